Background: an optimization exercise with open tools, aiming at small area. Do not read the settings as production practice. The RTL was checked by simulation tests, not by an equivalence proof against the original design. The runs stand in the order in which they began. Some may have run side by side, so a run need not build on the results above it, and the first need not be the original design. Not every run is shown, and edits may drop behaviour that the tests do not exercise. Power figures rest on the tool's default switching activity, not on a simulated workload.

File: design.v
`timescale 1ns / 1ps
module CPU(
    input clk,
    input rst_n,
    input [7:0] op,
    input [7:0] Data,
    input prog_done,
    output reg [7:0] pos,
    output reg [6:0] seg1,
    output reg [6:0] seg2 
);
    wire rst;
    assign rst = ~rst_n;
    wire clk_bps;
    reg [7:0] R [3:0];
    reg [15:0] dict[31:0];
    wire set;
    reg [3:0] PC;
    reg [3:0] num;
    keyfilter Setfilter(clk, rst, prog_done, set);
    clkDiv ClkDiv(clk, rst, clk_bps);
    segMsg segMsg(clk,num, pos, seg1, seg2);
    always @ (posedge rst or posedge clk) begin
        if(rst) begin
            PC <= 0;
            num <= 0;
            pos <= 8'b00000001;
            {R[0], R[1], R[2], R[3]} <= 0;
            {dict[ 0], dict[ 1], dict[ 2], dict[ 3], dict[ 4], 
             dict[ 5], dict[ 6], dict[ 7], dict[ 8], dict[ 9],
             dict[10], dict[11], dict[12], dict[13], dict[14],
             dict[15], dict[16], dict[17], dict[18], dict[19],
             dict[20], dict[21], dict[22], dict[23], dict[24],
             dict[25], dict[26], dict[27], dict[28], dict[29], dict[30], dict[31]} <= 0;
        end
        else begin
            if(set) begin
                case(op[7:4])
                    4'b0000: begin  
                        R[op[3:2]] <= Data;
                        dict[PC+1] <= Data;
                        PC <= PC + 1;
                    end
                    4'b0001: begin   
                        R[op[3:2]] <= R[op[1:0]];
                        dict[PC+1] <= R[op[1:0]];
                        PC <= PC + 1;
                    end 
                    4'b0010: begin   
                        R[op[3:2]] <= R[op[3:2]] + R[op[1:0]];
                        dict[PC+1] <= R[op[3:2]] + R[op[1:0]];
                        PC <= PC + 1;;
                    end 
                    4'b0011: begin  
                        R[op[3:2]] <= R[op[3:2]] - R[op[1:0]];
                        dict[PC+1] <= R[op[3:2]] - R[op[1:0]];
                        PC <= PC + 1;
                    end
                    4'b0100: begin  
                        dict[PC+1] <= (R[op[1:0]][0] ? R[op[3:2]]<<0 : 0) + 
                                      (R[op[1:0]][1] ? R[op[3:2]]<<1 : 0) +
                                      (R[op[1:0]][2] ? R[op[3:2]]<<2 : 0) +
                                      (R[op[1:0]][3] ? R[op[3:2]]<<3 : 0) +
                                      (R[op[1:0]][4] ? R[op[3:2]]<<4 : 0) +
                                      (R[op[1:0]][5] ? R[op[3:2]]<<5 : 0) +
                                      (R[op[1:0]][6] ? R[op[3:2]]<<6 : 0) +
                                      (R[op[1:0]][7] ? R[op[3:2]]<<7 : 0) ;
                        PC <= PC + 1;
                    end
                    default: ;
                endcase
            end
            if(clk_bps) begin
                pos <= (pos << 1) | (pos >> 7);
            end
            if(op[7:4] == 4'b1111) begin
                case(pos)
                    8'b00000001: num <= dict[op[3:0]]%10;
                    8'b00000010: num <= dict[op[3:0]]/10%10;
                    8'b00000100: num <= dict[op[3:0]]/100%10;
                    8'b00001000: num <= dict[op[3:0]]/1000%10;
                    8'b00010000: num <= dict[op[3:0]]/10000;
                    8'b00100000: num <= op[3:0]%10;
                    8'b01000000: num <= op[3:0]/10%10;
                    8'b10000000: num <= op[3:0]/100;
                    default: num <= 0;
                endcase
            end   
            else begin
                num <= 0;
            end       
        end
    end
endmodule
`timescale 1ns / 1ps
module keyfilter(
    input   wire  clk,
    input   wire  rst,
    input   wire  key_in,
    output  reg   key_flag            
);  
    reg [2:0] cnt_10ms;
    parameter CNT_10MS_MAX=3'd4;
    always @ (posedge clk or posedge rst) begin
        if(rst)
            cnt_10ms<=3'd0;
        else if(!key_in)
            cnt_10ms<=3'd0;
        else if(cnt_10ms==CNT_10MS_MAX && key_in==1)
            cnt_10ms<=CNT_10MS_MAX;
        else
            cnt_10ms<=cnt_10ms+1'b1;
    end
    always @ (posedge clk or posedge rst) begin
        if(rst)
            key_flag<=1'b0;
        else if(cnt_10ms==CNT_10MS_MAX-1'b1)
            key_flag<=1'b1;
        else
            key_flag<=1'b0;
    end
endmodule
`timescale 1ns / 1ps
module clkDiv (
    input  wire clk,
    input  wire rst,
    output wire clk_bps
);
    reg [2:0] cnt_first;
    reg [1:0] cnt_second;
    always @(posedge clk)
        if(rst)
            cnt_first <= 3'd0;
        else if(cnt_first == (3'd4))
            cnt_first <= 3'd0;
        else 
            cnt_first <= cnt_first + 1'b1;
    always @(posedge clk)
        if(rst)
            cnt_second <= 2'd0;
        else if(cnt_second == 2'd2)
            cnt_second <= 2'd0;
        else if(cnt_first == 3'd4)
            cnt_second <= cnt_second + 1'b1;
    assign clk_bps = cnt_second == 2'd2 ? 1'b1 : 1'b0;
endmodule
module segMsg(
    input clk,
    input [3:0] show,
    input [7:0] pos,
    output reg [6:0] seg1,
    output reg [6:0] seg2
);
    always @ (posedge clk) begin 
        if(pos <= 8'b0000_1000) begin
            case (show)
                4'd0: seg1 = 7'b0111111; 
                4'd1: seg1 = 7'b0000110; 
                4'd2: seg1 = 7'b1011011; 
                4'd3: seg1 = 7'b1001111; 
                4'd4: seg1 = 7'b1100110; 
                4'd5: seg1 = 7'b1101101; 
                4'd6: seg1 = 7'b1111101; 
                4'd7: seg1 = 7'b0000111; 
                4'd8: seg1 = 7'b1111111; 
                4'd9: seg1 = 7'b1101111; 
                default: seg1 = 7'b0111111; 
            endcase    
        end  
        else begin
            case (show)
                4'd0: seg2 = 7'b0111111; 
                4'd1: seg2 = 7'b0000110; 
                4'd2: seg2 = 7'b1011011; 
                4'd3: seg2 = 7'b1001111; 
                4'd4: seg2 = 7'b1100110; 
                4'd5: seg2 = 7'b1101101; 
                4'd6: seg2 = 7'b1111101; 
                4'd7: seg2 = 7'b0000111; 
                4'd8: seg2 = 7'b1111111; 
                4'd9: seg2 = 7'b1101111; 
                default: seg2 = 7'b0111111; 
            endcase            
        end  
    end
endmodule
File: run.sh
#!/bin/bash
# synth_recipe.tcl (not shown) runs the flow's synth.tcl, then flattens the netlist and writes it again
# the make line also repeats each setting of config.mk as NAME=value (left out here)
make -C /OpenROAD-flow-scripts/flow DESIGN_CONFIG=/design/flow/config.mk WORK_HOME=/design/flow/orfs CLKGATE_MAP_FILE= SYNTH_SCRIPT=/design/flow/synth_recipe.tcl finish
File: config.mk
export PLATFORM = sky130hd
export DESIGN_NAME = CPU
export DESIGN_NICKNAME = CPU
export VERILOG_FILES = /design/flow/design.v
export SDC_FILE = /design/flow/constraint.sdc
export NUM_CORES = 4
export LEC_CHECK = 0
export CAP_MARGIN = 20
export CORE_MARGIN = 2
export CORE_UTILIZATION = 40
export SLEW_MARGIN = 20
File: constraint.sdc
create_clock -name core_clock -period 150.0 [get_ports {clk}]
set_input_delay 30.0000 -clock core_clock [delete_from_list [all_inputs] [get_ports {clk}]]
set_output_delay 30.0000 -clock core_clock [all_outputs]
set_load 0.01 [all_outputs]
==> results_dict.tcl, run 1 <==
set metrics [dict create \
    drtPass1Iterations 6 \
    grt_max_degree 139 \
    crit_path_end "num[3]" \
    hold_violations 0 \
    hold_buffers 0 \
    r2r_start "pos[4]" \
    cts_setup_buffers 0 \
    num_vias 27710 \
    routed_wl_um 96290 \
    relSlewSlack 0.2997 \
    rsz0062_at_grt "no" \
    grt_antenna_before_repair 0 \
    worst_slack_ns 91.21 \
    cts_sinks 327 \
    yosysSeqAreaShare 0.2819 \
    die_w_um 274.1 \
    viasPerCell 6.085 \
    ys_async_sr_fraction 0.9419 \
    nets 3747 \
    ys_ff_latch 327 \
    status "timing/DRC/antenna clean" \
    synth-compound-area-share 0.2648 \
    synthMuxAreaShare 0.06121 \
    netlist_area_sq_um 29190 \
    path_clk_slew_ns 0.06 \
    drc 0 \
    total_power_uw 491.3 \
    synth-edff-count 14 \
    synth-xor-area-share 0.04342 \
    grt_pass1_vias 26490 \
    cp_slowest_stage_delay_ns 0.66 \
    fin_crit_sh 0.3919 \
    timing.setup.tns_ns 0 \
    syn_inst 3608 \
    leakage_nw 13.35 \
    netlist.area_leader.share 0.2632 \
    setup_viol 0 \
    reg2reg_depth 114 \
    yosys_warnings 6 \
    maxCapViolCount 0 \
    ios 41 \
    pre_cts_slack_ns 91.26 \
    hpwl_um 69910 \
    post-route-cell-area_sq_um 31880 \
    crit_fanout 45 \
    cp_data_required_time_ns 150.45 \
    cts_buffers 38 \
    antenna_cells 0 \
    min_path_type "reg -> reg" \
    synth.distinct_cells 134 \
    crit_path_end_kind "flop" \
    ys_top_cells_by_area "dfrtp_1 26%, nand2_1 6.8%, o21ai_0 6.6%" \
    synth-adder-area-share 0.08371 \
    cp-startpoint "op[2]" \
    grt_pass1_wl_um 152200 \
    synth_top_family_by_area "compound AO/OA/AOI/OAI gates" \
    synthFlopType "dfrtp_1" \
    rows 99 \
    cpMostUsedCell "ha_1" \
    p_per_area_nw_per_um2 15.41 \
    drt_iter0_markers 2468 \
    io_buffers 40 \
    grt_usage 0.2542 \
    synthSimpleGateAreaFrac 0.2231 \
    cts_root_buf "clkbuf_16" \
    synth.largest_area_cell "dfrtp_1" \
    holdWs_ns 0.4754 \
    clock_skew_ns 0.03898 \
    r2r-end "num[3]" \
    chipHeight_um 274.1 \
    max_freq_ghz 0.01701 \
    fin_util 0.4392 \
    cts_resized 0 \
    grt_overflow 0 \
    routabilityCongestion 0.9338 \
    h-tree-depth 2 \
    synth_commonest_cells "532 x nand2_1, 385 x o21ai_0, 307 x dfrtp_1" \
    die_area_sq_um 75150 \
    regArea_sq_um 8229 \
    irDropWorstVdd_uv 14.52 \
    multi_input_area_sq_um 19830 \
    crit_arrival_ns 59.23 \
    num-fill-cells 7334 \
    slew_viol_final 0 \
    drive_gt1_frac 0.09485 \
    avgSynthCellArea_sq_um 8.090 \
    coreArea_sq_um 72590 \
    placed_area_sq_um 30540 \
    clkLatencyLatePin_ns 0.59 \
    initial_core_util 0.4021 \
    synthToLayoutAreaGrowth_pct 9.203 \
    place_inst 4485 \
    cts_max_path_buffers 3 \
    final_antenna_net_count 0 \
    fin_crit_ns 58.79 \
    stdcell_count 4554 \
    cp_slowest_cell "o32ai_2" \
    start_kind "primary input" \
    crit_type "in -> reg" \
    tritoncts "yes" \
    yosys.cell_count.top_type "nand2_1" \
    worst_pin_slew_ns 1.041 \
    reg2reg_slack_ns 121.18 \
    wire_per_inst_um 21.14 \
]
==> layout make-up <==
class	count	area share
flip-flops and latches	327	0.2582
multi-input cells	2981	0.6222
repair buffers	106	0.02818
well taps	959	0.03764
clock buffers	51	0.03325
inverters	113	0.01331
clock inverters	17	0.007301
==> routing by layer <==
| layer | share of wire | track usage | wire (um) |
|---|---|---|---|
| met1 | 0.45 | 0.3482 | 43180 |
| met2 | 0.46 | 0.4140 | 44250 |
| met3 | 0.060 | 0.03398 | 5776 |
| met4 | 0.032 | 0.08252 | 3084 |
| met5 | 0 | 0 | 0 |
==> cell families (layout without fill, tap and decap cells) <==
kind of cell | after synthesis | count (layout)
simple gates | 1347 | 1347
other cells | 1 | 1
buf+inv | 300 | 287
flops | 327 | 327
fa+ha+maj | 173 | 173
compound gates | 1172 | 1172
xor+xnor | 143 | 143
mux | 145 | 145
==> critical path: cells and delay by family <==
family / cells / cell delay, ns
buffers and inverters: 6 / 1.67
XOR/XNOR: 7 / 1.27
multiplexers: 6 / 1.79
AND/OR/NAND/NOR: 46 / 10.40
adder cells (fa/ha/maj): 11 / 3.48
AO/OA/AOI/OAI: 41 / 10.55
==> worst min path at each step <==
stage,startpoint,end,slack [ns],cells past startpoint
3_5_place_dp,dict[6][11],dict[6][11],0.46,2
5_1_grt,dict[0][6],dict[0][6],0.49,2
4_1_cts,dict[6][11],dict[6][11],0.48,2
6_report,dict[11][6],dict[11][6],0.48,2
3_3_place_gp,dict[6][11],dict[6][11],0.46,2
2_1_floorplan,dict[1][14],dict[1][14],0.44,2
==> layout by cell type (no fill, tap or decap), types with 42 or more instances in the layout <==
cell type	instances
nand2_1	531
o21ai_0	384
dfrtp_1	307
nor2_1	278
a21oi_1	189
ha_1	120
inv_1	105
xnor2_1	99
nor3_1	87
nand3_1	84
buf_4	67
mux2_2	66
and2_1	58
mux2i_1	52
a21o_1	47
xor2_1	42
==> state kept, by name, indices dropped and copies added (netlist names) <==
register / count
PC: 4
pos: 8
num: 4
ClkDiv.cnt_second: 2
Setfilter.cnt_10ms: 3
segMsg.seg1: 7
segMsg.seg2: 7
R: 32
dict: 256
Setfilter.key_flag: 1
ClkDiv.cnt_first: 3
==> report_power, final <==
group          leakage, nW  internal (mW)  switching [mW]
registers             4.46         0.0939         0.00355
logic                 8.26          0.115           0.183
clock network        0.630         0.0557          0.0404
total                 13.3          0.264           0.227
==> inputs of run 2 (changes only) <==
==> design.v (replaced) <==
`timescale 1ns / 1ps
module CPU(
    input clk,
    input rst_n,
    input [7:0] op,
    input [7:0] Data,
    input prog_done,
    output [7:0] pos,
    output [6:0] seg1,
    output [6:0] seg2
);
    wire rst = ~rst_n;
    wire set;
    wire clk_bps;
    keyfilter Setfilter(clk, rst, prog_done, set);
    clkDiv ClkDiv(clk, rst, clk_bps);
    reg [2:0] p;
    always @(posedge clk or posedge rst)
        if (rst) p <= 3'd0;
        else if (clk_bps) p <= p + 3'd1;
    assign pos = 8'b1 << p;
    reg [7:0] R0, R1, R2, R3;
    reg [3:0] PC;
    reg full;                        
    wire [3:0] opc = op[7:4];
    wire exec = set & ~opc[3] & (~opc[2] | (opc[1:0] == 2'b00));
    reg [7:0] rx, ry;
    always @* begin
        case (op[3:2]) 2'd0: rx = R0; 2'd1: rx = R1; 2'd2: rx = R2; default: rx = R3; endcase
        case (op[1:0]) 2'd0: ry = R0; 2'd1: ry = R1; 2'd2: ry = R2; default: ry = R3; endcase
    end
    wire sub = opc[0];
    wire [8:0] s = {1'b0, rx} + {sub, ry ^ {8{sub}}} + {8'd0, sub};
    wire [15:0] prod = rx * ry;
    reg [15:0] wdata;
    always @* begin
        case (opc[2:0])
            3'd0: wdata = {8'd0, Data};
            3'd1: wdata = {8'd0, ry};
            3'd2: wdata = {7'd0, s};
            3'd3: wdata = {{7{s[8]}}, s};
            default: wdata = prod;
        endcase
    end
    wire wr_reg = exec & ~opc[2];
    always @(posedge clk or posedge rst)
        if (rst) begin
            R0 <= 8'd0; R1 <= 8'd0; R2 <= 8'd0; R3 <= 8'd0;
            PC <= 4'd0;
            full <= 1'b0;
        end else if (exec) begin
            PC <= PC + 4'd1;
            if (PC == 4'd15) full <= 1'b1;
            if (wr_reg) begin
                case (op[3:2])
                    2'd0: R0 <= wdata[7:0];
                    2'd1: R1 <= wdata[7:0];
                    2'd2: R2 <= wdata[7:0];
                    default: R3 <= wdata[7:0];
                endcase
            end
        end
    reg [15:0] dict [1:15];
    genvar k;
    generate
        for (k = 1; k < 16; k = k + 1) begin : g_dict
            always @(posedge clk)
                if (exec && PC == k - 1)
                    dict[k] <= wdata;
        end
    endgenerate
    wire [3:0] a = op[3:0];
    wire valid = (a != 4'd0) & (full | (a <= PC));
    reg [15:0] v;
    integer i;
    always @* begin
        v = 16'd0;
        for (i = 1; i < 16; i = i + 1)
            if (a == i) v = dict[i];
        if (!valid) v = 16'd0;
    end
    function [19:0] bin2bcd(input [15:0] b);
        integer x, y;
        reg [35:0] t;
        begin
            t = {20'd0, b};
            for (x = 0; x < 16; x = x + 1) begin
                for (y = 0; y < 5; y = y + 1)
                    if (t[16 + 4*y +: 4] >= 4'd5) t[16 + 4*y +: 4] = t[16 + 4*y +: 4] + 4'd3;
                t = t << 1;
            end
            bin2bcd = t[35:16];
        end
    endfunction
    wire [19:0] bcd = bin2bcd(v);
    reg [3:0] dig;
    always @* begin
        case (p)
            3'd0: dig = bcd[3:0];
            3'd1: dig = bcd[7:4];
            3'd2: dig = bcd[11:8];
            3'd3: dig = bcd[15:12];
            3'd4: dig = bcd[19:16];
            3'd5: dig = (a >= 4'd10) ? a - 4'd10 : a;
            3'd6: dig = {3'd0, a >= 4'd10};
            default: dig = 4'd0;
        endcase
    end
    reg [3:0] num;
    always @(posedge clk or posedge rst)
        if (rst) num <= 4'd0;
        else num <= (opc == 4'b1111) ? dig : 4'd0;
    segMsg segMsg(clk, num, p[2], seg1, seg2);
endmodule
`timescale 1ns / 1ps
module keyfilter(
    input   wire  clk,
    input   wire  rst,
    input   wire  key_in,
    output  reg   key_flag
);
    reg [2:0] cnt_10ms;
    always @ (posedge clk or posedge rst) begin
        if(rst)
            cnt_10ms <= 3'd0;
        else if(!key_in)
            cnt_10ms <= 3'd0;
        else if(cnt_10ms != 3'd4)
            cnt_10ms <= cnt_10ms + 1'b1;
    end
    always @ (posedge clk or posedge rst) begin
        if(rst)
            key_flag <= 1'b0;
        else
            key_flag <= cnt_10ms == 3'd3;
    end
endmodule
`timescale 1ns / 1ps
module clkDiv (
    input  wire clk,
    input  wire rst,
    output wire clk_bps
);
    reg [3:0] cnt;
    always @(posedge clk)
        if (rst)
            cnt <= 4'd0;
        else if (cnt == 4'd10)
            cnt <= 4'd1;
        else
            cnt <= cnt + 4'd1;
    assign clk_bps = cnt == 4'd10;
endmodule
module segMsg(
    input clk,
    input [3:0] show,
    input hi,                
    output reg [6:0] seg1,
    output reg [6:0] seg2
);
    reg [6:0] pat;
    always @* begin
        case (show)
            4'd1: pat = 7'b0000110;
            4'd2: pat = 7'b1011011;
            4'd3: pat = 7'b1001111;
            4'd4: pat = 7'b1100110;
            4'd5: pat = 7'b1101101;
            4'd6: pat = 7'b1111101;
            4'd7: pat = 7'b0000111;
            4'd8: pat = 7'b1111111;
            4'd9: pat = 7'b1101111;
            default: pat = 7'b0111111;
        endcase
    end
    always @(posedge clk) begin
        if (!hi) seg1 <= pat;
        else     seg2 <= pat;
    end
endmodule
--- a/config.mk
+++ b/config.mk
@@ -7,2 +7,3 @@
 export LEC_CHECK = 0
+export ABC_AREA = 1
 export CAP_MARGIN = 20
==> results_dict.tcl, run 2 <==
set metrics [dict create \
    cp_slowest_cell "clkdlybuf4s50_1" \
    fin_util 0.4528 \
    hold_buffers 0 \
    viasPerCell 5.150 \
    grt_pass1_wl_um 72320 \
    hold_path.startpoint "full" \
    rsz0062_at_grt "no" \
    max_freq_ghz 0.02413 \
    synth_commonest_cells "453 x nand2_1, 257 x inv_1, 254 x edfxtp_1" \
    yosys_warnings 5 \
    io_buffers 40 \
    ys_top_cells_by_area "edfxtp_1 40%, nand2_1 8.9%, ha_1 7.1%" \
    initial_core_util 0.4065 \
    ios 41 \
    coreArea_sq_um 46750 \
    synth.largest_area_cell "edfxtp_1" \
    crit_type "in -> reg" \
    cp_slowest_stage_delay_ns 1.00 \
    use_met3 0.01550 \
    tritoncts "yes" \
    worst_pin_slew_ns 1.048 \
    antenna_cells 0 \
    grt_overflow 0 \
    clkLatencyLatePin_ns 0.57 \
    cts_max_path_buffers 3 \
    final_common_cell "nand2_1" \
    grt_pass1_vias 14030 \
    grt_max_degree 52 \
    yosysSeqAreaShare 0.4687 \
    cts_sinks 306 \
    hold_depth 2 \
    netlist.area_leader.share 0.4013 \
    h-tree-depth 1 \
    cts_setup_buffers 0 \
    status "timing/DRC/antenna clean" \
    top_usage_layer "met2" \
    grt_antenna_before_repair 1 \
    timing.setup.tns_ns 0 \
    crit_path_end_kind "flop" \
    final_cell_mix "453 x nand2_1, 257 x inv_1, 254 x edfxtp_1" \
    cpMostUsedCell "nand2_1" \
    drtPass1Iterations 7 \
    synthToLayoutAreaGrowth_pct 11.40 \
    syn_inst 2051 \
    regMostFlops "dict" \
    min_path_type "reg -> reg" \
    routabilityCongestion 0.8742 \
    path_clk_slew_ns 0.06 \
    chipHeight_um 222.0 \
    netlist_area_sq_um 19010 \
    drt_iter0_markers 994 \
    yosys.cell_count.top_type "nand2_1" \
    grt_use_met2 0.3220 \
    drc 0 \
    relSlewSlack 0.3003 \
    fin_crit_sh 0.2763 \
    cts_root_buf "clkbuf_16" \
    drive_gt1_frac 0.1458 \
    hpwl_um 31880 \
    fin_crit_ns 41.44 \
    r2r-end "num[2]" \
    crit_arrival_ns 41.94 \
    die_w_um 222.0 \
    place_inst 2687 \
    cp_data_required_time_ns 150.50 \
    largest_reg_flops 240 \
    synth.distinct_cells 68 \
    rows 79 \
    maxCapViolCount 0 \
    use_met1 0.2382 \
    start_kind "primary input" \
    ys_async_sr_fraction 0.1569 \
    crit_fanout 18 \
    reg2reg_slack_ns 138.94 \
    wire_per_inst_um 16.15 \
    reg2reg_depth 90 \
    hold_violations 0 \
    holdWs_ns 0.4694 \
    hold_end "full" \
    stdcell_count 2740 \
    r2r_start "PC[1]" \
    slew_viol_final 0 \
    num-fill-cells 4395 \
    final_antenna_net_count 0 \
    ys_ff_latch 306 \
    setup_viol 0 \
    cts_buffers 29 \
    synth-edff-count 254 \
    routed_wl_um 44250 \
    nets 2275 \
    cts_resized 0 \
    avgSynthCellArea_sq_um 9.267 \
    synthFlopType "edfxtp_1" \
    num_vias 14110 \
    clock_skew_ns 0.009994 \
    die_area_sq_um 49270 \
    grt_usage 0.1807 \
]
-- run 2: worst max path at each step --
stage          start      to  depth (start not counted)
2_1_floorplan  op[0]  num[2]                         90
3_3_place_gp   op[0]  num[2]                         89
3_5_place_dp   op[0]  num[2]                         91
4_1_cts        op[0]  num[2]                         91
5_1_grt        op[0]  num[2]                         93
6_report       op[0]  num[2]                         89
-- run 2: per-stage QoR --
stage,setup WS [ns],cell area [sq um]
3_3_place_gp,108.61,20210
4_1_cts,108.62,21170
5_1_grt,107.34,21170
6_report,108.56,21170
3_5_place_dp,108.09,20220
2_1_floorplan,110.85,19010
-- run 2: metal layers --
| layer | vias up | share of wire |
|---|---|---|
| li1 | 7051 | - |
| met3 | 35 | 0.042 |
| met5 | - | 0 |
| met2 | 284 | 0.49 |
| met4 | 0 | 0.017 |
| met1 | 6742 | 0.46 |
-- run 2: cell type report --
cell class	instances	area [sq um]	area share
Clock buffer	36	752.0	0.03552
Multi-Input combinational cell	1410	8840	0.4175
Sequential cell	306	8909	0.4208
Clock inverter	17	198.9	0.009397
Tap cell	607	759.5	0.03587
Inverter	300	1137	0.05372
Timing Repair Buffer	64	575.6	0.02719
-- run 2: logic make-up (layout without fill, tap and decap cells) --
group,after synthesis,count (layout),synth area share
AOI/OAI and AO/OA,252,252,0.08071
xor gates and xnor gates,26,26,0.01396
adders and majority gates,145,145,0.1101
buffers and inverters,335,417,0.06919
DFF,306,306,0.4687
muxes,15,15,0.008887
and+or+nand+nor,972,972,0.2485
-- run 2: critical path, delay by kind of cell --
family	cells	cell delay (ns)
compound gates	1	0.33
fa+ha+maj	14	2.64
buf+inv	18	2.19
simple gates	56	6.79
Power of run 2 is left out: the tool's default activity adds up to more than one toggle a clock period on the data nets, which glitch-free logic cannot reach.
==> inputs of run 3 (changes only) <==
--- a/design.v
+++ b/design.v
@@ -33,3 +33,30 @@
     wire [8:0] s = {1'b0, rx} + {sub, ry ^ {8{sub}}} + {8'd0, sub};
-    wire [15:0] prod = rx * ry;
+    wire [15:0] prod;
+    wire [7:0] ms [0:7];
+    wire [7:0] mc [0:7];
+    assign ms[0] = rx & {8{ry[0]}};
+    assign mc[0] = 8'd0;
+    assign prod[0] = ms[0][0];
+    genvar mi, mj;
+    generate
+        for (mi = 1; mi < 8; mi = mi + 1) begin : g_mrow
+            for (mj = 0; mj < 8; mj = mj + 1) begin : g_mcol
+                wire a_in = (mj == 7) ? 1'b0 : ms[mi-1][mj+1];
+                wire b_in = rx[mj] & ry[mi];
+                wire c_in = mc[mi-1][mj];
+                assign ms[mi][mj] = a_in ^ b_in ^ c_in;
+                assign mc[mi][mj] = (a_in & b_in) | (a_in & c_in) | (b_in & c_in);
+            end
+            assign prod[mi] = ms[mi][0];
+        end
+    endgenerate
+    wire [7:0] mcc;
+    wire [7:0] mss = {1'b0, ms[7][7:1]};
+    generate
+        for (mj = 0; mj < 8; mj = mj + 1) begin : g_mfin
+            wire ci = (mj == 0) ? 1'b0 : mcc[mj-1];
+            assign prod[8+mj] = mss[mj] ^ mc[7][mj] ^ ci;
+            assign mcc[mj] = (mss[mj] & mc[7][mj]) | (mss[mj] & ci) | (mc[7][mj] & ci);
+        end
+    endgenerate
     reg [15:0] wdata;
@@ -81,2 +108,13 @@
     end
+    function [3:0] add3(input [3:0] i);
+        case (i)
+            4'd5: add3 = 4'd8;
+            4'd6: add3 = 4'd9;
+            4'd7: add3 = 4'd10;
+            4'd8: add3 = 4'd11;
+            4'd9: add3 = 4'd12;
+            4'd10, 4'd11, 4'd12, 4'd13, 4'd14, 4'd15: add3 = 4'bxxxx;
+            default: add3 = i;
+        endcase
+    endfunction
     function [19:0] bin2bcd(input [15:0] b);
@@ -87,4 +125,5 @@
             for (x = 0; x < 16; x = x + 1) begin
-                for (y = 0; y < 5; y = y + 1)
-                    if (t[16 + 4*y +: 4] >= 4'd5) t[16 + 4*y +: 4] = t[16 + 4*y +: 4] + 4'd3;
+                for (y = 0; y < 4; y = y + 1)
+                    if (x >= 3 + 3*y + (y == 3))
+                        t[16 + 4*y +: 4] = add3(t[16 + 4*y +: 4]);
                 t = t << 1;
@@ -157,8 +196,12 @@
     input hi,                
-    output reg [6:0] seg1,
-    output reg [6:0] seg2
-);
-    reg [6:0] pat;
-    always @* begin
-        case (show)
+    output [6:0] seg1,
+    output [6:0] seg2
+);
+    reg [3:0] d1, d2;
+    always @(posedge clk) begin
+        if (!hi) d1 <= show;
+        else     d2 <= show;
+    end
+    function [6:0] pat(input [3:0] d);
+        case (d)
             4'd1: pat = 7'b0000110;
@@ -172,9 +215,8 @@
             4'd9: pat = 7'b1101111;
-            default: pat = 7'b0111111;
-        endcase
-    end
-    always @(posedge clk) begin
-        if (!hi) seg1 <= pat;
-        else     seg2 <= pat;
-    end
-endmodule
+            4'd0: pat = 7'b0111111;
+            default: pat = 7'bxxxxxxx;
+        endcase
+    endfunction
+    assign seg1 = pat(d1);
+    assign seg2 = pat(d2);
+endmodule
==> results_dict.tcl, run 3 <==
set metrics [dict create \
    tritoncts "yes" \
    ys_async_sr_fraction 0.1529 \
    drtPass1Iterations 5 \
    viasPerCell 5.080 \
    timing.setup.tns_ns 0 \
    relSlewSlack 0.2851 \
    final_common_cell "nand2_1" \
    wire_per_inst_um 17.34 \
    synth-edff-count 248 \
    synth_commonest_cells "486 x nand2_1, 248 x edfxtp_1, 237 x inv_1" \
    clock_skew_ns 0.02610 \
    fin_crit_ns 38.57 \
    final_antenna_net_count 0 \
    avgSynthCellArea_sq_um 9.084 \
    setup_viol 0 \
    slew_viol_final 0 \
    cp_slowest_stage_delay_ns 0.96 \
    min_path_type "reg -> reg" \
    h-tree-depth 2 \
    cts_buffers 34 \
    io_buffers 40 \
    rows 76 \
    netlist_area_sq_um 17600 \
    hold_violations 0 \
    clkLatencyLatePin_ns 0.54 \
    cts_setup_buffers 0 \
    grt_antenna_before_repair 0 \
    synth.distinct_cells 54 \
    largest_reg_flops 240 \
    cp_data_required_time_ns 150.16 \
    yosys.cell_count.top_type "nand2_1" \
    ys_top_cells_by_area "edfxtp_1 42%, nand2_1 10%, dfrtp_1 6.8%" \
    syn_inst 1937 \
    ys_ff_latch 314 \
    reg2reg_slack_ns 141.82 \
    grt_pass1_vias 13120 \
    coreArea_sq_um 43270 \
    grt_overflow 0 \
    worst_pin_slew_ns 1.065 \
    path_clk_slew_ns 0.06 \
    drt_iter0_markers 945 \
    grt_max_degree 52 \
    antenna_cells 0 \
    cts_sinks 314 \
    synthToLayoutAreaGrowth_pct 13.14 \
    maxCapViolCount 0 \
    die_w_um 213.7 \
    cts_root_buf "clkbuf_16" \
    crit_type "in -> reg" \
    cts_resized 0 \
    cp_slowest_cell "o21ai_1" \
    grt_pass1_wl_um 72290 \
    initial_core_util 0.4067 \
    hpwl_um 31950 \
    ios 41 \
    fin_crit_sh 0.2571 \
    cpMostUsedCell "fa_1" \
    synth.largest_area_cell "edfxtp_1" \
    crit_fanout 16 \
    yosysSeqAreaShare 0.5120 \
    rsz0062_at_grt "no" \
    start_kind "primary input" \
    chipHeight_um 213.7 \
    max_freq_ghz 0.02593 \
    netlist.area_leader.share 0.4232 \
    crit_family "adder cells" \
    drc 0 \
    status "timing/DRC/antenna clean" \
    crit_path_end_kind "flop" \
    cts_max_path_buffers 3 \
    grt_usage 0.2062 \
    synthFlopType "edfxtp_1" \
    routabilityCongestion 0.8880 \
    routed_wl_um 45410 \
    num_vias 13300 \
    regMostFlops "dict" \
    crit_arrival_ns 38.73 \
    die_area_sq_um 45680 \
    nets 2120 \
    hold_buffers 0 \
    yosys_warnings 5 \
    cp_num_buf_inv 7 \
    drive_gt1_frac 0.1087 \
    final_cell_mix "486 x nand2_1, 248 x edfxtp_1, 237 x inv_1" \
]
-- run 3: cell types whose count changed after synthesis, moves of 33 or more --
cell     change
ha_1        -63
nand2_1     +33
nand2_2     -40
nand3_1     -46
nor2_1      +79
-- run 3: cell families (layout without fill, tap and decap cells) --
logic type      Yosys count  in the layout  synth area share
flops                   314            314            0.5120
compound gates          258            258           0.08974
buf+inv                 309            405           0.06819
mux                       2              2          0.001138
fa+ha+maj                94             94           0.08775
xor+xnor                 12             12          0.005973
simple gates            948            948            0.2352
-- run 3: final cells by class --
class	instances	area [sq um]
multi-input combinational	1314	7412
fill	4091	23360
sequential	314	9009
clock buffer	41	919.6
timing repair buffer	71	628.1
clock inverter	21	186.4
tap	585	732.0
inverter	272	1021
-- run 3: per-layer routing --
metal / vias to the layer above / part of all wire / global-route usage
met2: 324 / 0.45 / 0.3346
li1: 6595 / - / -
met5: - / 0 / 0
met3: 79 / 0.059 / 0.03940
met1: 6302 / 0.45 / 0.2772
met4: 0 / 0.033 / 0.07256
-- run 3: tightest hold or removal path: stages (launching register included) --
cell,delay (ns)
dfrtp_1,0.32
inv_1,0.06
o21ai_0,0.06
-- run 3: final timing paths --
path | from | endpoint | depth (start not counted)
worst min-delay path | full | full | 2
worst min register to register | full | full | 2
worst max register to register | R2[1] | dict[13][14] | 26
worst max-delay path | op[0] | dict[13][14] | 26
max in group asynchronous | rst_n | R1[4] | 2
min in group asynchronous | rst_n | num[2] | 2
-- run 3: metrics by stage --
| step | instances | hold WS [ns] | utilization | area, sq um | setup WS [ns] |
|---|---|---|---|---|---|
| final | 2618 | 0.4757 | 0.4601 | 19910 | 111.43 |
| after global placement | 2556 | 0.4645 | 0.4346 | 18800 | 111.02 |
| after CTS | 2618 | 0.4825 | 0.4601 | 19910 | 111.43 |
| after global routing | 2618 | 0.5042 | 0.4601 | 19910 | 110.89 |
| after detailed placement | 2556 | 0.4677 | 0.4346 | 18800 | 110.88 |
| after floorplan | 1937 | 0.4279 | - | 17600 | 112.77 |
Power of run 3 is not shown: the default activity estimate is doubtful for this run.
==> inputs of run 4 (changes only) <==
--- a/config.mk
+++ b/config.mk
@@ -11,2 +11,3 @@
 export CORE_UTILIZATION = 40
+export CTS_BUF_LIST = sky130_fd_sc_hd__clkbuf_4
 export SLEW_MARGIN = 20
==> results_dict.tcl, run 4 <==
set metrics [dict create \
    ys_async_sr_fraction 0.1529 \
    setup_viol 0 \
    reg2reg_depth 26 \
    hold_buffers 0 \
    start_kind "primary input" \
    num_vias 13670 \
    hold_violations 0 \
    num-fill-cells 4151 \
    synth_commonest_cells "486 x nand2_1, 248 x edfxtp_1, 237 x inv_1" \
    drt_iter0_markers 900 \
    crit_type "in -> reg" \
    crit_path_end_kind "flop" \
    cp_slowest_cell "o21ai_1" \
    final_common_cell "nand2_1" \
    wire_per_inst_um 16.93 \
    rows 76 \
    cp_num_buf_inv 7 \
    cp_slowest_stage_delay_ns 0.96 \
    netlist_area_sq_um 17600 \
    yosys.cell_count.top_type "nand2_1" \
    reg2reg_slack_ns 141.79 \
    status "timing/DRC/antenna clean" \
    drtPass1Iterations 6 \
    rsz0062_at_grt "no" \
    cts_root_buf "clkbuf_4" \
    ys_ff_latch 314 \
    fin_crit_sh 0.2563 \
    cts_resized 0 \
    nets 2167 \
    cp_data_required_time_ns 150.33 \
    maxCapViolCount 0 \
    r2r-end "dict[11][14]" \
    cts_setup_buffers 0 \
    min_path_type "reg -> reg" \
    slew_viol_final 0 \
    r2r_start "R2[1]" \
    hpwl_um 31950 \
    placed_area_sq_um 18800 \
    crit_fanout 16 \
    regMostFlops "dict" \
    grt_max_degree 52 \
    ys_top_cells_by_area "edfxtp_1 42%, nand2_1 10%, dfrtp_1 6.8%" \
    h-tree-depth 3 \
    ios 41 \
    die_w_um 213.7 \
    relSlewSlack 0.2878 \
    synth-edff-count 248 \
    path_clk_slew_ns 0.07 \
    initial_core_util 0.4067 \
    routed_wl_um 45720 \
    yosys_warnings 5 \
    post-route-cell-area_sq_um 19800 \
    timing.setup.tns_ns 0 \
    hold_path.startpoint "full" \
    grt_pass1_wl_um 72980 \
    cts_buffers 81 \
    final_cell_mix "486 x nand2_1, 248 x edfxtp_1, 237 x inv_1" \
    hold_end "full" \
    die_area_sq_um 45680 \
    clock_skew_ns 0.05743 \
    pre_cts_slack_ns 110.88 \
    cts_max_path_buffers 3 \
    max_freq_ghz 0.02602 \
    netlist.area_leader.share 0.4232 \
    cpMostUsedCell "fa_1" \
    route.met3.wl_um 2946 \
    worst_pin_slew_ns 1.061 \
    routabilityCongestion 0.8880 \
    top_layer "met4" \
    synth.distinct_cells 54 \
    synthFlopType "edfxtp_1" \
    tritoncts "yes" \
    drive_gt1_frac 0.1410 \
    avgSynthCellArea_sq_um 9.084 \
    grt_overflow 0 \
    largest_reg_flops 240 \
    coreArea_sq_um 43270 \
    yosysSeqAreaShare 0.5120 \
    synthToLayoutAreaGrowth_pct 12.52 \
    grt_antenna_before_repair 1 \
    viasPerCell 5.061 \
    clkLatencyLatePin_ns 0.74 \
    crit_arrival_ns 38.77 \
    grt_usage 0.2082 \
    grt_pass1_vias 13580 \
    drc 0 \
    met2_length_um 21100 \
    synth.largest_area_cell "edfxtp_1" \
    syn_inst 1937 \
    worst_slack_ns 111.56 \
    hold_depth 2 \
    wl_met1_um 20520 \
    fin_crit_ns 38.44 \
    cts_sinks 314 \
    chipHeight_um 213.7 \
    crit_family "adder cells" \
    final_antenna_net_count 0 \
    io_buffers 40 \
]
[run 4: routing by layer]
metal  up-vias  GRT usage
li1       6747          -
met4         0    0.07160
met5         -          0
met3        78    0.04584
met1      6445     0.2746
met2       396     0.3405
[run 4: logic make-up (layout without fill, tap and decap cells)]
group | Yosys count | in the layout | synth area share
adders and majority gates | 94 | 94 | 0.08775
and+or+nand+nor | 948 | 948 | 0.2352
AOI/OAI and AO/OA | 258 | 258 | 0.08974
xor gates and xnor gates | 12 | 12 | 0.005973
DFF | 314 | 314 | 0.5120
other | 0 | 1 | 0
buffers and inverters | 309 | 486 | 0.06819
muxes | 2 | 2 | 0.001138
[run 4: stage by stage]
step                      hold WS (ns)  std cells  utilization
final                           0.4731       2700       0.4576
after global routing            0.4996       2700       0.4576
after CTS                       0.4847       2699       0.4575
after detailed placement        0.4677       2556       0.4346
after global placement          0.4645       2556       0.4346
after floorplan                 0.4279       1937            -
[run 4: worst min-delay path, cell delays in order, from the launching register on]
cell	delay, ns
dfrtp_1	0.33
inv_1	0.05
o21ai_0	0.06
[run 4: worst max-delay path by stage]
stage	from	slack [ns]	cells after the start	end
floorplan	op[2]	112.77	27	dict[10][13]
global placement	op[0]	111.02	26	dict[13][14]
detailed placement	op[0]	110.88	26	dict[13][14]
CTS	op[0]	111.64	26	dict[10][14]
global route	op[0]	111.11	26	dict[10][14]
finish	op[0]	111.56	26	dict[11][14]
[run 4: cell type report]
| type | instances | area, sq um | share of cell area |
|---|---|---|---|
| Antenna cell | 1 | 2.502 | 0.0001264 |
| Clock buffer | 114 | 855.8 | 0.04323 |
| Clock inverter | 29 | 138.9 | 0.007015 |
| Inverter | 272 | 1021 | 0.05157 |
| Multi-Input combinational cell | 1314 | 7412 | 0.3744 |
| Sequential cell | 314 | 9009 | 0.4550 |
| Tap cell | 585 | 732.0 | 0.03697 |
| Timing Repair Buffer | 71 | 628.1 | 0.03172 |
Power of run 4 is not shown: the default activity estimate is doubtful for this run.
==> inputs of run 5 (changes only) <==
--- a/design.v
+++ b/design.v
@@ -32,20 +32,44 @@
     wire sub = opc[0];
-    wire [8:0] s = {1'b0, rx} + {sub, ry ^ {8{sub}}} + {8'd0, sub};
-    wire [15:0] prod;
-    wire [7:0] ms [0:7];
-    wire [7:0] mc [0:7];
-    assign ms[0] = rx & {8{ry[0]}};
-    assign mc[0] = 8'd0;
-    assign prod[0] = ms[0][0];
+    wire [8:0] s;
+    wire [8:0] ac;
+    assign ac[0] = sub;
+    genvar aj;
+    generate
+        for (aj = 0; aj < 8; aj = aj + 1) begin : g_add
+            fa u_fa(.a(rx[aj]), .b(ry[aj] ^ sub), .c(ac[aj]), .s(s[aj]), .co(ac[aj+1]));
+        end
+    endgenerate
+    assign s[8] = ac[8] ^ sub;
+    wire [15:0] prod_n;
+    wire [7:0] ms [0:7];             
+    wire [7:0] mc [0:7];             
+    wire [7:0] pp_n [0:7];
     genvar mi, mj;
     generate
-        for (mi = 1; mi < 8; mi = mi + 1) begin : g_mrow
+        for (mi = 0; mi < 8; mi = mi + 1) begin : g_pp
+            assign pp_n[mi] = ~(rx & {8{ry[mi]}});
+        end
+    endgenerate
+    assign ms[0] = pp_n[0];
+    assign prod_n[0] = ms[0][0];
+    generate
+        for (mj = 0; mj < 8; mj = mj + 1) begin : g_mrow1
+            if (mj == 7) begin : g_top
+                assign ms[1][7] = pp_n[1][7];
+                assign mc[1][7] = 1'b1;
+            end else begin : g_ha
+                han u_ha(.a(ms[0][mj+1]), .b(pp_n[1][mj]), .s(ms[1][mj]), .co(mc[1][mj]));
+            end
+        end
+        assign prod_n[1] = ms[1][0];
+        for (mi = 2; mi < 8; mi = mi + 1) begin : g_mrow
             for (mj = 0; mj < 8; mj = mj + 1) begin : g_mcol
-                wire a_in = (mj == 7) ? 1'b0 : ms[mi-1][mj+1];
-                wire b_in = rx[mj] & ry[mi];
-                wire c_in = mc[mi-1][mj];
-                assign ms[mi][mj] = a_in ^ b_in ^ c_in;
-                assign mc[mi][mj] = (a_in & b_in) | (a_in & c_in) | (b_in & c_in);
-            end
-            assign prod[mi] = ms[mi][0];
+                if (mj == 7) begin : g_top
+                    han u_ha(.a(pp_n[mi][7]), .b(mc[mi-1][7]), .s(ms[mi][7]), .co(mc[mi][7]));
+                end else begin : g_fa
+                    fa u_fa(.a(ms[mi-1][mj+1]), .b(pp_n[mi][mj]), .c(mc[mi-1][mj]),
+                            .s(ms[mi][mj]), .co(mc[mi][mj]));
+                end
+            end
+            assign prod_n[mi] = ms[mi][0];
         end
@@ -53,10 +77,14 @@
     wire [7:0] mcc;
-    wire [7:0] mss = {1'b0, ms[7][7:1]};
     generate
         for (mj = 0; mj < 8; mj = mj + 1) begin : g_mfin
-            wire ci = (mj == 0) ? 1'b0 : mcc[mj-1];
-            assign prod[8+mj] = mss[mj] ^ mc[7][mj] ^ ci;
-            assign mcc[mj] = (mss[mj] & mc[7][mj]) | (mss[mj] & ci) | (mc[7][mj] & ci);
-        end
-    endgenerate
+            if (mj == 0) begin : g_ha
+                han u_ha(.a(ms[7][1]), .b(mc[7][0]), .s(prod_n[8]), .co(mcc[0]));
+            end else if (mj == 7) begin : g_top
+                han u_ha(.a(mc[7][7]), .b(mcc[6]), .s(prod_n[15]), .co(mcc[7]));
+            end else begin : g_fa
+                fa u_fa(.a(ms[7][mj+1]), .b(mc[7][mj]), .c(mcc[mj-1]), .s(prod_n[8+mj]), .co(mcc[mj]));
+            end
+        end
+    endgenerate
+    wire [15:0] prod = ~prod_n;
     reg [15:0] wdata;
@@ -99,11 +127,22 @@
     wire [3:0] a = op[3:0];
-    wire valid = (a != 4'd0) & (full | (a <= PC));
-    reg [15:0] v;
-    integer i;
-    always @* begin
-        v = 16'd0;
-        for (i = 1; i < 16; i = i + 1)
-            if (a == i) v = dict[i];
-        if (!valid) v = 16'd0;
-    end
+    wire [15:1] sel;
+    generate
+        for (k = 1; k < 16; k = k + 1) begin : g_sel
+            assign sel[k] = (a == k) & (full | (PC >= k));
+        end
+    endgenerate
+    wire [15:0] v;
+    genvar b;
+    generate
+        for (b = 0; b < 16; b = b + 1) begin : g_rd
+            wire [4:0] y;
+            for (k = 0; k < 5; k = k + 1) begin : g_grp
+                rdsel3 u_sel(
+                    .d({dict[3*k+3][b], dict[3*k+2][b], dict[3*k+1][b]}),
+                    .s(sel[3*k+3:3*k+1]),
+                    .y(y[k]));
+            end
+            rdnand5 u_or(.y(y), .v(v[b]));
+        end
+    endgenerate
     function [3:0] add3(input [3:0] i);
@@ -153,2 +192,48 @@
 endmodule
+module rdsel3(
+    input [2:0] d,
+    input [2:0] s,
+    output y
+);
+    assign y = ~((d[0] & s[0]) | (d[1] & s[1]) | (d[2] & s[2]));
+endmodule
+module rdnand5(
+    input [4:0] y,
+    output v
+);
+    assign v = ~&y;
+endmodule
+module fa(
+    input a,
+    input b,
+    input c,
+    output s,
+    output co
+);
+    assign s = a ^ b ^ c;
+    assign co = (a & b) | (a & c) | (b & c);
+endmodule
+module han(
+    input a,
+    input b,
+    output s,
+    output co
+);
+    xnor2m u_s(.a(a), .b(b), .y(s));
+    or2m u_c(.a(a), .b(b), .y(co));
+endmodule
+module xnor2m(
+    input a,
+    input b,
+    output y
+);
+    assign y = ~(a ^ b);
+endmodule
+module or2m(
+    input a,
+    input b,
+    output y
+);
+    assign y = a | b;
+endmodule
 `timescale 1ns / 1ps
@@ -204,19 +289,24 @@
     end
-    function [6:0] pat(input [3:0] d);
+    segdec u_dec1(.d(d1), .seg(seg1));
+    segdec u_dec2(.d(d2), .seg(seg2));
+endmodule
+module segdec(
+    input [3:0] d,
+    output reg [6:0] seg
+);
+    always @* begin
         case (d)
-            4'd1: pat = 7'b0000110;
-            4'd2: pat = 7'b1011011;
-            4'd3: pat = 7'b1001111;
-            4'd4: pat = 7'b1100110;
-            4'd5: pat = 7'b1101101;
-            4'd6: pat = 7'b1111101;
-            4'd7: pat = 7'b0000111;
-            4'd8: pat = 7'b1111111;
-            4'd9: pat = 7'b1101111;
-            4'd0: pat = 7'b0111111;
-            default: pat = 7'bxxxxxxx;
+            4'd0: seg = 7'b0111111;
+            4'd1: seg = 7'b0000110;
+            4'd2: seg = 7'b1011011;
+            4'd3: seg = 7'b1001111;
+            4'd4: seg = 7'b1100110;
+            4'd5: seg = 7'b1101101;
+            4'd6: seg = 7'b1111101;
+            4'd7: seg = 7'b0000111;
+            4'd8: seg = 7'b1111111;
+            4'd9: seg = 7'b1101111;
+            default: seg = 7'bxxxxxxx;
         endcase
-    endfunction
-    assign seg1 = pat(d1);
-    assign seg2 = pat(d2);
-endmodule
+    end
+endmodule
==> flow/run.sh (new file) <==
#!/bin/bash
# Own layout flow: the standard flow (standard.sh) with these changes:
#  - synthesis maps the logic with an area-oriented ABC script (flow/area.abc);
#    synth_recipe.tcl is otherwise unchanged, and registers are mapped before abc,
#    so they are the standard synthesis's registers;
#  - ports are buffered with the smallest buffer;
#  - clock tree: small clock buffers, larger sink clusters, no dummy loads.
# make's output goes to flow_make.log here; each tool's full log is under orfs/logs.
set -euo pipefail
W=$(pwd)
TARGET=${OWN_FLOW_TARGET:-finish}
{
  head -n 1 synth_recipe.tcl
  cat <<EOT
proc abc {args} {
  set i [lsearch -exact \$args -script]
  if { \$i >= 0 } { lset args [expr {\$i + 1}] $W/flow/area.abc }
  yosys abc {*}\$args
}
EOT
  tail -n +2 synth_recipe.tcl
} > own_synth.tcl
source flow/knobs.sh
bash standard.sh SYNTH_SCRIPT=$W/own_synth.tcl "${KNOBS[@]}" $TARGET > flow_make.log 2>&1
==> flow/area.abc (new file) <==
strash
dch
amap
strash
dch
amap
topo
stime -c
==> flow/knobs.sh (new file) <==
KNOBS=(
  "BUFFER_PORTS_ARGS=-buffer_cell sky130_fd_sc_hd__buf_1"
  "CTS_ARGS=-sink_clustering_enable -repair_clock_nets -dont_use_dummy_load -buf_list {sky130_fd_sc_hd__clkbuf_8} -sink_clustering_size 16 -sink_clustering_max_diameter 50"
)
==> standard.sh (new file) <==
#!/bin/bash
# synth_recipe.tcl (not shown) runs the flow's synth.tcl, then flattens the netlist and writes it again
# the make line also repeats each setting of config.mk as NAME=value (left out here)
make -C /OpenROAD-flow-scripts/flow DESIGN_CONFIG=/design/flow/config.mk WORK_HOME=/design/flow/orfs CLKGATE_MAP_FILE= SYNTH_SCRIPT=/design/flow/synth_recipe.tcl "${@:-finish}"
--- a/config.mk
+++ b/config.mk
@@ -11,3 +11,3 @@
 export CORE_UTILIZATION = 40
-export CTS_BUF_LIST = sky130_fd_sc_hd__clkbuf_4
 export SLEW_MARGIN = 20
+export SYNTH_HIERARCHICAL = 1
removed: run.sh
==> results_dict.tcl, run 5 <==
set metrics [dict create \
    cp_slowest_stage_delay_ns 0.60 \
    initial_core_util 0.4044 \
    die_area_sq_um 39470 \
    reg2reg_depth 63 \
    final_antenna_net_count 0 \
    grt_pass1_wl_um 59260 \
    cp-startpoint "op[1]" \
    hpwl_um 26700 \
    placed_area_sq_um 16390 \
    cts_max_path_buffers 3 \
    setup_viol 0 \
    crit_path_end_kind "flop" \
    cts_sinks 300 \
    stdcell_count 1941 \
    ios 41 \
    cts_buffers 26 \
    fin_crit_ns 43.03 \
    tritoncts "yes" \
    fin_crit_sh 0.2869 \
    crit_path_end "num[1]" \
    io_buffers 40 \
    max_freq_ghz 0.02324 \
    syn_inst 1316 \
    cpMostUsedCell "nor2_1" \
    slew_viol_final 0 \
    drt_iter0_markers 1232 \
    cp_slowest_cell "o21ai_0" \
    wire_per_inst_um 19.66 \
    post-route-cell-area_sq_um 16760 \
    synthToLayoutAreaGrowth_pct 10.56 \
    hold_violations 0 \
    rsz0062_at_grt "no" \
    num-fill-cells 3520 \
    regMostFlops "dict" \
    drtPass1Iterations 12 \
    grt_pass1_vias 10630 \
    num_vias 11000 \
    hold_buffers 0 \
    clkLatencyLatePin_ns 0.57 \
    cts_root_buf "clkbuf_8" \
    netlist_area_sq_um 15160 \
    rows 71 \
    clock_skew_ns 0.05765 \
    grt_overflow 0 \
    die_w_um 198.7 \
    status "timing/DRC/antenna clean" \
    grt_antenna_before_repair 1 \
    place_inst 1914 \
    chipHeight_um 198.7 \
    drive_gt1_frac 0.06438 \
    reg2reg_slack_ns 135.97 \
    crit_arrival_ns 43.46 \
    path_clk_slew_ns 0.07 \
    largest_reg_flops 240 \
    grt_max_degree 46 \
    r2r_start "PC[1]" \
    h-tree-depth 1 \
    cts_setup_buffers 0 \
    viasPerCell 5.666 \
    relSlewSlack 0.2354 \
    routed_wl_um 38160 \
    maxCapViolCount 0 \
    grt_usage 0.1943 \
    crit_type "in -> reg" \
    yosys_warnings 13 \
    cts_resized 0 \
    worst_pin_slew_ns 1.147 \
    drc 0 \
    nets 1534 \
    cp_data_required_time_ns 150.43 \
    coreArea_sq_um 37490 \
    r2r-end "num[1]" \
    routabilityCongestion 0.8679 \
    min_path_type "reg -> reg" \
    final_cell_mix "248 x edfxtp_1, 182 x nor2_1, 159 x clkinv_1" \
    crit_fanout 16 \
    avgSynthCellArea_sq_um 11.52 \
    start_kind "primary input" \
    final_common_cell "edfxtp_1" \
    timing.setup.tns_ns 0 \
]
[run 5: cell types whose count changed in the layout (fill, tap and decap cells not counted), moves of 83 or more]
cell      before  now
clkinv_1      20  159
nand2_1      486  115
a222oi_1       0   83
clkbuf_4     114    0
nand3_1      122   22
inv_1        237    0
[run 5: worst min path at each step]
stage	to	slack (ns)	cells after the start	start
finish	segMsg.d2[0]	0.43	0	num[0]
global route	segMsg.d2[0]	0.45	0	num[0]
CTS	segMsg.d2[0]	0.43	0	num[0]
detailed placement	segMsg.d2[0]	0.44	0	num[0]
global placement	segMsg.d2[0]	0.45	0	num[0]
floorplan	segMsg.d1[0]	0.42	0	num[0]
[run 5: metrics by stage]
stage / hold WS, ns / setup WS (ns) / util
floorplan: 0.4204 / 108.59 / -
global route: 0.4469 / 105.09 / 0.4470
detailed placement: 0.4407 / 106.65 / 0.4373
CTS: 0.4306 / 107.16 / 0.4469
finish: 0.4293 / 106.97 / 0.4471
global placement: 0.4548 / 107.35 / 0.4373
[run 5: worst max-delay path: cells and delay by family]
| family | cells | cell delay (ns) |
|---|---|---|
| compound gates | 26 | 8.45 |
| buf+inv | 15 | 2.44 |
| simple gates | 21 | 2.54 |
[run 5: metal layers]
metal,global-route usage,wire length [um],vias to the layer above
met5,0,0,-
met4,0.04533,658,0
met3,0.02425,2409,46
met2,0.3193,17840,318
met1,0.2759,17260,5434
li1,-,-,5199
[run 5: layout make-up]
cell class              count  area, sq um  share of cell area
flip-flops and latches    300         8728              0.5208
multi-input cells         859         5947              0.3548
well taps                 511        639.4             0.03815
inverters                 159        596.8             0.03561
repair buffers             85        489.2             0.02919
clock buffers              26        357.8             0.02135
diodes                      1        2.502           0.0001493
Power of run 5 is left out: the tool's default activity adds up to more than one toggle a clock period on the data nets, which glitch-free logic cannot reach.
==> inputs of run 6 (changes only) <==
--- a/design.v
+++ b/design.v
@@ -31,13 +31,8 @@
     end
-    wire sub = opc[0];
-    wire [8:0] s;
-    wire [8:0] ac;
-    assign ac[0] = sub;
-    genvar aj;
-    generate
-        for (aj = 0; aj < 8; aj = aj + 1) begin : g_add
-            fa u_fa(.a(rx[aj]), .b(ry[aj] ^ sub), .c(ac[aj]), .s(s[aj]), .co(ac[aj+1]));
-        end
-    endgenerate
-    assign s[8] = ac[8] ^ sub;
+    wire is_mul = opc[2];
+    wire is_sub = ~opc[2] & opc[1] & opc[0];
+    wire [7:0] my = {ry[7:1] & {7{is_mul}}, is_mul ? ry[0] : opc[1]};
+    wire [7:0] mz = is_mul ? 8'd0 :
+                    opc[1] ? (ry ^ {8{opc[0]}}) :
+                    opc[0] ? ry : Data;
     wire [15:0] prod_n;
@@ -49,7 +44,12 @@
         for (mi = 0; mi < 8; mi = mi + 1) begin : g_pp
-            assign pp_n[mi] = ~(rx & {8{ry[mi]}});
+            if (mi == 1) begin : g_z
+                assign pp_n[1] = ~((rx & {8{my[1]}}) | {1'b0, mz[7:1]});
+            end else begin : g_p
+                assign pp_n[mi] = ~(rx & {8{my[mi]}});
+            end
         end
     endgenerate
+    wire k0_n;
+    fa u_bit0(.a(pp_n[0][0]), .b(~mz[0]), .c(~is_sub), .s(prod_n[0]), .co(k0_n));
     assign ms[0] = pp_n[0];
-    assign prod_n[0] = ms[0][0];
     generate
@@ -59,2 +59,4 @@
                 assign mc[1][7] = 1'b1;
+            end else if (mj == 0) begin : g_fa
+                fa u_fa(.a(ms[0][1]), .b(pp_n[1][0]), .c(k0_n), .s(ms[1][0]), .co(mc[1][0]));
             end else begin : g_ha
@@ -88,13 +90,4 @@
     endgenerate
-    wire [15:0] prod = ~prod_n;
-    reg [15:0] wdata;
-    always @* begin
-        case (opc[2:0])
-            3'd0: wdata = {8'd0, Data};
-            3'd1: wdata = {8'd0, ry};
-            3'd2: wdata = {7'd0, s};
-            3'd3: wdata = {{7{s[8]}}, s};
-            default: wdata = prod;
-        endcase
-    end
+    wire [15:0] mp = ~prod_n;
+    wire [15:0] wdata = {mp[15:9] | {7{is_sub & ~mp[8]}}, mp[8] ^ is_sub, mp[7:0]};
     wire wr_reg = exec & ~opc[2];
--- a/flow/run.sh
+++ b/flow/run.sh
@@ -2,5 +2,7 @@
 # Own layout flow: the standard flow (standard.sh) with these changes:
-#  - synthesis maps the logic with an area-oriented ABC script (flow/area.abc);
-#    synth_recipe.tcl is otherwise unchanged, and registers are mapped before abc,
-#    so they are the standard synthesis's registers;
+#  - synthesis maps the logic with an area-oriented ABC script (flow/area.abc),
+#    and looks for full adders only in the module fa (elsewhere extract_fa
+#    turns random logic into half-adder cells plus inverters); synth_recipe.tcl
+#    is otherwise unchanged, and registers are mapped before both steps, so they
+#    are the standard synthesis's registers;
 #  - ports are buffered with the smallest buffer;
@@ -19,2 +21,3 @@
 }
+proc extract_fa {args} { yosys extract_fa {*}\$args fa }
 EOT
==> flow/area.abc (replaced) <==
strash
dch
amap
strash
dch
amap
strash
dch
amap
topo
stime -c
==> results_dict.tcl, run 6 <==
set metrics [dict create \
    min_path_type "reg -> reg" \
    holdWs_ns 0.4528 \
    cts_resized 0 \
    path_clk_slew_ns 0.07 \
    slew_viol_final 0 \
    routabilityCongestion 0.9219 \
    crit_arrival_ns 43.75 \
    cp_slowest_stage_delay_ns 0.59 \
    viasPerCell 5.876 \
    netlist_area_sq_um 14720 \
    relSlewSlack 0.2834 \
    rows 70 \
    worst_pin_slew_ns 1.072 \
    fin_crit_ns 43.32 \
    chipHeight_um 195.9 \
    regMostFlops "dict" \
    num_vias 10820 \
    start_kind "primary input" \
    rsz0062_at_grt "no" \
    cts_sinks 300 \
    synthToLayoutAreaGrowth_pct 10.18 \
    setup_viol 0 \
    cts_max_path_buffers 3 \
    maxCapViolCount 0 \
    grt_pass1_wl_um 57690 \
    largest_reg_flops 240 \
    hpwl_um 25870 \
    cts_buffers 28 \
    cp_data_required_time_ns 150.43 \
    cts_root_buf "clkbuf_8" \
    nets 1444 \
    hold_path.startpoint "num[2]" \
    final_antenna_net_count 0 \
    tritoncts "yes" \
    drive_gt1_frac 0.05972 \
    hold_buffers 0 \
    die_area_sq_um 38360 \
    die_w_um 195.9 \
    h-tree-depth 1 \
    crit_type "in -> reg" \
    wire_per_inst_um 19.57 \
    final_common_cell "edfxtp_1" \
    cp-startpoint "op[3]" \
    status "timing/DRC/antenna clean" \
    yosys_warnings 13 \
    final_cell_mix "248 x edfxtp_1, 200 x nor2_1, 142 x clkinv_1" \
    timing.setup.tns_ns 0 \
    avgSynthCellArea_sq_um 11.66 \
    syn_inst 1263 \
    grt_pass1_vias 10550 \
    grt_antenna_before_repair 0 \
    antenna_cells 0 \
    cts_setup_buffers 0 \
    crit_path_end_kind "flop" \
    grt_overflow 0 \
    hold_violations 0 \
    drc 0 \
    clock_skew_ns 0.03625 \
    max_freq_ghz 0.02309 \
    drtPass1Iterations 7 \
    io_buffers 40 \
    grt_max_degree 53 \
    clkLatencyLatePin_ns 0.57 \
    grt_usage 0.1890 \
    cp_slowest_cell "o21ai_0" \
    initial_core_util 0.4041 \
    ios 41 \
    drt_iter0_markers 961 \
    reg2reg_slack_ns 135.88 \
    coreArea_sq_um 36430 \
    fin_crit_sh 0.2888 \
    crit_fanout 16 \
    routed_wl_um 36030 \
    r2r_start "PC[3]" \
]
## run 6: layer usage
metal  vias up  global-route usage  share of wire
li1       5069                   -              -
met1      5368              0.2705           0.45
met2       340              0.3107           0.47
met3        40             0.02819          0.063
met4         0             0.03367          0.013
met5         -                   0              0
## run 6: final timing paths
kind,endpoint,cells after the start
max,num[3],61
min in group asynchronous,p[2],2
max in group asynchronous,Setfilter.cnt_10ms[1],4
min,segMsg.d1[2],0
max reg2reg,num[3],60
min reg2reg,segMsg.d1[2],0
## run 6: critical path, delay by kind of cell
family / cells / cell delay [ns]
buf+inv: 14 / 2.64
compound gates: 29 / 8.64
simple gates: 18 / 2.45
## run 6: area by class of cell
type	instances	area (sq um)
Clock buffer	28	385.4
Fill cell	3385	20210
Inverter	142	533.0
Multi-Input combinational cell	823	5539
Sequential cell	300	8728
Tap cell	468	585.6
Timing Repair Buffer	80	451.7
## run 6: through the flow
step                std cells  utilization  worst slack (ns)  instance area (sq um)
global route             1841       0.4453            104.93                  16220
finish                   1841       0.4453            106.68                  16220
floorplan                1265            -            108.85                  14730
detailed placement       1813       0.4345            106.52                  15830
CTS                      1841       0.4451            107.05                  16220
global placement         1813       0.4345            107.44                  15830
Power of run 6 is left out for the same reason.
==> inputs of run 7 (changes only) <==
--- a/design.v
+++ b/design.v
@@ -38,4 +38,2 @@
     wire [15:0] prod_n;
-    wire [7:0] ms [0:7];             
-    wire [7:0] mc [0:7];             
     wire [7:0] pp_n [0:7];
@@ -51,41 +49,78 @@
     endgenerate
-    wire k0_n;
-    fa u_bit0(.a(pp_n[0][0]), .b(~mz[0]), .c(~is_sub), .s(prod_n[0]), .co(k0_n));
-    assign ms[0] = pp_n[0];
-    generate
-        for (mj = 0; mj < 8; mj = mj + 1) begin : g_mrow1
-            if (mj == 7) begin : g_top
-                assign ms[1][7] = pp_n[1][7];
-                assign mc[1][7] = 1'b1;
-            end else if (mj == 0) begin : g_fa
-                fa u_fa(.a(ms[0][1]), .b(pp_n[1][0]), .c(k0_n), .s(ms[1][0]), .co(mc[1][0]));
-            end else begin : g_ha
-                han u_ha(.a(ms[0][mj+1]), .b(pp_n[1][mj]), .s(ms[1][mj]), .co(mc[1][mj]));
-            end
-        end
-        assign prod_n[1] = ms[1][0];
-        for (mi = 2; mi < 8; mi = mi + 1) begin : g_mrow
-            for (mj = 0; mj < 8; mj = mj + 1) begin : g_mcol
-                if (mj == 7) begin : g_top
-                    han u_ha(.a(pp_n[mi][7]), .b(mc[mi-1][7]), .s(ms[mi][7]), .co(mc[mi][7]));
-                end else begin : g_fa
-                    fa u_fa(.a(ms[mi-1][mj+1]), .b(pp_n[mi][mj]), .c(mc[mi-1][mj]),
-                            .s(ms[mi][mj]), .co(mc[mi][mj]));
-                end
-            end
-            assign prod_n[mi] = ms[mi][0];
-        end
-    endgenerate
-    wire [7:0] mcc;
-    generate
-        for (mj = 0; mj < 8; mj = mj + 1) begin : g_mfin
-            if (mj == 0) begin : g_ha
-                han u_ha(.a(ms[7][1]), .b(mc[7][0]), .s(prod_n[8]), .co(mcc[0]));
-            end else if (mj == 7) begin : g_top
-                han u_ha(.a(mc[7][7]), .b(mcc[6]), .s(prod_n[15]), .co(mcc[7]));
-            end else begin : g_fa
-                fa u_fa(.a(ms[7][mj+1]), .b(mc[7][mj]), .c(mcc[mj-1]), .s(prod_n[8+mj]), .co(mcc[mj]));
-            end
-        end
-    endgenerate
+    wire d_n1, d_n2, d_n3, d_n4, d_n5, d_n6, d_n7, d_n8, d_n9, d_n10, d_n11, d_n12, d_n13, d_n14, d_n15, d_n16, d_n17, d_n18, d_n19, d_n20, d_n21, d_n22, d_n23, d_n24, d_n25, d_n26, d_n27, d_n28, d_n29, d_n30, d_n31, d_n32, d_n33, d_n34, d_n35, d_n36, d_n37, d_n38, d_n39, d_n40, d_n41, d_n42, d_n43, d_n44, d_n45, d_n46, d_n47, d_n48, d_n49, d_n50, d_n51, d_n52, d_n53, d_n54, d_n55, d_n56, d_n57, d_n58, d_n59, d_n60, d_n61, d_n62, d_n63, d_n64, d_n65, d_n66, d_n67, d_n68, d_n69, d_n70, d_n71, d_n72, d_n73, d_n74, d_n75, d_n76, d_n77, d_n78, d_n79, d_n80, d_n81, d_n82, d_n83, d_n84, d_n85, d_n86, d_n87, d_n88, d_n89, d_n90, d_n91, d_n92, d_n93, d_n94, d_n95, d_n96, d_n97, d_n98, d_n99, d_n100, d_n101, d_n102, d_n103, d_n104, d_n105, d_n106, d_n107, d_n108, d_n109, d_n110, d_n111, d_n112, d_n113, d_n114;
+    wire d_w0_s, d_w0_c;
+    fa u_d0(.a(pp_n[0][0]), .b(~mz[0]), .c(~is_sub), .s(d_w0_s), .co(d_w0_c));
+    han u_d_n1(.a(pp_n[0][6]), .b(pp_n[1][5]), .s(d_n1), .co(d_n2));
+    fa u_d_n3(.a(pp_n[0][7]), .b(pp_n[1][6]), .c(pp_n[2][5]), .s(d_n3), .co(d_n4));
+    han u_d_n5(.a(pp_n[3][4]), .b(pp_n[4][3]), .s(d_n5), .co(d_n6));
+    fa u_d_n7(.a(pp_n[1][7]), .b(pp_n[2][6]), .c(pp_n[3][5]), .s(d_n7), .co(d_n8));
+    han u_d_n9(.a(pp_n[4][4]), .b(pp_n[5][3]), .s(d_n9), .co(d_n10));
+    fa u_d_n11(.a(pp_n[2][7]), .b(pp_n[3][6]), .c(pp_n[4][5]), .s(d_n11), .co(d_n12));
+    han u_d_n13(.a(pp_n[0][4]), .b(pp_n[1][3]), .s(d_n13), .co(d_n14));
+    fa u_d_n15(.a(pp_n[0][5]), .b(pp_n[1][4]), .c(pp_n[2][3]), .s(d_n15), .co(d_n16));
+    han u_d_n17(.a(pp_n[3][2]), .b(pp_n[4][1]), .s(d_n17), .co(d_n18));
+    fa u_d_n19(.a(d_n1), .b(pp_n[2][4]), .c(pp_n[3][3]), .s(d_n19), .co(d_n20));
+    fa u_d_n21(.a(pp_n[4][2]), .b(pp_n[5][1]), .c(pp_n[6][0]), .s(d_n21), .co(d_n22));
+    fa u_d_n23(.a(d_n3), .b(d_n5), .c(pp_n[5][2]), .s(d_n23), .co(d_n24));
+    fa u_d_n25(.a(pp_n[6][1]), .b(pp_n[7][0]), .c(d_n2), .s(d_n25), .co(d_n26));
+    fa u_d_n27(.a(d_n7), .b(d_n9), .c(pp_n[6][2]), .s(d_n27), .co(d_n28));
+    fa u_d_n29(.a(pp_n[7][1]), .b(d_n4), .c(d_n6), .s(d_n29), .co(d_n30));
+    fa u_d_n31(.a(d_n11), .b(pp_n[5][4]), .c(pp_n[6][3]), .s(d_n31), .co(d_n32));
+    fa u_d_n33(.a(pp_n[7][2]), .b(d_n8), .c(d_n10), .s(d_n33), .co(d_n34));
+    fa u_d_n35(.a(pp_n[3][7]), .b(pp_n[4][6]), .c(pp_n[5][5]), .s(d_n35), .co(d_n36));
+    fa u_d_n37(.a(pp_n[6][4]), .b(pp_n[7][3]), .c(d_n12), .s(d_n37), .co(d_n38));
+    fa u_d_n39(.a(pp_n[4][7]), .b(pp_n[5][6]), .c(pp_n[6][5]), .s(d_n39), .co(d_n40));
+    han u_d_n41(.a(pp_n[0][3]), .b(pp_n[1][2]), .s(d_n41), .co(d_n42));
+    fa u_d_n43(.a(d_n13), .b(pp_n[2][2]), .c(pp_n[3][1]), .s(d_n43), .co(d_n44));
+    fa u_d_n45(.a(d_n15), .b(d_n17), .c(pp_n[5][0]), .s(d_n45), .co(d_n46));
+    fa u_d_n47(.a(d_n19), .b(d_n21), .c(d_n16), .s(d_n47), .co(d_n48));
+    fa u_d_n49(.a(d_n23), .b(d_n25), .c(d_n20), .s(d_n49), .co(d_n50));
+    fa u_d_n51(.a(d_n27), .b(d_n29), .c(d_n24), .s(d_n51), .co(d_n52));
+    fa u_d_n53(.a(d_n31), .b(d_n33), .c(d_n28), .s(d_n53), .co(d_n54));
+    fa u_d_n55(.a(d_n35), .b(d_n37), .c(d_n32), .s(d_n55), .co(d_n56));
+    fa u_d_n57(.a(d_n39), .b(pp_n[7][4]), .c(d_n36), .s(d_n57), .co(d_n58));
+    fa u_d_n59(.a(pp_n[5][7]), .b(pp_n[6][6]), .c(pp_n[7][5]), .s(d_n59), .co(d_n60));
+    han u_d_n61(.a(pp_n[0][1]), .b(pp_n[1][0]), .s(d_n61), .co(d_n62));
+    fa u_d_n63(.a(pp_n[0][2]), .b(pp_n[1][1]), .c(pp_n[2][0]), .s(d_n63), .co(d_n64));
+    fa u_d_n65(.a(d_n41), .b(pp_n[2][1]), .c(pp_n[3][0]), .s(d_n65), .co(d_n66));
+    fa u_d_n67(.a(d_n43), .b(pp_n[4][0]), .c(d_n42), .s(d_n67), .co(d_n68));
+    fa u_d_n69(.a(d_n45), .b(d_n14), .c(d_n44), .s(d_n69), .co(d_n70));
+    fa u_d_n71(.a(d_n47), .b(d_n18), .c(d_n46), .s(d_n71), .co(d_n72));
+    fa u_d_n73(.a(d_n49), .b(d_n22), .c(d_n48), .s(d_n73), .co(d_n74));
+    fa u_d_n75(.a(d_n51), .b(d_n26), .c(d_n50), .s(d_n75), .co(d_n76));
+    fa u_d_n77(.a(d_n53), .b(d_n30), .c(d_n52), .s(d_n77), .co(d_n78));
+    fa u_d_n79(.a(d_n55), .b(d_n34), .c(d_n54), .s(d_n79), .co(d_n80));
+    fa u_d_n81(.a(d_n57), .b(d_n38), .c(d_n56), .s(d_n81), .co(d_n82));
+    fa u_d_n83(.a(d_n59), .b(d_n40), .c(d_n58), .s(d_n83), .co(d_n84));
+    fa u_d_n85(.a(pp_n[6][7]), .b(pp_n[7][6]), .c(d_n60), .s(d_n85), .co(d_n86));
+    han u_d_n87(.a(d_n61), .b(d_w0_c), .s(d_n87), .co(d_n88));
+    fa u_d_n89(.a(d_n63), .b(d_n62), .c(d_n88), .s(d_n89), .co(d_n90));
+    fa u_d_n91(.a(d_n65), .b(d_n64), .c(d_n90), .s(d_n91), .co(d_n92));
+    fa u_d_n93(.a(d_n67), .b(d_n66), .c(d_n92), .s(d_n93), .co(d_n94));
+    fa u_d_n95(.a(d_n69), .b(d_n68), .c(d_n94), .s(d_n95), .co(d_n96));
+    fa u_d_n97(.a(d_n71), .b(d_n70), .c(d_n96), .s(d_n97), .co(d_n98));
+    fa u_d_n99(.a(d_n73), .b(d_n72), .c(d_n98), .s(d_n99), .co(d_n100));
+    fa u_d_n101(.a(d_n75), .b(d_n74), .c(d_n100), .s(d_n101), .co(d_n102));
+    fa u_d_n103(.a(d_n77), .b(d_n76), .c(d_n102), .s(d_n103), .co(d_n104));
+    fa u_d_n105(.a(d_n79), .b(d_n78), .c(d_n104), .s(d_n105), .co(d_n106));
+    fa u_d_n107(.a(d_n81), .b(d_n80), .c(d_n106), .s(d_n107), .co(d_n108));
+    fa u_d_n109(.a(d_n83), .b(d_n82), .c(d_n108), .s(d_n109), .co(d_n110));
+    fa u_d_n111(.a(d_n85), .b(d_n84), .c(d_n110), .s(d_n111), .co(d_n112));
+    fa u_d_n113(.a(pp_n[7][7]), .b(d_n86), .c(d_n112), .s(d_n113), .co(d_n114));
+    assign prod_n[0] = d_w0_s;
+    assign prod_n[1] = d_n87;
+    assign prod_n[2] = d_n89;
+    assign prod_n[3] = d_n91;
+    assign prod_n[4] = d_n93;
+    assign prod_n[5] = d_n95;
+    assign prod_n[6] = d_n97;
+    assign prod_n[7] = d_n99;
+    assign prod_n[8] = d_n101;
+    assign prod_n[9] = d_n103;
+    assign prod_n[10] = d_n105;
+    assign prod_n[11] = d_n107;
+    assign prod_n[12] = d_n109;
+    assign prod_n[13] = d_n111;
+    assign prod_n[14] = d_n113;
+    assign prod_n[15] = d_n114;
     wire [15:0] mp = ~prod_n;
==> results_dict.tcl, run 7 <==
set metrics [dict create \
    status "timing/DRC/antenna clean" \
    coreArea_sq_um 36350 \
    drtPass1Iterations 7 \
    netlist.area_leader.share 0.5083 \
    ios 41 \
    cts_resized 0 \
    fin_crit_ns 42.31 \
    crit_path_end_kind "flop" \
    routed_wl_um 36290 \
    yosys.cell_count.top_type "edfxtp_1" \
    worst_pin_slew_ns 1.084 \
    tritoncts "yes" \
    cp_slowest_cell "o21ai_0" \
    die_w_um 195.4 \
    reg2reg_slack_ns 136.83 \
    chipHeight_um 195.4 \
    grt_pass1_vias 10620 \
    wire_per_inst_um 19.94 \
    grt_usage 0.1911 \
    num_vias 10720 \
    synthFlopType "edfxtp_1" \
    cts_setup_buffers 0 \
    io_buffers 40 \
    hold_path.startpoint "num[2]" \
    h-tree-depth 1 \
    cts_root_buf "clkbuf_8" \
    ys_async_sr_fraction 0.1600 \
    syn_inst 1245 \
    final_cell_mix "248 x edfxtp_1, 199 x nor2_1, 146 x clkinv_1" \
    clock_skew_ns 0.04428 \
    clkLatencyLatePin_ns 0.56 \
    min_path_type "reg -> reg" \
    setup_viol 0 \
    r2r_start "PC[3]" \
    drc 0 \
    die_area_sq_um 38180 \
    post-route-cell-area_sq_um 16160 \
    cts_buffers 28 \
    hold_violations 0 \
    cp-startpoint "op[3]" \
    cts_sinks 300 \
    maxCapViolCount 0 \
    final_common_cell "edfxtp_1" \
    cp_slowest_stage_delay_ns 0.55 \
    crit_type "in -> reg" \
    viasPerCell 5.890 \
    synth-edff-count 248 \
    drive_gt1_frac 0.06065 \
    rows 70 \
    initial_core_util 0.4031 \
    worst_slack_ns 107.69 \
    ys_ff_latch 300 \
    ys_top_cells_by_area "edfxtp_1 51%, dfrtp_1 8.2%, fa_1 6.8%" \
    final_antenna_net_count 0 \
    grt_pass1_wl_um 57910 \
    routabilityCongestion 0.8981 \
    hold_depth 0 \
    nets 1423 \
    yosys_warnings 13 \
    fin_crit_sh 0.2820 \
    cp_data_required_time_ns 150.47 \
    synthToLayoutAreaGrowth_pct 10.32 \
    num-fill-cells 3340 \
    start_kind "primary input" \
    crit_fanout 16 \
    relSlewSlack 0.2753 \
    synth.distinct_cells 38 \
    r2r-end "num[1]" \
    crit_path_end "num[1]" \
    regMostFlops "dict" \
    reg2reg_depth 59 \
    grt_antenna_before_repair 0 \
    synth.largest_area_cell "edfxtp_1" \
    place_inst 1791 \
    pre_cts_slack_ns 107.20 \
    max_freq_ghz 0.02364 \
    yosysSeqAreaShare 0.5957 \
    netlist_area_sq_um 14650 \
    path_clk_slew_ns 0.08 \
    largest_reg_flops 240 \
    cpMostUsedCell "clkinv_1" \
    timing.setup.tns_ns 0 \
    antenna_cells 0 \
    grt_overflow 0 \
    rsz0062_at_grt "no" \
    slew_viol_final 0 \
    hpwl_um 25280 \
    synth_commonest_cells "248 x edfxtp_1, 199 x nor2_1, 146 x clkinv_1" \
    grt_max_degree 53 \
    hold_buffers 0 \
    avgSynthCellArea_sq_um 11.77 \
    cts_max_path_buffers 3 \
    drt_iter0_markers 1133 \
    stdcell_count 1820 \
    crit_arrival_ns 42.78 \
    placed_area_sq_um 15730 \
]
==> run 7: metrics by stage <==
stage,util,hold slack [ns]
2_1_floorplan,-,0.4204
3_3_place_gp,0.4327,0.4394
3_5_place_dp,0.4327,0.4394
4_1_cts,0.4433,0.4594
5_1_grt,0.4447,0.4685
6_report,0.4447,0.4602
==> run 7: cells by family after synthesis <==
group                      count (synthesis)  synth area share
and+or+nand+nor                          400            0.1257
AOI/OAI and AO/OA                        349            0.1728
adders and majority gates                 50           0.06832
buffers and inverters                    146           0.03740
DFF                                      300            0.5957
==> run 7: Yosys stat by module (local to each module, per instance), a selection <==
module | area, sq um | times used
CPU | 11850 | 1
rdsel3 | 10.01 | 80
keyfilter | 143.9 | 1
rdnand5 | 12.51 | 16
or2m | 6.256 | 8
segMsg | 244.0 | 1
fa | 20.02 | 50
segdec | 78.83 | 2
xnor2m | 8.758 | 8
clkDiv | 138.9 | 1
==> run 7: layout make-up <==
type | count | area [sq um] | share of cell area
multi-input cells | 799 | 5453 | 0.3373
clock buffers | 28 | 385.4 | 0.02384
repair buffers | 79 | 464.2 | 0.02872
flip-flops and latches | 300 | 8728 | 0.5400
well taps | 468 | 585.6 | 0.03623
inverters | 146 | 548.0 | 0.03390
==> run 7: layer usage <==
metal | track usage | share of wire | wire [um] | vias up
met3 | 0.02142 | 0.058 | 2120 | 53
li1 | - | - | - | 5026
met5 | 0 | 0 | 0 | -
met2 | 0.3181 | 0.48 | 17290 | 319
met1 | 0.2714 | 0.45 | 16280 | 5322
met4 | 0.04156 | 0.017 | 602 | 0
==> run 7: worst min-delay path by stage <==
stage / endpoint / slack [ns]
6_report: segMsg.d1[2] / 0.46
5_1_grt: segMsg.d2[1] / 0.47
4_1_cts: segMsg.d1[2] / 0.46
3_5_place_dp: segMsg.d1[2] / 0.44
3_3_place_gp: ClkDiv.cnt[0] / 0.44
2_1_floorplan: segMsg.d1[0] / 0.42
==> run 7: worst max-delay path, delay by kind of cell <==
kind                   cells  cell delay [ns]
buffers and inverters     14             2.59
AND/OR/NAND/NOR           16             2.73
AO/OA/AOI/OAI             28             7.41
Power of run 7 is left out for the same reason.
==> inputs of run 8 (changes only) <==
==> flow/area.abc (replaced) <==
strash
&get -n
&deepsyn -T 20
&put
dch
amap
strash
dch
amap
topo
stime -c
==> results_dict.tcl, run 8 <==
set metrics [dict create \
    drt_iter0_markers 1208 \
    cp-startpoint "op[1]" \
    avgSynthCellArea_sq_um 11.90 \
    max_freq_ghz 0.02415 \
    multi_input_area_sq_um 5180 \
    worst_pin_slew_ns 0.9371 \
    grt_usage 0.1895 \
    synth.largest_area_cell "edfxtp_1" \
    num_vias 10310 \
    drtPass1Iterations 9 \
    cts_sinks 300 \
    crit_path_end_kind "flop" \
    initial_core_util 0.4046 \
    clkLatencyLatePin_ns 0.57 \
    grt_antenna_before_repair 0 \
    final_cell_mix "248 x edfxtp_1, 176 x nor2_1, 128 x clkinv_1" \
    cts_setup_buffers 0 \
    netlist_area_sq_um 14360 \
    grt_max_degree 51 \
    regMostFlops "dict" \
    status "timing/DRC/antenna clean" \
    chipHeight_um 193.5 \
    slew_viol_final 0 \
    crit_fanout 16 \
    ys_async_sr_fraction 0.1600 \
    crit_arrival_ns 41.83 \
    min_path_type "reg -> reg" \
    antenna_cells 0 \
    cts_resized 0 \
    reg2reg_depth 63 \
    cts_max_path_buffers 3 \
    synth_commonest_cells "248 x edfxtp_1, 176 x nor2_1, 128 x clkinv_1" \
    yosys.cell_count.top_type "edfxtp_1" \
    synth-edff-count 248 \
    drc 0 \
    final_common_cell "edfxtp_1" \
    r2r-end "num[3]" \
    path_clk_slew_ns 0.07 \
    syn_inst 1206 \
    yosys_warnings 13 \
    cp_slowest_cell "nand2_1" \
    relSlewSlack 0.3753 \
    r2r_start "PC[2]" \
    cts_root_buf "clkbuf_8" \
    rsz0062_at_grt "no" \
    grt_pass1_wl_um 56300 \
    clock_skew_ns 0.05653 \
    start_kind "primary input" \
    fin_crit_ns 41.41 \
    hold_violations 0 \
    crit_path_end "num[3]" \
    cp_slowest_stage_delay_ns 0.55 \
    die_w_um 193.5 \
    io_buffers 40 \
    drive_gt1_frac 0.05851 \
    die_area_sq_um 37420 \
    ios 41 \
    regArea_sq_um 8728 \
    coreArea_sq_um 35480 \
    h-tree-depth 1 \
    fin_crit_sh 0.2760 \
    cp_data_required_time_ns 150.42 \
    reg2reg_slack_ns 138.15 \
    routabilityCongestion 0.8705 \
    grt_overflow 0 \
    netlist.area_leader.share 0.5187 \
    nets 1387 \
    setup_viol 0 \
    hpwl_um 25210 \
    wire_per_inst_um 20.15 \
    final_antenna_net_count 0 \
    cpMostUsedCell "nor2_1" \
    synthToLayoutAreaGrowth_pct 10.10 \
    synth.distinct_cells 35 \
    ys_top_cells_by_area "edfxtp_1 52%, dfrtp_1 8.4%, fa_1 7.0%" \
    rows 69 \
    tritoncts "yes" \
    cts_buffers 27 \
    num-fill-cells 3272 \
    hold_buffers 0 \
    synthFlopType "edfxtp_1" \
    crit_type "in -> reg" \
    largest_reg_flops 240 \
    routed_wl_um 35810 \
    ys_ff_latch 300 \
    maxCapViolCount 0 \
    timing.setup.tns_ns 0 \
    yosysSeqAreaShare 0.6080 \
    viasPerCell 5.801 \
    grt_pass1_vias 10250 \
]
## run 8: per-module statistics from Yosys, one instance, submodules excluded, excerpt
module / times used / cells / cell area, sq um / flops+latches
or2m: 8 / 1 / 6.256 / 0
rdnand5: 16 / 2 / 12.51 / 0
xnor2m: 8 / 2 / 8.758 / 0
clkDiv: 1 / 16 / 138.9 / 4
keyfilter: 1 / 14 / 143.9 / 4
CPU: 1 / 945 / 11530 / 284
segMsg: 1 / 9 / 244.0 / 8
rdsel3: 80 / 1 / 10.01 / 0
segdec: 2 / 18 / 87.58 / 0
fa: 50 / 1 / 20.02 / 0
## run 8: cell families after synthesis
family / synth area share
simple gates: 0.1296
compound gates: 0.1592
flops: 0.6080
fa+ha+maj: 0.06972
buf+inv: 0.03347
## run 8: through the flow
stage	util	worst slack, ns	cells	cell area, sq um	hold slack (ns)
floorplan	-	109.26	1206	14360	0.4204
finish	0.4455	108.59	1777	15810	0.4450
detailed placement	0.4349	108.33	1749	15430	0.4291
CTS	0.4453	108.88	1776	15800	0.4451
global route	0.4455	106.81	1777	15810	0.4512
global placement	0.4347	108.89	1748	15420	0.4271
## run 8: final cells by class
class | instances | area share
clock buffer | 27 | 0.02351
inverter | 128 | 0.03040
multi-input combinational | 778 | 0.3277
sequential | 300 | 0.5522
tap | 461 | 0.03649
timing repair buffer | 83 | 0.02968
## run 8: critical path: cells and delay by family
family                 cells  cell delay [ns]
AND/OR/NAND/NOR           25             3.62
AO/OA/AOI/OAI             24             5.73
buffers and inverters     14             2.45
## run 8: per-layer routing
| metal | vias to the layer above | GRT usage | part of all wire |
|---|---|---|---|
| met4 | 0 | 0.03958 | 0.015 |
| met5 | - | 0 | 0 |
| met2 | 359 | 0.3208 | 0.49 |
| li1 | 4843 | - | - |
| met1 | 5066 | 0.2652 | 0.42 |
| met3 | 40 | 0.02092 | 0.070 |
## run 8: worst min-delay path by stage
| stage | endpoint | start | slack [ns] | cells after the start |
|---|---|---|---|---|
| 4_1_cts | segMsg.d1[0] | num[0] | 0.45 | 0 |
| 5_1_grt | segMsg.d1[0] | num[0] | 0.45 | 0 |
| 3_3_place_gp | segMsg.d1[0] | num[0] | 0.43 | 0 |
| 6_report | segMsg.d1[0] | num[0] | 0.45 | 0 |
| 3_5_place_dp | segMsg.d1[0] | num[0] | 0.43 | 0 |
| 2_1_floorplan | segMsg.d1[0] | num[0] | 0.42 | 0 |
Power of run 8 is not shown: the default activity estimate is doubtful for this run.
==> inputs of run 9 (changes only) <==
--- a/design.v
+++ b/design.v
@@ -175,41 +175,4 @@
     endgenerate
-    function [3:0] add3(input [3:0] i);
-        case (i)
-            4'd5: add3 = 4'd8;
-            4'd6: add3 = 4'd9;
-            4'd7: add3 = 4'd10;
-            4'd8: add3 = 4'd11;
-            4'd9: add3 = 4'd12;
-            4'd10, 4'd11, 4'd12, 4'd13, 4'd14, 4'd15: add3 = 4'bxxxx;
-            default: add3 = i;
-        endcase
-    endfunction
-    function [19:0] bin2bcd(input [15:0] b);
-        integer x, y;
-        reg [35:0] t;
-        begin
-            t = {20'd0, b};
-            for (x = 0; x < 16; x = x + 1) begin
-                for (y = 0; y < 4; y = y + 1)
-                    if (x >= 3 + 3*y + (y == 3))
-                        t[16 + 4*y +: 4] = add3(t[16 + 4*y +: 4]);
-                t = t << 1;
-            end
-            bin2bcd = t[35:16];
-        end
-    endfunction
-    wire [19:0] bcd = bin2bcd(v);
-    reg [3:0] dig;
-    always @* begin
-        case (p)
-            3'd0: dig = bcd[3:0];
-            3'd1: dig = bcd[7:4];
-            3'd2: dig = bcd[11:8];
-            3'd3: dig = bcd[15:12];
-            3'd4: dig = bcd[19:16];
-            3'd5: dig = (a >= 4'd10) ? a - 4'd10 : a;
-            3'd6: dig = {3'd0, a >= 4'd10};
-            default: dig = 4'd0;
-        endcase
-    end
+    wire [3:0] dig;
+    dispdig u_dd(.v(v), .p(p), .a(a), .dig(dig));
     reg [3:0] num;
@@ -266,2 +229,47 @@
 endmodule
+module dispdig(
+    input [15:0] v,
+    input [2:0] p,
+    input [3:0] a,
+    output reg [3:0] dig
+);
+    function [3:0] add3(input [3:0] i);
+        case (i)
+            4'd5: add3 = 4'd8;
+            4'd6: add3 = 4'd9;
+            4'd7: add3 = 4'd10;
+            4'd8: add3 = 4'd11;
+            4'd9: add3 = 4'd12;
+            4'd10, 4'd11, 4'd12, 4'd13, 4'd14, 4'd15: add3 = 4'bxxxx;
+            default: add3 = i;
+        endcase
+    endfunction
+    function [19:0] bin2bcd(input [15:0] b);
+        integer x, y;
+        reg [35:0] t;
+        begin
+            t = {20'd0, b};
+            for (x = 0; x < 16; x = x + 1) begin
+                for (y = 0; y < 4; y = y + 1)
+                    if (x >= 3 + 3*y + (y == 3))
+                        t[16 + 4*y +: 4] = add3(t[16 + 4*y +: 4]);
+                t = t << 1;
+            end
+            bin2bcd = t[35:16];
+        end
+    endfunction
+    wire [19:0] bcd = bin2bcd(v);
+    always @* begin
+        case (p)
+            3'd0: dig = bcd[3:0];
+            3'd1: dig = bcd[7:4];
+            3'd2: dig = bcd[11:8];
+            3'd3: dig = bcd[15:12];
+            3'd4: dig = bcd[19:16];
+            3'd5: dig = (a >= 4'd10) ? a - 4'd10 : a;
+            3'd6: dig = {3'd0, a >= 4'd10};
+            default: dig = 4'd0;
+        endcase
+    end
+endmodule
 `timescale 1ns / 1ps
--- a/flow/run.sh
+++ b/flow/run.sh
@@ -2,3 +2,4 @@
 # Own layout flow: the standard flow (standard.sh) with these changes:
-#  - synthesis maps the logic with an area-oriented ABC script (flow/area.abc),
+#  - synthesis maps the logic with area-oriented ABC scripts: flow/deep.abc
+#    (a time-limited &deepsyn) for the top module and dispdig, flow/area.abc elsewhere,
 #    and looks for full adders only in the module fa (elsewhere extract_fa
@@ -18,4 +19,8 @@
   set i [lsearch -exact \$args -script]
-  if { \$i >= 0 } { lset args [expr {\$i + 1}] $W/flow/area.abc }
-  yosys abc {*}\$args
+  if { \$i < 0 } { yosys abc {*}\$args; return }
+  set deep \$args
+  lset deep [expr {\$i + 1}] $W/flow/deep.abc
+  lset args [expr {\$i + 1}] $W/flow/area.abc
+  yosys abc {*}\$deep CPU dispdig
+  yosys abc {*}\$args CPU dispdig %u %n
 }
==> flow/area.abc (replaced) <==
strash
dch
amap
strash
dch
amap
strash
dch
amap
topo
stime -c
==> flow/deep.abc (new file) <==
strash
&get -n
&deepsyn -T 60
&put
dch
amap
strash
dch
amap
topo
stime -c
==> results_dict.tcl, run 9 <==
set metrics [dict create \
    status "timing/DRC/antenna clean" \
    num_vias 10100 \
    max_freq_ghz 0.02456 \
    grt_usage 0.1919 \
    synthFlopType "edfxtp_1" \
    num-fill-cells 3251 \
    synth.largest_area_cell "edfxtp_1" \
    cts_root_buf "clkbuf_8" \
    ios 41 \
    cpMostUsedCell "nor2_1" \
    path_clk_slew_ns 0.08 \
    cp_data_required_time_ns 150.43 \
    stdcell_count 1755 \
    io_buffers 40 \
    ys_top_cells_by_area "edfxtp_1 52%, dfrtp_1 8.4%, fa_1 7.0%" \
    cts_sinks 300 \
    place_inst 1727 \
    synth_commonest_cells "248 x edfxtp_1, 164 x nor2_1, 127 x clkinv_1" \
    tritoncts "yes" \
    chipHeight_um 193.1 \
    grt_overflow 0 \
    largest_reg_flops 240 \
    worst_slack_ns 109.28 \
    worst_pin_slew_ns 1.115 \
    routabilityCongestion 0.8789 \
    clkLatencyLatePin_ns 0.57 \
    multi_input_area_sq_um 5102 \
    avgSynthCellArea_sq_um 12.06 \
    antenna_cells 0 \
    clock_skew_ns 0.03609 \
    nets 1365 \
    die_w_um 193.1 \
    regMostFlops "dict" \
    final_antenna_net_count 0 \
    drt_iter0_markers 976 \
    cts_setup_buffers 0 \
    viasPerCell 5.757 \
    fin_crit_ns 40.72 \
    start_kind "primary input" \
    crit_path_end_kind "flop" \
    grt_pass1_vias 10050 \
    maxCapViolCount 0 \
    regArea_sq_um 8728 \
    pre_cts_slack_ns 108.77 \
    min_path_type "reg -> reg" \
    syn_inst 1186 \
    h-tree-depth 1 \
    netlist.area_leader.share 0.5207 \
    yosys.cell_count.top_type "edfxtp_1" \
    drtPass1Iterations 8 \
    routed_wl_um 34900 \
    cts_max_path_buffers 3 \
    final_common_cell "edfxtp_1" \
    cts_resized 0 \
    crit_type "in -> reg" \
    synth.distinct_cells 37 \
    setup_viol 0 \
    yosysSeqAreaShare 0.6103 \
    synth-edff-count 248 \
    drive_gt1_frac 0.05410 \
    ys_async_sr_fraction 0.1600 \
    rsz0062_at_grt "no" \
    hold_violations 0 \
    coreArea_sq_um 35400 \
    fin_crit_sh 0.2715 \
    grt_max_degree 46 \
    cp_slowest_cell "o21ai_0" \
    grt_antenna_before_repair 0 \
    rows 69 \
    drc 0 \
    ys_ff_latch 300 \
    hold_buffers 0 \
    initial_core_util 0.4041 \
    netlist_area_sq_um 14300 \
    synthToLayoutAreaGrowth_pct 9.824 \
    cts_buffers 27 \
    crit_fanout 16 \
    slew_viol_final 0 \
    relSlewSlack 0.2564 \
    crit_arrival_ns 41.15 \
    timing.setup.tns_ns 0 \
    yosys_warnings 14 \
    final_cell_mix "248 x edfxtp_1, 164 x nor2_1, 127 x clkinv_1" \
    die_area_sq_um 37290 \
    wire_per_inst_um 19.88 \
    hpwl_um 23900 \
    grt_pass1_wl_um 55350 \
    cp_slowest_stage_delay_ns 0.63 \
]
run 9: changes by cell type in the layout (fill, tap and decap cells not counted), moves of 4 or more:
cell      delta
a211oi_1     +6
a21oi_1      +6
a221oi_1     +4
a22oi_1      -4
nand2_1     -13
nand3_1      +8
nor2_1      -12
nor2b_1      +4
nor3_1      +10
o21ai_0     -15
o22a_1       -4
or3_1        -7
run 9: Yosys stat by module (local to each module, per instance), excerpt:
module     copies in the design  cells  flip-flops and latches  area (sq um)
CPU                           1    617                     284         10020
dispdig                       1    312                       0          1479
segMsg                        1      9                       8         244.0
keyfilter                     1     14                       4         143.9
clkDiv                        1     16                       4         140.1
segdec                        2     16                       0         78.83
fa                           50      1                       0         20.02
rdnand5                      16      2                       0         12.51
rdsel3                       80      1                       0         10.01
xnor2m                        8      2                       0         8.758
or2m                          8      1                       0         6.256
run 9: kinds of logic (layout without fill, tap and decap cells):
logic type,after synthesis,count (layout),share of synthesized area
buf+inv,127,235,0.03333
compound gates,321,321,0.1599
flops,300,300,0.6103
simple gates,388,388,0.1265
fa+ha+maj,50,50,0.06999
run 9: metrics by stage:
stage	cell area [sq um]	hold slack, ns	util
CTS	15700	0.4366	0.4436
global placement	15320	0.4303	0.4328
global route	15710	0.4424	0.4438
finish	15710	0.4388	0.4438
detailed placement	15330	0.4319	0.4331
floorplan	14300	0.4204	-
run 9: critical path: cells and delay by family:
kind | cells | cell delay [ns]
buffers and inverters | 8 | 1.49
and+or+nand+nor | 23 | 3.79
AOI/OAI and AO/OA | 27 | 5.83
run 9: path summary, 6_finish.rpt:
kind	start	end	slack, ns	depth (start not counted)
worst min register to register	num[2]	segMsg.d2[2]	0.44	0
max in group asynchronous	rst_n	Setfilter.cnt_10ms[1]	119.84	4
worst min-delay path	num[2]	segMsg.d2[2]	0.44	0
worst max register to register	full	num[0]	138.63	58
worst max-delay path	op[3]	num[0]	109.28	58
min in group asynchronous	rst_n	num[0]	29.52	2
run 9: metal layers:
layer | up-vias | GRT usage | share of wire
li1 | 4766 | - | -
met1 | 5013 | 0.2499 | 0.43
met2 | 276 | 0.3282 | 0.49
met3 | 49 | 0.04290 | 0.069
met4 | 0 | 0.04371 | 0.016
met5 | - | 0 | 0
run 9: area by class of cell:
type,instances,area share
Sequential cell,300,0.5557
Multi-Input combinational cell,759,0.3248
Tap cell,461,0.03672
Inverter,127,0.03035
Timing Repair Buffer,81,0.02876
Clock buffer,27,0.02366
Power of run 9 is not shown: default switching activity piles up to over one toggle a cycle in this logic, so the estimate is an artifact.

[re-timing with driven ports]
In the flow no input, the clock included, has a driving cell. The finished layouts below were timed again as built, in two steps. Step 1 sets driving cells, clkbuf_16 on the clock port and buf_2 on the other inputs (assumed; they add their load-dependent delay and slew). Step 2 also shifts input and output timing later by t, the mid clock arrival at the registers, as if the neighbouring blocks saw the same clock. a / b / c = no drivers / after step 1 / after step 2; a / b = the first two.
| run | t, ns | setup WS [ns] | hold slack, ns |
|---|---|---|---|
| run 1 | 0.633 | 91.214 / 91.252 / 90.619 | 0.475 / 0.475 / 0.475 |
| run 2 | 0.610 | 108.557 / 108.534 / 107.924 | 0.469 / 0.469 / 0.469 |
| run 3 | 0.587 | 111.432 / 111.435 / 110.847 | 0.476 / 0.476 / 0.476 |
| run 4 | 0.750 | 111.562 / 111.557 / 110.807 | 0.473 / 0.473 / 0.473 |
| run 5 | 0.585 | 106.967 / 106.985 / 106.400 | 0.429 / 0.429 / 0.429 |
| run 6 | 0.601 | 106.684 / 106.700 / 106.099 | 0.453 / 0.453 / 0.453 |
| run 7 | 0.589 | 107.694 / 107.706 / 107.117 | 0.460 / 0.460 / 0.460 |
| run 8 | 0.592 | 108.593 / 108.613 / 108.021 | 0.445 / 0.445 / 0.445 |
| run 9 | 0.594 | 109.278 / 109.303 / 108.709 | 0.439 / 0.439 / 0.439 |
After both steps setup and hold are still met in every run listed. The setup slack of run 4, which loses most, moves by -0.005 ns with the drivers and by -0.755 ns with both steps.
